This design comes from an exercise in tuning for small area on the open sky130 flow, not from production work. In this exercise RTL edits were held to simulation tests only and were not proved equivalent to the original. The runs stand in the order in which they began. Some may have run side by side, so a run need not build on the results above it, and the first need not be the original design. The series may have gaps, and a smaller design here may also do less where the tests do not look. No activity file was given, so power comes from the tool's default toggle rates.

<file path="flow/design.v">
`timescale 1ns / 1ps
module decryption_regfile #(
			parameter addr_witdth = 8,
			parameter reg_width 	 = 16
		)(
			input clk, 
			input rst_n,
			input[addr_witdth - 1:0] addr,
			input read,
			input write,
			input [reg_width -1 : 0] wdata,
			output reg [reg_width -1 : 0] rdata,
			output reg done,
			output reg error,
			output reg[reg_width - 1 : 0] select,
			output reg[reg_width - 1 : 0] caesar_key,
			output reg[reg_width - 1 : 0] scytale_key,
			output reg[reg_width - 1 : 0] zigzag_key
    );
		reg [reg_width - 1: 0] select_register;
		reg [reg_width - 1: 0] caesar_key_register;
		reg [reg_width - 1: 0] scytale_key_register;
		reg [reg_width - 1: 0] zigzag_key_register;
		reg wtb;
		reg rdb;
		reg err;
		always @(posedge clk, negedge rst_n) begin
			if(!rst_n) begin
				select_register <= 16'h0;
				caesar_key_register <= 16'h0;
				scytale_key_register <= 16'hFFFF;
				zigzag_key_register <= 16'h02;
				rdata <= 16'h0;
				done <= 1'b0;
				error <= 1'b0;
				wtb <= 1'b0;
				rdb <= 1'b0;
				err <= 1'b0;
			end 
			else begin
				if(wtb || rdb) begin
					done <= 1;
					wtb <= 0;
					rdb <= 0;
				end
				else if(err) begin
					done <= 1;
					error <= 1;
					err <= 0;
				end
				else begin 
					error <= 0;
					done <= 0;
				end
				case(addr)
					8'h0: begin
						if(write) begin
							select_register[0] <= wdata[0];
							select_register[1] <= wdata[1];
							wtb <= 1;
						end
						else if(read) begin
							rdata <= select_register;
							rdb <= 1;
						end
					end
					8'h10: begin
						if(write) begin	
							caesar_key_register <= wdata;
							wtb <= 1;
						end
						else if (read) begin
							rdata <= caesar_key_register;
							rdb <= 1;
						end
					end
					8'h12: begin
						if(write) begin
							scytale_key_register <= wdata;
							wtb <= 1;
						end
						else if (read) begin
							rdata <= scytale_key_register;
							rdb <= 1;
						end
					end
					8'h14: begin
						if(write) begin
							zigzag_key_register <= wdata;
							wtb <= 1;
						end
						else if(read) begin
							rdata <= zigzag_key_register;
							rdb <= 1;
						end
					end
					default: err <= 1;
				endcase
			end
		end
		always @(*) begin
			select = select_register;
			caesar_key = caesar_key_register;
			scytale_key = scytale_key_register;
			zigzag_key = zigzag_key_register;
		end
endmodule
`timescale 1ns / 1ps
module demux #(
		parameter MST_DWIDTH = 32,
		parameter SYS_DWIDTH = 8
	)(
		input clk_sys,
		input clk_mst,
		input rst_n,
		input[15:0] select,
		input [MST_DWIDTH -1  : 0]	 data_i,
		input 						 	 valid_i,
		output reg [SYS_DWIDTH - 1 : 0] 	data0_o,
		output reg     						valid0_o,
		output reg [SYS_DWIDTH - 1 : 0] 	data1_o,
		output reg     						valid1_o,
		output reg [SYS_DWIDTH - 1 : 0] 	data2_o,
		output reg     						valid2_o
    );
		reg [SYS_DWIDTH+1:0] i,j;
		reg [0:(MST_DWIDTH*SYS_DWIDTH*2)-1] data;
	always @( negedge rst_n, posedge clk_sys) begin
		if(!rst_n) begin
			data0_o <= 0;
			valid0_o <= 0;
			data1_o <= 0;
			valid1_o <= 0;
			data2_o <= 0;
			valid2_o <= 0;
			data <= 0;
			i <= 0;
			j <= 0;
		end
		else if(clk_sys) begin
			if(valid_i) begin
				if(i-(4*(i>>2)) == 0)
					data[(i>>2)*MST_DWIDTH +: MST_DWIDTH] <= data_i;
				i <= i+1;
			end
			if( i>2 ) begin
					case(select)
						'h00:begin			
							valid0_o <= 1;
							data0_o <= data[j*SYS_DWIDTH +: SYS_DWIDTH];
							j <= j+1;
							if(j == i && i != 0) begin
								valid0_o <= 0;
								data0_o <=0;
								i <= 0;
								j <= 0;
								data <= 0;
							end
						end
						'h01:begin
							valid1_o <= 1;
							data1_o <= data[j*SYS_DWIDTH +: SYS_DWIDTH];
							j <= j+1;
							if(j == i && i != 0) begin
								valid1_o <= 0;
								i <= 0;
								j <= 0;
								data1_o <=0;
								data <= 0;
							end
						end
						'h02:begin
							valid2_o <= 1;
							data2_o <= data[j*SYS_DWIDTH +: SYS_DWIDTH];
							j <= j+1;
							if(j == i && i != 0) begin
								valid2_o <= 0;
								i <= 0;
								j <= 0;
								data2_o <=0;
								data<= 0;
							end
						end
					endcase
			end
		end
	end
endmodule
`timescale 1ns / 1ps
module caesar_decryption #(
				parameter D_WIDTH = 8,
				parameter KEY_WIDTH = 16
			)(
			input clk,
			input rst_n,
			input[D_WIDTH - 1:0] data_i,
			input valid_i,
			input[KEY_WIDTH - 1 : 0] key,
			output reg[D_WIDTH - 1:0] data_o,
			output reg valid_o,
			output reg busy
    );
		always @(posedge clk, negedge rst_n) begin
			if(!rst_n) begin
				valid_o <= 0;
				data_o <= 0;
				busy <= 0;
				data_o <= 0;
			end
			else begin
				if(valid_i) begin
					data_o <= data_i-key;
					valid_o <= 1;
				end
				else begin
					valid_o <= 0;
					data_o <= 0;
				end
			end
		end
endmodule
`timescale 1ns / 1ps
module scytale_decryption #(
			parameter D_WIDTH = 8, 
			parameter KEY_WIDTH = 8, 
			parameter MAX_NOF_CHARS = 50,
			parameter START_DECRYPTION_TOKEN = 8'hFA
		)(
			input clk,
			input rst_n,
			input[D_WIDTH - 1:0] data_i,
			input valid_i,
			input[KEY_WIDTH - 1 : 0] key_N,
			input[KEY_WIDTH - 1 : 0] key_M,
			output reg[D_WIDTH - 1:0] data_o,
			output reg valid_o,
			output reg busy
    );
			reg [D_WIDTH-1:0] string_mem [0:MAX_NOF_CHARS-1];  
			reg [5:0] i,j;  
			reg flag;  
			always @(posedge clk, negedge rst_n) begin
				if(!rst_n) begin
					busy <= 0;
					valid_o <= 0;
					data_o <= 0;	
					i <= 0;
					j <= 0;
					flag <= 0;
				end
				else begin
					if(valid_i && !busy) begin
						string_mem[i] <= data_i;
						i <= i+1;
					end
					if(data_i == START_DECRYPTION_TOKEN) begin
						busy <= 1;
					end
					if(busy) begin
							valid_o <= 1;
							data_o <= string_mem[j];
							if(j+key_N > i-2)
									j <= j+key_N+2-i;
							else 
									j <= j+key_N;
							if(j == i-2) begin
								flag <= 1;
								i <= 0;
							end
							if(flag) begin
								data_o <= 'h00;
								j <= 0;
								valid_o <= 0;
								busy <= 0;
								flag <= 0;
							end
					end
				end
			end
endmodule
`timescale 1ns / 1ps
module zigzag_decryption #(
				parameter D_WIDTH = 8,
				parameter KEY_WIDTH = 8,
				parameter MAX_NOF_CHARS = 50,
				parameter START_DECRYPTION_TOKEN = 8'hFA
			)(
			input clk,
			input rst_n,
			input[D_WIDTH - 1:0] data_i,
			input valid_i,
			input[KEY_WIDTH - 1 : 0] key,
			output reg[D_WIDTH - 1:0] data_o,
			output reg valid_o,
			output reg busy
    );
			reg [D_WIDTH-1:0] string_mem [0:MAX_NOF_CHARS-1];  
			reg [5:0] i,j;  
			reg flag, is_special;  
			reg [4:0] div, div3;  
			always @(posedge clk, negedge rst_n) begin
				if(!rst_n) begin
					busy <= 0;
					valid_o <= 0;
					data_o <= 0;	
					i <= 0;
					j <= 0;
					flag <= 0;
					div <= 0;
					div3 <= 0;
					is_special <= 0;
				end
				else begin
					if(valid_i && !busy) begin
						string_mem[i] <= data_i;
						i <= i+1;
						div <= i>>1;
						div3 <= (i-div)>>1;
						if(key == 2 && i[0] == 1)begin
							div <= div + 1;
						end	
					end
						if(data_i == START_DECRYPTION_TOKEN) begin
							busy <= 1;
							if(i-div-1-2*div3 == 1 && key == 3) begin
										is_special <= 1;
							end
							if(i-div-1-2*div3 == 0 && key == 3 && i[0] == 1) begin
								is_special <= 1;
								div3 <= div3 + 1;
							end
						end
						if(busy) begin
							valid_o <= 1;
							case(key)
									'h02: begin
											data_o <= string_mem[j];
											if(j < div) 
												j <= j+div; 
											else
												j <= j+1-div; 
											if((j == i-2 && i[0] == 1) || (j+div == i-1 && i[0] == 0)) begin
												flag <= 1;
												i <= 0;
											end
									end
									'h03: begin
												data_o <= string_mem[j];
												if(j < div3)
													j <= 2*j+div3;
												else if(j > div+div3-1 && j < i-1) begin
													if(!is_special) begin
															if(div[0] == 0)
																j <= j-(i-j+div3-2);
															else 
																j <= j-(i-j+div3-2)+1;
													end
													else begin
															if(div[0] == 1)
																j <= j-(i-j+div3-2);
															else 
																j <= j-(i-j+div3-2)+1;
													end
												end
												else begin
													if(div3[0] == 0) begin
														if(j[0] == 0)
															j <= j+div-((j-div3)>>1);
														else j <= ((j-div3)>>1)+1;
													end
													else begin
														if(j[0] == 1)
															j <= j+div-((j-div3)>>1);
														else j <= ((j-div3)>>1)+1;
													end
												end
												if(!is_special && ((j == i-2 && i[0] == 0) || (j+div3+1 == i-1 && i[0] == 1))) begin
													flag <= 1;
													i <= 0;
												end
												else if(is_special && ((j == div3+div-1 && i[0] == 1) || (j == div3-1 && i[0] == 0)))begin
													flag <= 1;
													i <= 0;
												end
									end
							endcase
											if(flag) begin
												data_o <= 'h00;
												j <= 0;
												valid_o <= 0;
												busy <= 0;
												flag <= 0;
												div <= 0;
												div3 <= 0;
												is_special<=0;
											end		
						end		
				end
			end
endmodule
`timescale 1ns / 1ps
module mux #(
		parameter D_WIDTH = 8
	)(
		input clk,
		input rst_n,
		input[15:0] select,
		output reg[D_WIDTH - 1 : 0] data_o,
		output reg						 valid_o,
		input [D_WIDTH - 1 : 0] 	data0_i,
		input   							valid0_i,
		input [D_WIDTH - 1 : 0] 	data1_i,
		input   							valid1_i,
		input [D_WIDTH - 1 : 0] 	data2_i,
		input     						valid2_i
    );
	always @(posedge clk, negedge rst_n) begin
		if(!rst_n) begin
			data_o <= 0;
			valid_o <= 0;
		end
		else begin
			case(select)
				'h00:begin
					data_o <= data0_i;
					if(data0_i != 'h00)
						valid_o <= 1;
					if(data0_i == 'h00 && valid_o) begin 
						valid_o <= 0;
						data_o <= 0;
					end
				end
				'h01:begin
					data_o <= data1_i;
					if(data1_i != 'h00)
						valid_o <= 1;
					if(data1_i == 'h00 && valid_o) begin
						valid_o <= 0;
						data_o <= 0;
					end
				end
				'h02:begin
					data_o <= data2_i;
					if(data2_i != 'h00)
						valid_o <= 1;
					if(data2_i == 'h00 && valid_o) begin
						valid_o <= 0;
						data_o <= 0;
					end
				end
			endcase
		end
	end
endmodule
`timescale 1ns / 1ps
module decryption_top #(
			parameter addr_witdth = 8,
			parameter reg_width 	 = 16,
			parameter MST_DWIDTH = 32,
			parameter SYS_DWIDTH = 8
		)(
		input clk_sys,
		input rst_n,
		input [MST_DWIDTH -1 : 0] data_i,
		input 						  valid_i,
		output busy,
		output [SYS_DWIDTH - 1 : 0] data_o,
		output      					 valid_o,
		input[addr_witdth - 1:0] addr,
		input read,
		input write,
		input [reg_width - 1 : 0] wdata,
		output[reg_width - 1 : 0] rdata,
		output done,
		output error
    );
		wire [reg_width-1 :0] select;
		wire [reg_width-1 :0] caesar_key;
		wire [reg_width-1 :0] scytale_key;
		wire [SYS_DWIDTH-1 :0] zigzag_key;
		wire [SYS_DWIDTH - 1 : 0] 	data0_o;
		wire     						valid0_o;
		wire [SYS_DWIDTH - 1 : 0] 	data0_o1;
		wire     						valid0_o1;
		wire [SYS_DWIDTH - 1 : 0] 	data1_o;
		wire     						valid1_o;
		wire [SYS_DWIDTH - 1 : 0] 	data1_o1;
		wire     						valid1_o1;
		wire [SYS_DWIDTH - 1 : 0] 	data2_o;
		wire     						valid2_o;
		wire [SYS_DWIDTH - 1 : 0] 	data2_o1;
		wire     						valid2_o1;
		wire busy0, busy1, busy2;
		decryption_regfile #(addr_witdth,reg_width) r(clk_sys,rst_n,addr,read,write,wdata,rdata,done,error,select,caesar_key,scytale_key,zigzag_key);
		demux #(MST_DWIDTH,SYS_DWIDTH) dm(clk_sys,1'b0,rst_n,select,data_i,valid_i,data0_o,valid0_o,data1_o,valid1_o,data2_o,valid2_o);
		caesar_decryption #(SYS_DWIDTH,reg_width) cd(clk_sys,rst_n,data0_o,valid0_o,caesar_key,data0_o1,valid0_o1, busy0);
		scytale_decryption #(SYS_DWIDTH,SYS_DWIDTH,50,8'hFA) sd(clk_sys,rst_n,data1_o,valid1_o,scytale_key[15:8],scytale_key[7:0],data1_o1,valid1_o1,busy1);
		zigzag_decryption #(SYS_DWIDTH,SYS_DWIDTH,50,8'hFA) zd(clk_sys,rst_n,data2_o,valid2_o,zigzag_key,data2_o1,valid2_o1,busy2);
		or or1(busy,busy0,busy1,busy2);
		mux #(SYS_DWIDTH) m(clk_sys,rst_n,select,data_o,valid_o, data0_o1,valid0_o1, data1_o1, valid1_o1, data2_o1, valid2_o1);
endmodule
</file>
<file path="flow/run.sh">
#!/bin/bash
# synth_recipe.tcl (not shown) runs the flow's synth.tcl, then flattens the netlist and writes it again
# the make line also repeats each setting of config.mk as NAME=value (left out here)
make -C /OpenROAD-flow-scripts/flow DESIGN_CONFIG=/design/flow/config.mk WORK_HOME=/design/flow/orfs CLKGATE_MAP_FILE= SYNTH_SCRIPT=/design/flow/synth_recipe.tcl finish
</file>
<file path="flow/config.mk">
export PLATFORM = sky130hd
export DESIGN_NAME = decryption_top
export DESIGN_NICKNAME = decryption_top
export VERILOG_FILES = /design/flow/design.v
export SDC_FILE = /design/flow/constraint.sdc
export NUM_CORES = 4
export LEC_CHECK = 0
export CAP_MARGIN = 20
export CORE_MARGIN = 2
export CORE_UTILIZATION = 40
export SLEW_MARGIN = 20
</file>
<file path="flow/constraint.sdc">
create_clock -name core_clock -period 10.0 [get_ports {clk_sys}]
set_input_delay 2.0000 -clock core_clock [delete_from_list [all_inputs] [get_ports {clk_sys}]]
set_output_delay 2.0000 -clock core_clock [all_outputs]
set_load 0.01 [all_outputs]
</file>
==> flow_metrics.env, run 1 <==
export IMPL_crit_slowest_cell="dfrtp_1"
export IMPL_cp_start_kind="flop"
export IMPL_slew_violations=0
export IMPL_core_area_sq_um=169000
export IMPL_synth_adder_area_share_pct=3.23
export IMPL_fin_worst_skew_ps=54.4
export IMPL_start_util_pct=40.2
export IMPL_async_reset_ff_share_pct=46.7
export IMPL_min_period_ps=6140
export IMPL_crit_top_cell="ha_1"
export IMPL_synthesis_nets=5877
export IMPL_synth_compound_area_share_pct=11.1
export IMPL_grt_max_degree=230
export IMPL_syn_to_final_growth_pct=13.0
export IMPL_synth_edff_count=800
export IMPL_fillers=15300
export IMPL_globalplace_congestion=0.964
export IMPL_netlist_top_cells_area="edfxtp_1, dfrtp_1, nand2_1"
export IMPL_worstSetupPathType="reg -> reg"
export IMPL_die_w_microns=417
export IMPL_cts_root_buf="clkbuf_16"
export IMPL_worst_pin_slew_ps=1210
export IMPL_dp_hpwl_mm=137
export IMPL_finalSetupTns_ps=0
export IMPL_grt_pass1_vias=46200
export IMPL_synth_top_area_cell="edfxtp_1"
export IMPL_grt_ovfl_total=0
export IMPL_io_pins=89
export IMPL_postRouteAntennaNets=0
export IMPL_dpl_cell_area_sq_um=71600
export IMPL_hold_viol_final=0
export IMPL_synth_area_sq_um=68100
export IMPL_syn_inst=5651
export IMPL_path_depth=21
export IMPL_ir_worst_vdd_mv=0.186
export IMPL_critPathCaptureType="flop"
export IMPL_core_rowCount=151
export IMPL_met1_usage_pct=33.7
export IMPL_crit_buf_inv=1
export IMPL_critPathMaxStageDelay_ps=690
export IMPL_grt_first_pass_wirelength_mm=313
export IMPL_cp_arrival_ps=6870
export IMPL_synthMuxAreaShare_pct=7.51
export IMPL_clk_pin_slew_ps=60
export IMPL_cap_violations=0
export IMPL_grt_util_all_layers_pct=24.2
export IMPL_drive_above_1_share_pct=13.2
export IMPL_p_per_area_nw_per_um2=229
export IMPL_cts_resized=0
export IMPL_busiest_layer="met2"
export IMPL_drcViolationCount=0
export IMPL_synth_common_cells="nand2_1, edfxtp_1, dfrtp_1"
export IMPL_synth_xor_area_share_pct=1.75
export IMPL_rr_worst_depth=21
export IMPL_cp_cell_sequence="inv_1, ha_1, nor2b_1, o21a_1, o21ai_0, nor4b_1, a2111oi_0, ha_1, nand2_1, a21oi_1, a211oi_2, nand2_1, ha_1, nor4_1, nand3b_1, nor3_1, and3_1, o2111ai_1, or3_1, mux2_1, a21oi_1"
export IMPL_die_area_sq_um=174000
export IMPL_static_leakage_power_nw=30.1
export IMPL_clock_latency_ps=830
export IMPL_ys_warnings_count=9
export IMPL_dr_first_iter_drc_count=6463
export IMPL_io_buffers=88
export IMPL_synth_seq_cells=1502
export IMPL_finalPower_mw=17.6
export IMPL_ys_types=92
export IMPL_wl_per_cell_microns=26.4
export IMPL_r2r_setup_slack_ps=3860
export IMPL_synth_flop_cell="edfxtp_1"
export IMPL_slew_headroom_pct=19.3
export IMPL_synth_top_area_share_pct=35.3
export IMPL_timing_final_crit_share_pct=61.4
export IMPL_num_vias=47800
export IMPL_hold_class="reg -> reg"
export IMPL_postCtsSetupRepairBufs=0
export IMPL_postLayoutCellArea_sq_um=76900
export IMPL_cts_tree="yes"
export IMPL_avgSynthCellArea_sq_um=12.0
export IMPL_synth_simple_area_share_pct=12.4
export IMPL_antenna_found_initial=4
export IMPL_firstDrtPassIters=8
export IMPL_die_h_microns=417
export IMPL_hold_depth=1
export IMPL_numClockSinks=1502
export IMPL_grt_setup_unrepaired="false"
export IMPL_grtUsageMet2_pct=37.4
export IMPL_viasPerCell=5.93
export IMPL_fmax_ghz=0.163
export IMPL_use_met3_pct=4.78
export IMPL_yosysSeqAreaShare_pct=61.1
export IMPL_synth_top_family_by_area="simple AND/OR/NAND/NOR gates"
export IMPL_htreeDepth=4
export IMPL_cp_max_fo=13
export IMPL_cp_required_ps=10740
export IMPL_drt_total_wl_mm=213
export IMPL_cpLargestDelayFamily="simple AND/OR/NAND/NOR gates"
export IMPL_holdBufCountCts=0
export IMPL_synth_most_common_cell="nand2_1"
export IMPL_setup_viol=0
export IMPL_outcome="no timing/DRC/antenna violations"
export IMPL_fin_nets=5929
export IMPL_numCtsBuffers=161
export IMPL_clock_path_buffers=3
cells by family after synthesis:
group,count (synthesis)
fa+ha+maj,166
compound gates,1192
simple gates,1903
xor+xnor,135
flops,1502
mux,294
buf+inv,459
where the power goes:
part	switching [mW]	total, mW	leakage [nW]	internal [mW]
clock	2.61	5.97	2.57	3.37
sequential	0.661	7.74	18.3	7.08
combinational	2.29	3.93	9.28	1.64
total	5.56	17.6	30.1	12.1
per-stage QoR:
| stage | cells | hold WS, ps | worst slack [ps] | utilization, % |
|---|---|---|---|---|
| 2_1_floorplan | 5651 | 442 | 4860 | - |
| 3_3_place_gp | 7756 | 463 | 3750 | 42.3 |
| 3_5_place_dp | 7757 | 472 | 3600 | 42.3 |
| 4_1_cts | 8051 | 486 | 3590 | 45.4 |
| 5_1_grt | 8052 | 498 | 3170 | 45.4 |
| 6_report | 8053 | 479 | 3860 | 45.4 |
worst register-to-register path, stage by stage, from the launching register on:
cell,delay [ps]
dfrtp_1,690
inv_1,310
ha_1,280
nor2b_1,120
o21a_1,150
o21ai_0,100
nor4b_1,160
a2111oi_0,650
ha_1,410
nand2_1,90
a21oi_1,50
a211oi_2,570
nand2_1,130
ha_1,330
nor4_1,280
nand3b_1,110
nor3_1,230
and3_1,180
o2111ai_1,190
or3_1,560
mux2_1,360
a21oi_1,140
cell usage in the layout, fill, tap and decap left out, types with 19 or more instances in the layout:
cell / synthesis / routed
nor2_2: 30 / 44
nand3_1: 86 / 86
buf_4: 5 / 171
clkdlybuf4s50_1: 0 / 85
mux2_2: 55 / 55
xnor2_1: 88 / 88
o21ai_0: 72 / 72
nor4_1: 34 / 31
ha_1: 148 / 148
inv_1: 83 / 83
a221oi_1: 59 / 59
dfrtp_1: 685 / 666
nor3_1: 39 / 37
nor2_1: 319 / 305
clkbuf_1: 225 / 45
mux2i_1: 70 / 70
nand2_1: 1127 / 1127
a21oi_1: 578 / 576
edfxtp_1: 800 / 800
nor2b_1: 23 / 22
clkinv_2: 0 / 27
mux4_2: 168 / 168
a22o_1: 79 / 79
nand4_1: 90 / 90
clkbuf_8: 0 / 19
clkbuf_16: 0 / 161
xor2_1: 46 / 46
a22oi_1: 276 / 276
state kept, by name (all words and copies together) (netlist names), 16 cells and up:
name	cells
dm.data	512
zd.string_mem	400
r.zigzag_key_register	16
r.rdata	16
r.caesar_key_register	16
r.scytale_key_register	16
sd.string_mem	400
final timing paths:
check / startpoint / endpoint
min: r.err / r.done
min in group asynchronous: rst_n / dm.data[422]
max reg2reg: zd.i[0] / zd.div3[0]
max in group asynchronous: rst_n / dm.data[83]
min reg2reg: r.err / r.done
max: zd.i[0] / zd.div3[0]
metal layers:
metal | up-vias | routed length, microns
met2 | 2374 | 97100
met1 | 24200 | 87300
met5 | - | 25
met3 | 463 | 19900
li1 | 20800 | -
met4 | 4 | 8550
cell type report:
class / instances / area [sq um] / area share [%]
clock buffers: 225 / 4460 / 5.80
well taps: 2218 / 2780 / 3.61
clock inverters: 69 / 828 / 1.08
repair buffers: 262 / 2210 / 2.87
multi-input cells: 3690 / 24700 / 32.1
flip-flops and latches: 1502 / 41700 / 54.2
diodes: 1 / 2.50 / 0.00325
inverters: 86 / 323 / 0.420
==> inputs of run 2 (changes only) <==
==> flow/design.v (replaced) <==
module decryption_regfile (
    input             clk,
    input             rst_n,
    input      [7:0]  addr,
    input             read,
    input             write,
    input      [15:0] wdata,
    output reg [15:0] rdata,
    output reg        done,
    output reg        error,
    output reg [1:0]  select,
    output reg [15:0] caesar_key,
    output reg [15:0] scytale_key,
    output reg [15:0] zigzag_key
);
    wire a_sel = (addr == 8'h00);
    wire a_cae = (addr == 8'h10);
    wire a_scy = (addr == 8'h12);
    wire a_zig = (addr == 8'h14);
    wire a_ok  = a_sel | a_cae | a_scy | a_zig;
    reg acc;    
    reg err;    
    always @(posedge clk or negedge rst_n) begin
        if (!rst_n) begin
            select      <= 2'b00;
            caesar_key  <= 16'h0000;
            scytale_key <= 16'hFFFF;
            zigzag_key  <= 16'h0002;
            rdata       <= 16'h0000;
            done        <= 1'b0;
            error       <= 1'b0;
            acc         <= 1'b0;
            err         <= 1'b0;
        end else begin
            done  <= acc | err;
            if (!acc) error <= err;
            acc <= a_ok & (read | write);
            err <= ~a_ok;
            if (write) begin
                if (a_sel) select      <= wdata[1:0];
                if (a_cae) caesar_key  <= wdata;
                if (a_scy) scytale_key <= wdata;
                if (a_zig) zigzag_key  <= wdata;
            end else if (read & a_ok) begin
                rdata <= ({16{a_sel}} & {14'b0, select})
                       | ({16{a_cae}} & caesar_key)
                       | ({16{a_scy}} & scytale_key)
                       | ({16{a_zig}} & zigzag_key);
            end
        end
    end
endmodule
module decryption_top #(
    parameter addr_witdth = 8,
    parameter reg_width   = 16,
    parameter MST_DWIDTH  = 32,
    parameter SYS_DWIDTH  = 8
)(
    input                       clk_sys,
    input                       rst_n,
    input  [MST_DWIDTH-1:0]     data_i,
    input                       valid_i,
    output reg                  busy,
    output reg [SYS_DWIDTH-1:0] data_o,
    output                      valid_o,
    input  [addr_witdth-1:0]    addr,
    input                       read,
    input                       write,
    input  [reg_width-1:0]      wdata,
    output [reg_width-1:0]      rdata,
    output                      done,
    output                      error
);
    wire [1:0]  select;
    wire [15:0] caesar_key, scytale_key, zigzag_key;
    decryption_regfile r (
        .clk(clk_sys), .rst_n(rst_n), .addr(addr), .read(read), .write(write),
        .wdata(wdata), .rdata(rdata), .done(done), .error(error), .select(select),
        .caesar_key(caesar_key), .scytale_key(scytale_key), .zigzag_key(zigzag_key));
    assign valid_o = |data_o;
    wire sel_c = (select == 2'd0);
    wire sel_s = (select == 2'd1);
    wire sel_z = (select == 2'd2);
    reg [31:0] mem [0:11];
    reg [7:0]  mem48;
    reg        act;         
    reg        rx;          
    reg [6:0]  n;           
    reg [6:0]  k;           
    reg [5:0]  ra;          
    wire       k_neg = k[6] & k[5];
    wire [5:0] t     = k[5:0];
    wire [6:0] nw   = act ? n : 7'd0;
    wire       wr   = valid_i & (nw[1:0] == 2'b00);
    wire [3:0] q    = nw[5:2];
    wire [3:0] slot = (q[3] & q[2]) ? {2'b00, q[1:0]} : q;
    wire       wr_w = wr & (~(q[3] & q[2]) | sel_c);
    always @(posedge clk_sys) begin
        if (wr_w) mem[slot] <= data_i;
        if (wr & (q == 4'd12)) mem48 <= data_i[31:24];
    end
    wire       z3   = zigzag_key[0];
    wire [5:0] L1   = n[5:0] - 6'd1;                  
    wire [5:0] h2   = n[6:1];                         
    wire [5:0] a3   = {2'b00, n[5:2]} + {5'b0, n[1]};  
    wire [5:0] ab3  = L1 - {2'b00, n[5:2]};           
    wire [5:0] zoff = (t[0] | ~z3) ? {1'b0, t[5:1]} : {2'b00, t[5:2]};
    wire [5:0] zbas = t[0] ? (z3 ? a3 : h2) : ((z3 & t[1]) ? ab3 : 6'd0);
    wire [5:0] zidx = zbas + zoff;
    wire [5:0] N    = scytale_key[13:8];
    wire [6:0] s1   = {1'b0, ra} + {1'b0, N};
    wire [6:0] s2   = s1 + 7'd2 - n;                  
    wire       wrap = ~s2[6] & (s2 != 7'd0);
    wire [5:0] cidx = (t[5] & t[4]) ? {2'b00, t[3:0]} : t;
    wire [5:0] ridx = sel_c ? cidx : (sel_s ? ra : zidx);
    reg [7:0] rbyte;
    always @(*) begin
        if (ridx[5:2] < 4'd12) rbyte = mem[ridx[5:2]][31 - 8*ridx[1:0] -: 8];
        else                   rbyte = mem48;
    end
    always @(posedge clk_sys or negedge rst_n) begin
        if (!rst_n) begin
            act    <= 1'b0;
            rx     <= 1'b0;
            busy   <= 1'b0;
            data_o <= 8'h00;
        end else if (!act) begin
            if (valid_i) begin
                act <= 1'b1;
                rx  <= 1'b1;
            end
        end else begin
            if (rx & ~valid_i) rx <= 1'b0;
            if (sel_c) begin
                if (!k_neg) begin
                    if (k == n & ~rx) begin
                        data_o <= 8'h00;
                        act    <= 1'b0;
                    end else begin
                        data_o <= rbyte - caesar_key[7:0];
                    end
                end
            end else if (!rx) begin
                if (k == 7'd126) busy <= 1'b1;
                if (!k_neg) begin
                    if (busy) begin
                        data_o <= rbyte;
                        if (t == n[5:0] - 6'd2) busy <= 1'b0;
                    end else begin
                        data_o <= 8'h00;
                        act    <= 1'b0;
                    end
                end
            end
        end
    end
    always @(posedge clk_sys) begin
        if (!act) begin
            n <= 7'd1;
            k <= 7'd124;
        end else begin
            if (valid_i) n <= n + 7'd1;
            if (rx & ~valid_i & ~sel_c) k <= 7'd124;
            else k <= k + 7'd1;
        end
        if (k_neg) ra <= 6'd0;
        else if (busy) ra <= wrap ? s2[5:0] : s1[5:0];
    end
endmodule
==> run 2 against run 1 <==
Synthesized cell count shrank 74%. Non-clock buffer count down 148. Sequential power down 68%. Critical path depth grew 6. Highest routed layer unchanged. Still clean on timing, DRC and antenna. Register-to-register slack got worse by 1400 ps.
==> flow_metrics.env, run 2 <==
export IMPL_grt_pass1_vias=12900
export IMPL_synth_seq_cells=493
export IMPL_numCtsBuffers=51
export IMPL_clock_path_buffers=3
export IMPL_setup_viol=0
export IMPL_slew_headroom_pct=35.3
export IMPL_ys_types=74
export IMPL_min_period_ps=7580
export IMPL_cts_tree="yes"
export IMPL_synth_most_common_cell="edfxtp_1"
export IMPL_final_cell_mix="edfxtp_1, nand2_1, clkdlybuf4s50_1, a21oi_1"
export IMPL_synth_top_area_cell="edfxtp_1"
export IMPL_intPower_mw=4.62
export IMPL_outcome="no timing/DRC/antenna violations"
export IMPL_r2r_setup_slack_ps=2420
export IMPL_htreeDepth=2
export IMPL_holdBufCountCts=0
export IMPL_dr_first_iter_drc_count=1095
export IMPL_crit_slowest_cell="buf_4"
export IMPL_viasPerCell=5.51
export IMPL_core_rowCount=85
export IMPL_cp_start_kind="flop"
export IMPL_finalSetupTns_ps=0
export IMPL_p_per_area_nw_per_um2=284
export IMPL_top_register="mem"
export IMPL_diodes=0
export IMPL_yosysSeqAreaShare_pct=65.5
export IMPL_grt_util_all_layers_pct=18.6
export IMPL_clockPowerShare_pct=27.2
export IMPL_seqPwrFrac_pct=35.2
export IMPL_slew_violations=0
export IMPL_syn_inst=1470
export IMPL_critPathMaxStageDelay_ps=670
export IMPL_drt_total_wl_mm=51.6
export IMPL_r2r_end="data_o[7]"
export IMPL_ys_warnings_count=2
export IMPL_die_h_microns=237
export IMPL_p_sw_mw=2.49
export IMPL_hold_class="reg -> reg"
export IMPL_io_pins=89
export IMPL_clock_latency_ps=600
export IMPL_drive_above_1_share_pct=17.6
export IMPL_wl_per_cell_microns=22.5
export IMPL_numClockSinks=493
export IMPL_die_w_microns=237
export IMPL_cap_violations=0
export IMPL_synthesis_nets=1580
export IMPL_synth_top_area_share_pct=54.3
export IMPL_antenna_found_initial=2
export IMPL_critPathCaptureType="flop"
export IMPL_grt_ovfl_total=0
export IMPL_crit_start="n[3]"
export IMPL_avgSynthCellArea_sq_um=14.8
export IMPL_ir_worst_vdd_mv=0.155
export IMPL_static_leakage_power_nw=8.82
export IMPL_globalplace_congestion=0.812
export IMPL_final_common_cell="edfxtp_1"
export IMPL_worst_pin_slew_ps=969
export IMPL_netlist_top_cells_area="edfxtp_1, dfrtp_1, mux4_2"
export IMPL_fin_worst_skew_ps=16.0
export IMPL_hold_viol_final=0
export IMPL_postCtsSetupRepairBufs=0
export IMPL_syn_to_final_growth_pct=15.3
export IMPL_worstSetupPathType="reg -> reg"
export IMPL_dp_hpwl_mm=30.1
export IMPL_rr_startpoint="n[3]"
export IMPL_num_vias=12600
export IMPL_postRouteAntennaNets=0
export IMPL_synth_flop_cell="edfxtp_1"
export IMPL_p_comb_share_pct=37.6
export IMPL_dp_slack_ps=2450
export IMPL_setup_ws_ps=2420
export IMPL_io_buffers=88
export IMPL_timing_final_crit_share_pct=75.8
export IMPL_synth_edff_count=392
export IMPL_start_util_pct=40.4
export IMPL_clk_pin_slew_ps=60
export IMPL_die_area_sq_um=56100
export IMPL_grt_setup_unrepaired="false"
export IMPL_async_reset_ff_share_pct=16.4
export IMPL_core_area_sq_um=53700
export IMPL_switching_share_pct=35.0
export IMPL_cp_arrival_ps=8100
export IMPL_synth_area_sq_um=21700
export IMPL_grt_first_pass_wirelength_mm=79.4
export IMPL_rr_worst_depth=27
export IMPL_worstSetupEndpoint="data_o[7]"
export IMPL_cp_required_ps=10520
export IMPL_cts_resized=0
export IMPL_fin_nets=1666
export IMPL_cts_root_buf="clkbuf_16"
export IMPL_firstDrtPassIters=5
export IMPL_synth_common_cells="edfxtp_1, nand2_1, a21oi_1"
export IMPL_largest_reg_flops=384
export IMPL_cp_max_fo=50
export IMPL_grt_max_degree=82
export IMPL_drcViolationCount=0
export IMPL_fmax_ghz=0.132
-- run 2: cell types whose count changed after synthesis, sizes merged, moves of 104 or more --
cell / previous run / this run
a21oi: 578 / 74
a22oi: 276 / 4
buf: 147 / 42
clkbuf: 226 / 39
dfrtp: 685 / 64
edfxtp: 800 / 392
ha: 148 / 44
nand2: 1127 / 178
nor2: 349 / 72
-- run 2: routing by layer --
layer  vias up  track usage (%)  share of wire (%)
met5         -                0              0.043
met4         4             6.16                2.9
met3        99             3.19                5.5
met2       373             30.6                 48
met1      6408             25.2                 44
li1       5746                -                  -
-- run 2: cells by family after synthesis --
kind of cell               share of synthesized area, %
muxes                                              12.9
and+or+nand+nor                                    7.69
DFF                                                65.5
AOI/OAI and AO/OA                                  6.42
xor gates and xnor gates                           1.65
buffers and inverters                              2.71
adders and majority gates                          3.05
-- run 2: power by group through the flow --
stage | registers (mW) | logic (mW) | clock network (mW)
floorplan | 2.48 | 2.00 | 0
global placement | 2.54 | 2.65 | 0
detailed placement | 2.55 | 2.68 | 0
CTS | 2.51 | 2.69 | 1.98
global route | 2.53 | 2.92 | 2.05
finish | 2.51 | 2.67 | 1.94
-- run 2: cell type report --
class | count | area (sq um)
clock buffer | 68 | 1400
clock inverter | 26 | 313
fill | 4665 | 28700
inverter | 35 | 131
multi-input combinational | 861 | 6980
sequential | 493 | 14200
tap | 696 | 871
timing repair buffer | 114 | 1090
-- run 2: metrics by stage --
| step | hold WS (ps) | instance area, sq um | std cells | total power, mW | utilization (%) |
|---|---|---|---|---|---|
| floorplan | 435 | 21700 | 1470 | 4.48 | - |
| global placement | 443 | 23300 | 2199 | 5.19 | 43.4 |
| detailed placement | 446 | 23300 | 2199 | 5.23 | 43.4 |
| CTS | 460 | 25000 | 2293 | 7.18 | 46.6 |
| global route | 481 | 25000 | 2293 | 7.50 | 46.6 |
| finish | 458 | 25000 | 2293 | 7.11 | 46.6 |
-- run 2: worst min path at each step --
stage	end	slack, ps	from	cells after the start
floorplan	r.done	440	r.err	1
CTS	r.done	460	r.err	1
global route	r.done	480	r.err	1
finish	r.done	460	r.err	1
detailed placement	r.done	450	r.err	1
global placement	r.done	440	r.err	1
-- run 2: critical path: cells and delay by family, from the launching register on --
family	cells	cell delay [ps]
compound gates	13	2900
xor+xnor	1	110
fa+ha+maj	3	1010
buf+inv	2	910
flops	1	650
mux	2	610
simple gates	6	1270
==> inputs of run 3 (changes only) <==
--- a/flow/design.v
+++ b/flow/design.v
@@ -82,25 +82,26 @@
     wire sel_s = (select == 2'd1);
     wire sel_z = (select == 2'd2);
-    reg [31:0] mem [0:11];
-    reg [7:0]  mem48;
+    reg [7:0]  st [0:48];
     reg        act;         
     reg        rx;          
-    reg [6:0]  n;           
-    reg [6:0]  k;           
+    reg [5:0]  n;           
+    reg [5:0]  k;           
     reg [5:0]  ra;          
-    wire       k_neg = k[6] & k[5];
-    wire [5:0] t     = k[5:0];
-    wire [6:0] nw   = act ? n : 7'd0;
-    wire       wr   = valid_i & (nw[1:0] == 2'b00);
-    wire [3:0] q    = nw[5:2];
-    wire [3:0] slot = (q[3] & q[2]) ? {2'b00, q[1:0]} : q;
-    wire       wr_w = wr & (~(q[3] & q[2]) | sel_c);
+    reg [5:0]  z;           
+    wire       k_neg = k[5] & k[4] & k[3] & k[2];
+    wire [5:0] t     = k;
+    wire       wr   = valid_i & (~act | (n[1:0] == 2'b00));
+    wire       wr_l = wr & (~act | ~(n[5] & n[4]) | sel_c);
+    integer s;
     always @(posedge clk_sys) begin
-        if (wr_w) mem[slot] <= data_i;
-        if (wr & (q == 4'd12)) mem48 <= data_i[31:24];
+        for (s = 4; s < 49; s = s + 1) st[s] <= st[s-1];
+        st[3] <= wr   ? data_i[31:24] : st[2];
+        st[2] <= wr_l ? data_i[23:16] : st[1];
+        st[1] <= wr_l ? data_i[15:8]  : st[0];
+        st[0] <= wr_l ? data_i[7:0]   : st[48];
     end
     wire       z3   = zigzag_key[0];
-    wire [5:0] L1   = n[5:0] - 6'd1;                  
-    wire [5:0] h2   = n[6:1];                         
+    wire [5:0] L1   = n - 6'd1;                       
+    wire [5:0] h2   = {1'b0, n[5:1]};                 
     wire [5:0] a3   = {2'b00, n[5:2]} + {5'b0, n[1]};  
     wire [5:0] ab3  = L1 - {2'b00, n[5:2]};           
@@ -110,13 +111,11 @@
     wire [5:0] N    = scytale_key[13:8];
     wire [6:0] s1   = {1'b0, ra} + {1'b0, N};
-    wire [6:0] s2   = s1 + 7'd2 - n;                  
+    wire [6:0] s2   = s1 + 7'd2 - {1'b0, n};          
     wire       wrap = ~s2[6] & (s2 != 7'd0);
-    wire [5:0] cidx = (t[5] & t[4]) ? {2'b00, t[3:0]} : t;
-    wire [5:0] ridx = sel_c ? cidx : (sel_s ? ra : zidx);
-    reg [7:0] rbyte;
-    always @(*) begin
-        if (ridx[5:2] < 4'd12) rbyte = mem[ridx[5:2]][31 - 8*ridx[1:0] -: 8];
-        else                   rbyte = mem48;
-    end
+    wire [5:0] ridx = sel_s ? ra : zidx;
+    wire [6:0] sd   = {1'b0, z} - {1'b0, ridx};
+    wire [5:0] sdm  = sd[6] ? sd[5:0] + 6'd49 : sd[5:0];
+    wire [5:0] stg  = sel_c ? 6'd7 : sdm;
+    wire [7:0] rbyte = st[stg];
     always @(posedge clk_sys or negedge rst_n) begin
         if (!rst_n) begin
@@ -133,18 +132,16 @@
             if (rx & ~valid_i) rx <= 1'b0;
             if (sel_c) begin
-                if (!k_neg) begin
-                    if (k == n & ~rx) begin
-                        data_o <= 8'h00;
-                        act    <= 1'b0;
-                    end else begin
-                        data_o <= rbyte - caesar_key[7:0];
-                    end
+                if (~rx & ~k_neg) begin
+                    data_o <= 8'h00;
+                    act    <= 1'b0;
+                end else if (rx ^ k_neg) begin
+                    data_o <= rbyte - caesar_key[7:0];
                 end
             end else if (!rx) begin
-                if (k == 7'd126) busy <= 1'b1;
+                if (k == 6'd62) busy <= 1'b1;
                 if (!k_neg) begin
                     if (busy) begin
                         data_o <= rbyte;
-                        if (t == n[5:0] - 6'd2) busy <= 1'b0;
+                        if (t == n - 6'd2) busy <= 1'b0;
                     end else begin
                         data_o <= 8'h00;
@@ -157,10 +154,12 @@
     always @(posedge clk_sys) begin
         if (!act) begin
-            n <= 7'd1;
-            k <= 7'd124;
+            n <= 6'd1;
+            k <= 6'd60;
+            z <= 6'd3;
         end else begin
-            if (valid_i) n <= n + 7'd1;
-            if (rx & ~valid_i & ~sel_c) k <= 7'd124;
-            else k <= k + 7'd1;
+            if (valid_i) n <= n + 6'd1;
+            if (rx & ~valid_i) k <= 6'd60;
+            else k <= k + 6'd1;
+            z <= (z == 6'd48) ? 6'd0 : z + 6'd1;
         end
         if (k_neg) ra <= 6'd0;
==> run 3 against run 2 <==
Still clean on timing, DRC and antenna. Utilization rose by 1.3 points. Critical path depth rose by 11. Area after synthesis fell by 16%. Register-to-register slack got worse by 1600 ps. Clock-buffer cell count rose by 2. Via count rose by 6.3%. Flip-flop and latch count rose by 4. Global-route usage rose by 4.4 points.
==> flow_metrics.env, run 3 <==
export IMPL_grt_pass1_vias=13500
export IMPL_critPathCaptureType="flop"
export IMPL_holdBufCountCts=0
export IMPL_synthesis_nets=1722
export IMPL_seq_area_sq_um=10400
export IMPL_final_common_cell="dfxtp_1"
export IMPL_cp_required_ps=10450
export IMPL_start_util_pct=40.4
export IMPL_grt_setup_unrepaired="false"
export IMPL_finalSetupTns_ps=0
export IMPL_cp_arrival_ps=9640
export IMPL_die_w_microns=218
export IMPL_clock_path_buffers=3
export IMPL_diodes=0
export IMPL_die_h_microns=218
export IMPL_numCtsBuffers=48
export IMPL_fin_worst_skew_ps=22.3
export IMPL_cpLargestDelayFamily="compound AO/OA/AOI/OAI gates"
export IMPL_cp_max_fo=12
export IMPL_core_rowCount=78
export IMPL_synth_top_area_cell="dfxtp_1"
export IMPL_cts_tree="yes"
export IMPL_die_area_sq_um=47400
export IMPL_cap_violations=0
export IMPL_clk_pin_slew_ps=60
export IMPL_largest_reg_flops=392
export IMPL_globalplace_congestion=0.919
export IMPL_timing_final_crit_share_pct=91.9
export IMPL_synth_edff_count=0
export IMPL_synth_area_sq_um=18300
export IMPL_synth_seq_cells=497
export IMPL_grt_first_pass_wirelength_mm=83.2
export IMPL_numClockSinks=497
export IMPL_top_layer="met4"
export IMPL_netlist_top_cells_area="dfxtp_1, dfrtp_1, mux2_2"
export IMPL_antenna_found_initial=1
export IMPL_slew_violations=0
export IMPL_final_cell_mix="dfxtp_1, mux2_2, nand2_1, clkdlybuf4s50_1, a22oi_1"
export IMPL_synth_top_area_share_pct=45.6
export IMPL_drt_met1_wl_mm=23.8
export IMPL_ys_types=97
export IMPL_fin_nets=1829
export IMPL_drt_total_wl_mm=55.0
export IMPL_worstSetupPathType="reg -> reg"
export IMPL_num_vias=13400
export IMPL_ys_warnings_count=3
export IMPL_synth_most_common_cell="dfxtp_1"
export IMPL_cts_resized=0
export IMPL_dr_first_iter_drc_count=1232
export IMPL_io_buffers=88
export IMPL_io_pins=89
export IMPL_grt_util_all_layers_pct=23.1
export IMPL_grt_ovfl_total=0
export IMPL_grt_max_degree=82
export IMPL_crit_buf_inv=4
export IMPL_firstDrtPassIters=7
export IMPL_synth_flop_cell="dfxtp_1"
export IMPL_met3WireLength_mm=3.92
export IMPL_postCtsSetupRepairBufs=0
export IMPL_htreeDepth=2
export IMPL_fillers=4153
export IMPL_drive_above_1_share_pct=16.8
export IMPL_crit_slowest_cell="nand4b_1"
export IMPL_worst_pin_slew_ps=976
export IMPL_cp_start_kind="flop"
export IMPL_fmax_ghz=0.109
export IMPL_synth_common_cells="dfxtp_1, mux2_2, nand2_1"
export IMPL_slew_headroom_pct=34.6
export IMPL_yosysSeqAreaShare_pct=56.8
export IMPL_multi_input_area_sq_um=7500
export IMPL_syn_inst=1604
export IMPL_top_register="st"
export IMPL_outcome="no timing/DRC/antenna violations"
export IMPL_hold_viol_final=0
export IMPL_critPathMaxStageDelay_ps=700
export IMPL_setup_viol=0
export IMPL_avgSynthCellArea_sq_um=11.4
export IMPL_drcViolationCount=0
export IMPL_hold_class="reg -> reg"
export IMPL_core_area_sq_um=45300
export IMPL_cts_root_buf="clkbuf_16"
export IMPL_async_reset_ff_share_pct=16.3
export IMPL_wl_per_cell_microns=23.4
export IMPL_postRouteAntennaNets=0
export IMPL_viasPerCell=5.72
export IMPL_clock_latency_ps=590
export IMPL_met2_length_mm=25.3
export IMPL_min_period_ps=9190
export IMPL_syn_to_final_growth_pct=18.7
export IMPL_dp_hpwl_mm=37.6
run 3: cell types whose count changed after synthesis, sizes merged, moves of 45 or more:
cell    delta
dfxtp    +396
edfxtp   -392
nand2     -85
nor3      +45
a22oi     +69
mux4      -67
run 3: cells by family (layout without fill, tap and decap cells):
family                   Yosys count  in the layout  share of synthesized area, %
XOR/XNOR                          50             50                          2.87
buffers and inverters            127            270                          2.77
AO/OA/AOI/OAI                    400            400                          16.3
AND/OR/NAND/NOR                  347            347                          9.54
adder cells (fa/ha/maj)           57             57                          4.15
flip-flops                       497            497                          56.8
multiplexers                     126            126                          7.61
run 3: worst paths after layout:
kind | startpoint | to | slack (ps) | depth (start not counted)
min in group asynchronous | rst_n | r.caesar_key[12] | 1460 | 1
max | n[2] | data_o[7] | 810 | 38
min | st[29][7] | st[30][7] | 340 | 0
max reg2reg | n[2] | data_o[7] | 810 | 38
min reg2reg | st[29][7] | st[30][7] | 340 | 0
max in group asynchronous | rst_n | r.zigzag_key[2] | 8030 | 1
run 3: metrics by stage:
stage	utilization (%)	instance area [sq um]	cells	worst slack (ps)	hold slack, ps
4_1_cts	47.9	21700	2347	1060	342
3_3_place_gp	44.2	20000	2261	1350	328
5_1_grt	47.9	21700	2347	270	345
6_report	47.9	21700	2347	809	337
2_1_floorplan	-	18300	1604	2600	323
3_5_place_dp	44.2	20000	2261	1110	330
run 3: area by class of cell:
class                      count  area share (%)
clock inverter                16            1.19
sequential                   497            47.8
tap                          600            3.46
inverter                      50           0.865
clock buffer                  70            6.43
timing repair buffer         134            5.66
multi-input combinational    980            34.6
run 3: layer usage:
layer,vias up,global-route usage [%]
li1,6134,-
met5,-,0
met3,121,3.84
met1,6619,30.7
met2,552,37.6
met4,0,8.75
Power of run 3 is not shown: the default activity estimate is doubtful for this run.
==> inputs of run 4 (changes only) <==
--- a/flow/config.mk
+++ b/flow/config.mk
@@ -6,6 +6,7 @@
 export NUM_CORES = 4
 export LEC_CHECK = 0
-export CAP_MARGIN = 20
+export CAP_MARGIN = 0
 export CORE_MARGIN = 2
-export CORE_UTILIZATION = 40
-export SLEW_MARGIN = 20
+export CORE_UTILIZATION = 70
+export PLACE_DENSITY = 0.8
+export SLEW_MARGIN = 0
==> run 4 against run 3 <==
Area after synthesis unchanged. Worst setup slack got worse by 120 ps. Fmax decreased by 1.3%. Clock-buffer cell count shrank 3. Design area shrank 2.0%. Via count rose by 4.6%. Highest routed layer is now met5.
==> flow_metrics.env, run 4 <==
export IMPL_fin_nets=1819
export IMPL_grt_first_pass_wirelength_mm=83.4
export IMPL_cp_start_kind="flop"
export IMPL_io_pins=89
export IMPL_avgSynthCellArea_sq_um=11.4
export IMPL_cts_resized=0
export IMPL_num_vias=14000
export IMPL_synth_most_common_cell="dfxtp_1"
export IMPL_cts_tree="yes"
export IMPL_critPathCaptureType="flop"
export IMPL_htreeDepth=2
export IMPL_synth_seq_cells=497
export IMPL_synth_top_area_share_pct=45.6
export IMPL_wl_per_cell_microns=26.1
export IMPL_hold_viol_final=0
export IMPL_top_register="st"
export IMPL_antenna_found_initial=4
export IMPL_setup_viol=0
export IMPL_drcViolationCount=0
export IMPL_synthesis_nets=1722
export IMPL_cap_violations=0
export IMPL_final_common_cell="dfxtp_1"
export IMPL_fmax_ghz=0.107
export IMPL_numCtsBuffers=47
export IMPL_critPathMaxStageDelay_ps=820
export IMPL_clock_latency_ps=560
export IMPL_globalplace_congestion=0.963
export IMPL_postRouteAntennaNets=0
export IMPL_finalSetupTns_ps=0
export IMPL_synth_flop_cell="dfxtp_1"
export IMPL_ys_types=97
export IMPL_grt_util_all_layers_pct=38.9
export IMPL_synth_edff_count=0
export IMPL_grt_max_degree=82
export IMPL_cp_max_fo=14
export IMPL_syn_to_final_growth_pct=16.3
export IMPL_placed_cells=1987
export IMPL_yosysSeqAreaShare_pct=56.8
export IMPL_viasPerCell=6.79
export IMPL_async_reset_ff_share_pct=16.3
export IMPL_cp_required_ps=10430
export IMPL_firstDrtPassIters=8
export IMPL_fin_worst_skew_ps=15.8
export IMPL_crit_slowest_cell="nor4_1"
export IMPL_slew_headroom_pct=22.6
export IMPL_synth_common_cells="dfxtp_1, mux2_2, nand2_1"
export IMPL_fillers=1503
export IMPL_outcome="no timing/DRC/antenna violations"
export IMPL_core_area_sq_um=25800
export IMPL_synth_area_sq_um=18300
export IMPL_crit_top_cell="ha_1"
export IMPL_synth_top_area_cell="dfxtp_1"
export IMPL_worst_pin_slew_ps=1150
export IMPL_drive_above_1_share_pct=16.1
export IMPL_dr_first_iter_drc_count=1827
export IMPL_drt_total_wl_mm=54.0
export IMPL_grt_ovfl_total=0
export IMPL_cts_root_buf="clkbuf_16"
export IMPL_ys_warnings_count=3
export IMPL_die_h_microns=166
export IMPL_postCtsSetupRepairBufs=0
export IMPL_die_area_sq_um=27400
export IMPL_core_rowCount=59
export IMPL_clk_pin_slew_ps=60
export IMPL_die_w_microns=166
export IMPL_holdBufCountCts=0
export IMPL_start_util_pct=70.8
export IMPL_netlist_top_cells_area="dfxtp_1, dfrtp_1, mux2_2"
export IMPL_numClockSinks=497
export IMPL_cp_arrival_ps=9740
export IMPL_layout_cells_non_filler=2068
export IMPL_worstSetupPathType="reg -> reg"
export IMPL_syn_inst=1604
export IMPL_largest_reg_flops=392
export IMPL_dp_hpwl_mm=35.1
export IMPL_grt_setup_unrepaired="false"
export IMPL_timing_final_crit_share_pct=93.1
export IMPL_hold_class="reg -> reg"
export IMPL_clock_path_buffers=3
export IMPL_min_period_ps=9310
export IMPL_slew_violations=0
export IMPL_final_cell_mix="dfxtp_1, mux2_2, nand2_1, clkdlybuf4s50_1, a22oi_1"
export IMPL_grt_pass1_vias=14500
export IMPL_io_buffers=88
run 4: cell counts after synthesis:
No cell type changed its count.
run 4: final cells by class:
class / count / area (sq um) / share of cell area [%]
Antenna cell: 1 / 2.50 / 0.0118
Clock buffer: 67 / 1400 / 6.57
Clock inverter: 13 / 230 / 1.08
Inverter: 50 / 188 / 0.883
Multi-Input combinational cell: 980 / 7500 / 35.3
Sequential cell: 497 / 10400 / 48.8
Tap cell: 335 / 419 / 1.97
Timing Repair Buffer: 125 / 1160 / 5.44
run 4: worst paths after layout:
check,from,endpoint,slack [ps],cells after the start
min,st[44][7],st[45][7],340,0
min reg2reg,st[44][7],st[45][7],340,0
min in group asynchronous,rst_n,busy,1610,1
max,n[1],data_o[7],690,30
max reg2reg,n[1],data_o[7],690,30
max in group asynchronous,rst_n,r.done,7690,1
run 4: cell families after synthesis:
group / Yosys count / synth area share [%]
AND/OR/NAND/NOR: 347 / 9.54
multiplexers: 126 / 7.61
buffers and inverters: 127 / 2.77
AO/OA/AOI/OAI: 400 / 16.3
XOR/XNOR: 50 / 2.87
flip-flops: 497 / 56.8
adder cells (fa/ha/maj): 57 / 4.15
run 4: stage by stage:
step	hold WS, ps	cell area, sq um	worst slack, ps	util [%]
detailed placement	330	19600	939	76.0
global route	350	21300	310	82.3
global placement	326	19600	1180	76.0
floorplan	323	18300	2600	-
finish	343	21300	689	82.3
CTS	343	21300	962	82.3
run 4: critical path, delay by kind of cell (launching register included):
kind | cells | cell delay, ps
buffers and inverters | 3 | 700
AO/OA/AOI/OAI | 12 | 2490
AND/OR/NAND/NOR | 6 | 2330
XOR/XNOR | 1 | 140
multiplexers | 2 | 670
flip-flops | 1 | 520
adder cells (fa/ha/maj) | 6 | 2320
run 4: routing by layer:
metal / wire, microns / global-route usage [%] / share of wire, % / vias up
met5: 35 / 0 / 0.065 / -
li1: - / - / - / 6106
met3: 5710 / 10.3 / 11 / 247
met1: 20300 / 48.0 / 38 / 6806
met4: 3050 / 19.8 / 5.6 / 6
met2: 24900 / 63.3 / 46 / 878
Power of run 4 is not shown: the default activity estimate is doubtful for this run.
==> inputs of run 5 (changes only) <==
==> flow/flow/run.sh (new file) <==
#!/bin/bash
# Layout flow: the standard ORFS flow, with two changes.
#  - Synthesis is the standard synthesis (same script, same registers), but the
#    combinational logic is mapped by ABC with an area-oriented script
#    (flow/area.abc) instead of ORFS's speed script.
#  - Port buffers use buf_1 and CTS uses small clock buffers without dummy loads.
# Each tool's output goes to the ORFS logs under orfs/logs; make's own output
# goes to flow_make.log here.
set -euo pipefail
W=$(pwd)

# synthesis core: ORFS synth.tcl with the ABC script swapped
sed -e "s#^\(\s*\)log_cmd abc {\*}\$abc_args#\1set abc_args [lreplace \$abc_args 1 1 $W/flow/area.abc]\n\1log_cmd abc {*}\$abc_args#" \
    "$FLOW_HOME/scripts/synth.tcl" > "$W/flow_synth_core.tcl"
grep -q "flow/area.abc" "$W/flow_synth_core.tcl"
sed -e "s#^source \$::env(SCRIPTS_DIR)/synth.tcl#source $W/flow_synth_core.tcl#" \
    "$W/synth_recipe.tcl" > "$W/flow_synth.tcl"
grep -q "flow_synth_core.tcl" "$W/flow_synth.tcl"

# standard.sh with the synthesis script replaced
sed -e "s#SYNTH_SCRIPT=[^ ]*#SYNTH_SCRIPT=$W/flow_synth.tcl#" "$W/standard.sh" > "$W/flow_standard.sh"
grep -q "flow_synth.tcl" "$W/flow_standard.sh"

export BUFFER_PORTS_ARGS="-buffer_cell sky130_fd_sc_hd__buf_1"
export SYNTH_OPERATIONS_ARGS="-nofsm"
export ADDER_MAP_FILE=""
export CTS_ARGS="-sink_clustering_enable -repair_clock_nets -dont_use_dummy_load -buf_list {sky130_fd_sc_hd__clkbuf_4 sky130_fd_sc_hd__clkbuf_8}"

bash "$W/flow_standard.sh" "${@:-finish}" > "$W/flow_make.log" 2>&1
==> flow/flow/area.abc (new file) <==
strash
&get -n
&st
&dch -f
&nf -R 1000
&put
==> flow/standard.sh (new file) <==
#!/bin/bash
# synth_recipe.tcl (not shown) runs the flow's synth.tcl, then flattens the netlist and writes it again
# the make line also repeats each setting of config.mk as NAME=value (left out here)
make -C /OpenROAD-flow-scripts/flow DESIGN_CONFIG=/design/flow/config.mk WORK_HOME=/design/flow/orfs CLKGATE_MAP_FILE= SYNTH_SCRIPT=/design/flow/synth_recipe.tcl "${@:-finish}"
--- a/flow/config.mk
+++ b/flow/config.mk
@@ -6,7 +6,6 @@
 export NUM_CORES = 4
 export LEC_CHECK = 0
-export CAP_MARGIN = 0
+export CAP_MARGIN = 20
 export CORE_MARGIN = 2
-export CORE_UTILIZATION = 70
-export PLACE_DENSITY = 0.8
-export SLEW_MARGIN = 0
+export CORE_UTILIZATION = 40
+export SLEW_MARGIN = 20
removed: flow/run.sh
==> run 5 against run 4 <==
Synthesized cell count fell by 17%. Routed wire length shrank 26%. Global-route usage down 19 points. Design area fell by 14%. Register-to-register slack gained 480 ps. Still clean on timing, DRC and antenna. Utilization shrank 36 points. Clock-buffer cell count increased by 13. Final cell count down 1.4%. Largest cell class unchanged. Worst setup slack improved by 480 ps. Worst hold slack lost 47 ps.
==> flow_metrics.env, run 5 <==
export IMPL_outcome="no timing/DRC/antenna violations"
export IMPL_grt_max_degree=82
export IMPL_grt_setup_unrepaired="false"
export IMPL_grt_util_all_layers_pct=19.5
export IMPL_antenna_found_initial=6
export IMPL_hold_depth=0
export IMPL_slew_headroom_pct=29.3
export IMPL_cp_start_kind="flop"
export IMPL_critPathCaptureType="flop"
export IMPL_crit_start="n[1]"
export IMPL_postCtsSetupRepairBufs=0
export IMPL_synth_most_common_cell="dfxtp_1"
export IMPL_io_buffers=88
export IMPL_fin_nets=1573
export IMPL_setup_ws_ps=1170
export IMPL_synth_seq_cells=497
export IMPL_die_area_sq_um=41900
export IMPL_synthesis_nets=1393
export IMPL_grt_ovfl_total=0
export IMPL_worstSetupPathType="reg -> reg"
export IMPL_start_util_pct=40.6
export IMPL_final_common_cell="dfxtp_1"
export IMPL_slew_violations=0
export IMPL_io_pins=89
export IMPL_yosysSeqAreaShare_pct=64.3
export IMPL_clock_latency_ps=620
export IMPL_avgSynthCellArea_sq_um=12.1
export IMPL_timing_final_crit_share_pct=88.3
export IMPL_dp_slack_ps=1270
export IMPL_critPathMaxStageDelay_ps=710
export IMPL_largest_reg_flops=392
export IMPL_core_area_sq_um=39700
export IMPL_hold_class="reg -> reg"
export IMPL_worstSetupEndpoint="data_o[7]"
export IMPL_fillers=3759
export IMPL_synth_area_sq_um=16100
export IMPL_ys_types=44
export IMPL_synth_common_cells="dfxtp_1, nor2_1, nand2_1"
export IMPL_cts_tree="yes"
export IMPL_globalplace_congestion=0.888
export IMPL_drive_above_1_share_pct=7.48
export IMPL_cp_max_fo=16
export IMPL_holdBufCountCts=0
export IMPL_num_vias=11200
export IMPL_crit_top_cell="xnor2_1"
export IMPL_die_h_microns=205
export IMPL_synth_flop_cell="dfxtp_1"
export IMPL_synth_edff_count=0
export IMPL_numCtsBuffers=80
export IMPL_rr_startpoint="n[1]"
export IMPL_hold_path_startpoint="st[26][7]"
export IMPL_viasPerCell=5.49
export IMPL_final_cell_mix="dfxtp_1, nor2_1, nand2_1, buf_1, mux2_1"
export IMPL_postLayoutCellArea_sq_um=18300
export IMPL_syn_inst=1332
export IMPL_wl_per_cell_microns=19.7
export IMPL_synth_top_area_share_pct=51.6
export IMPL_r2r_setup_slack_ps=1170
export IMPL_top_register="st"
export IMPL_drcViolationCount=0
export IMPL_hold_viol_final=0
export IMPL_syn_to_final_growth_pct=13.7
export IMPL_firstDrtPassIters=8
export IMPL_clk_pin_slew_ps=60
export IMPL_clock_path_buffers=3
export IMPL_core_rowCount=73
export IMPL_drt_total_wl_mm=40.1
export IMPL_netlist_top_cells_area="dfxtp_1, dfrtp_1, mux2_1"
export IMPL_postRouteAntennaNets=0
export IMPL_htreeDepth=3
export IMPL_grt_pass1_vias=11300
export IMPL_finalSetupTns_ps=0
export IMPL_ys_warnings_count=3
export IMPL_dp_hpwl_mm=28.3
export IMPL_grt_first_pass_wirelength_mm=63.2
export IMPL_die_w_microns=205
export IMPL_async_reset_ff_share_pct=16.3
export IMPL_cp_arrival_ps=9300
export IMPL_cp_required_ps=10470
export IMPL_fin_worst_skew_ps=65.0
export IMPL_cts_root_buf="clkbuf_8"
export IMPL_crit_slowest_cell="o41ai_1"
export IMPL_cts_resized=0
export IMPL_numClockSinks=497
export IMPL_setup_viol=0
export IMPL_worst_pin_slew_ps=1060
export IMPL_dpl_cell_area_sq_um=17200
export IMPL_min_period_ps=8830
export IMPL_r2r_end="data_o[7]"
export IMPL_rr_worst_depth=34
export IMPL_cap_violations=0
export IMPL_fmax_ghz=0.113
export IMPL_dr_first_iter_drc_count=1023
export IMPL_synth_top_area_cell="dfxtp_1"
[run 5: changes by cell type in the layout (fill, tap and decap cells not counted), sizes merged, moves of 16 or more]
| cell | before | now |
|---|---|---|
| o31ai | 19 | 1 |
| inv | 50 | 0 |
| a21oi | 67 | 41 |
| nand3 | 41 | 25 |
| mux2 | 101 | 83 |
| a222oi | 26 | 80 |
| a22oi | 73 | 52 |
| a31oi | 24 | 8 |
| ha | 51 | 0 |
| buf | 38 | 97 |
| nor3 | 49 | 17 |
| nor2 | 75 | 122 |
| clkdlybuf4s50 | 87 | 0 |
| xnor2 | 35 | 59 |
[run 5: per-stage QoR]
step,std cells,util [%],hold WS (ps)
after global routing,2038,46.1,291
after floorplan,1332,-,330
after global placement,1955,43.3,332
after CTS,2035,46.1,287
after detailed placement,1955,43.3,335
final,2039,46.1,296
[run 5: worst max-delay path, delay by kind of cell (launching register included)]
| kind | cells | cell delay, ps |
|---|---|---|
| AOI/OAI and AO/OA | 11 | 2730 |
| DFF | 1 | 650 |
| and+or+nand+nor | 13 | 2840 |
| xor gates and xnor gates | 7 | 1230 |
| adders and majority gates | 3 | 1290 |
[run 5: how the worst min path moves through the flow]
stage | end | slack [ps]
2_1_floorplan | st[10][0] | 330
3_3_place_gp | st[15][0] | 330
3_5_place_dp | st[4][6] | 340
4_1_cts | st[27][7] | 290
5_1_grt | st[27][7] | 290
6_report | st[27][7] | 300
[run 5: cell type report]
type	count	area, sq um	share of cell area (%)
Tap cell	525	657	3.58
Clock buffer	80	1100	6.01
Antenna cell	4	10.0	0.0546
Timing Repair Buffer	98	413	2.25
Sequential cell	497	10400	56.6
Inverter	10	37.5	0.205
Multi-Input combinational cell	825	5740	31.3
[run 5: per-layer routing]
metal	routed length (microns)	share of wire [%]	vias up	GRT usage [%]
li1	-	-	5329	-
met1	18100	45	5391	26.0
met2	17600	44	366	29.0
met3	2710	6.8	100	5.15
met4	1670	4.2	2	9.91
met5	13	0.032	-	0
[run 5: cell families (layout without fill, tap and decap cells)]
family	Yosys count	in the layout	synth area share [%]
AOI/OAI and AO/OA	276	276	13.1
xor gates and xnor gates	85	85	4.62
buffers and inverters	10	188	0.233
other	0	4	0
adders and majority gates	11	11	0.683
DFF	497	497	64.3
muxes	99	99	6.79
and+or+nand+nor	354	354	10.2
Power of run 5 is not shown: the default activity estimate is doubtful for this run.
==> inputs of run 6 (changes only) <==
--- a/flow/design.v
+++ b/flow/design.v
@@ -90,4 +90,5 @@
     reg [5:0]  z;           
     wire       k_neg = k[5] & k[4] & k[3] & k[2];
+    wire       n_ge5 = ~((n[5:3] == 3'b000) & (n[2:0] != 3'd0) & (n[2:0] <= 3'd4));
     wire [5:0] t     = k;
     wire       wr   = valid_i & (~act | (n[1:0] == 2'b00));
@@ -116,6 +117,6 @@
     wire [6:0] sd   = {1'b0, z} - {1'b0, ridx};
     wire [5:0] sdm  = sd[6] ? sd[5:0] + 6'd49 : sd[5:0];
-    wire [5:0] stg  = sel_c ? 6'd7 : sdm;
-    wire [7:0] rbyte = st[stg];
+    wire [7:0] rbyte = st[sdm];
+    wire [7:0] cbyte = st[7] - caesar_key[7:0];
     always @(posedge clk_sys or negedge rst_n) begin
         if (!rst_n) begin
@@ -135,6 +136,6 @@
                     data_o <= 8'h00;
                     act    <= 1'b0;
-                end else if (rx ^ k_neg) begin
-                    data_o <= rbyte - caesar_key[7:0];
+                end else if (rx ? n_ge5 : 1'b1) begin
+                    data_o <= cbyte;
                 end
             end else if (!rx) begin
@@ -159,5 +160,5 @@
         end else begin
             if (valid_i) n <= n + 6'd1;
-            if (rx & ~valid_i) k <= 6'd60;
+            if (rx) k <= 6'd60;
             else k <= k + 6'd1;
             z <= (z == 6'd48) ? 6'd0 : z + 6'd1;
--- a/flow/flow/run.sh
+++ b/flow/flow/run.sh
@@ -25,5 +25,5 @@
 export SYNTH_OPERATIONS_ARGS="-nofsm"
 export ADDER_MAP_FILE=""
-export CTS_ARGS="-sink_clustering_enable -repair_clock_nets -dont_use_dummy_load -buf_list {sky130_fd_sc_hd__clkbuf_4 sky130_fd_sc_hd__clkbuf_8}"
+export CTS_ARGS="-sink_clustering_enable -repair_clock_nets -dont_use_dummy_load -buf_list {sky130_fd_sc_hd__clkbuf_4} -sink_clustering_size 10 -sink_clustering_max_diameter 40"
 
 bash "$W/flow_standard.sh" "${@:-finish}" > "$W/flow_make.log" 2>&1
--- a/flow/config.mk
+++ b/flow/config.mk
@@ -8,4 +8,4 @@
 export CAP_MARGIN = 20
 export CORE_MARGIN = 2
-export CORE_UTILIZATION = 40
+export CORE_UTILIZATION = 50
 export SLEW_MARGIN = 20
==> run 6 against run 5 <==
Utilization rose by 9.2 points. Critical endpoint is now data_o[2]. Clock-buffer cell count fell by 14. Critical path depth fell by 7. Die area fell by 20%. Register-to-register slack improved by 1400 ps.
==> flow_metrics.env, run 6 <==
export IMPL_outcome="no timing/DRC/antenna violations"
export IMPL_ys_warnings_count=3
export IMPL_dp_slack_ps=2630
export IMPL_placed_cells=1819
export IMPL_firstDrtPassIters=9
export IMPL_fin_nets=1546
export IMPL_worst_pin_slew_ps=1150
export IMPL_cts_resized=0
export IMPL_cts_tree="yes"
export IMPL_hold_viol_final=0
export IMPL_whs_endpoint="st[39][2]"
export IMPL_die_w_microns=183
export IMPL_final_common_cell="dfxtp_1"
export IMPL_antenna_found_initial=2
export IMPL_grt_max_degree=62
export IMPL_async_reset_ff_share_pct=16.3
export IMPL_syn_inst=1319
export IMPL_cts_root_buf="clkbuf_4"
export IMPL_drcViolationCount=0
export IMPL_start_util_pct=50.9
export IMPL_globalplace_congestion=0.921
export IMPL_numCtsBuffers=66
export IMPL_clock_latency_ps=740
export IMPL_seq_area_sq_um=10400
export IMPL_finalSetupTns_ps=0
export IMPL_top_register="st"
export IMPL_holdBufCountCts=0
export IMPL_hold_path_startpoint="st[38][2]"
export IMPL_io_buffers=88
export IMPL_cp_start_kind="flop"
export IMPL_fmax_ghz=0.135
export IMPL_ys_types=42
export IMPL_hold_class="reg -> reg"
export IMPL_synth_flop_cell="dfxtp_1"
export IMPL_synth_most_common_cell="dfxtp_1"
export IMPL_crit_buf_inv=1
export IMPL_grt_first_pass_wirelength_mm=64.7
export IMPL_die_area_sq_um=33600
export IMPL_grt_setup_unrepaired="false"
export IMPL_critPathCaptureType="flop"
export IMPL_critPathMaxStageDelay_ps=920
export IMPL_grt_util_all_layers_pct=25.6
export IMPL_numClockSinks=497
export IMPL_min_period_ps=7400
export IMPL_slew_headroom_pct=22.6
export IMPL_fin_worst_skew_ps=78.6
export IMPL_syn_to_final_growth_pct=8.81
export IMPL_cp_required_ps=10640
export IMPL_synth_edff_count=0
export IMPL_crit_slowest_cell="nor3_1"
export IMPL_fillers=2773
export IMPL_synthesis_nets=1380
export IMPL_final_cell_mix="dfxtp_1, nor2_1, a222oi_1, buf_1, mux2_1"
export IMPL_die_h_microns=183
export IMPL_setup_ws_ps=2600
export IMPL_r2r_end="data_o[2]"
export IMPL_core_area_sq_um=31600
export IMPL_htreeDepth=3
export IMPL_cap_violations=0
export IMPL_cp_max_fo=16
export IMPL_rr_startpoint="n[0]"
export IMPL_yosysSeqAreaShare_pct=64.6
export IMPL_largest_reg_flops=392
export IMPL_synth_area_sq_um=16100
export IMPL_postLayoutCoreUtil_pct=55.4
export IMPL_synth_seq_cells=497
export IMPL_hold_depth=0
export IMPL_grt_pass1_vias=11100
export IMPL_r2r_setup_slack_ps=2600
export IMPL_synth_top_area_share_pct=51.9
export IMPL_cpLargestDelayFamily="simple AND/OR/NAND/NOR gates"
export IMPL_drt_total_wl_mm=42.1
export IMPL_dr_first_iter_drc_count=1209
export IMPL_netlist_top_cells_area="dfxtp_1, dfrtp_1, a222oi_1"
export IMPL_num_vias=11300
export IMPL_cp_arrival_ps=8040
export IMPL_clock_path_buffers=3
export IMPL_core_rowCount=65
export IMPL_layout_cells_non_filler=1886
export IMPL_worstSetupPathType="reg -> reg"
export IMPL_postRouteAntennaNets=0
export IMPL_multi_input_area_sq_um=5620
export IMPL_synth_top_area_cell="dfxtp_1"
export IMPL_io_pins=89
export IMPL_avgSynthCellArea_sq_um=12.2
export IMPL_synth_common_cells="dfxtp_1, nor2_1, a222oi_1"
export IMPL_setup_viol=0
export IMPL_rr_worst_depth=27
export IMPL_timing_final_crit_share_pct=74.0
export IMPL_wl_per_cell_microns=22.3
export IMPL_dp_hpwl_mm=29.1
export IMPL_drive_above_1_share_pct=6.41
export IMPL_clk_pin_slew_ps=110
export IMPL_viasPerCell=5.98
export IMPL_postCtsSetupRepairBufs=0
export IMPL_grt_ovfl_total=0
export IMPL_slew_violations=0
## run 6: changes by cell type after synthesis, moves of 13 or more
cell,delta
nand3_1,+37
a222oi_1,+31
a221oi_1,-16
a22o_1,-15
a22oi_1,-14
nand2_1,-14
nand4_1,-13
## run 6: worst max path at each step
| stage | start | slack, ps | endpoint | depth (start not counted) |
|---|---|---|---|---|
| global route | n[0] | 1960 | data_o[2] | 28 |
| global placement | n[2] | 2870 | data_o[3] | 27 |
| detailed placement | n[0] | 2630 | data_o[2] | 27 |
| floorplan | n[0] | 3290 | data_o[6] | 26 |
| finish | n[0] | 2600 | data_o[2] | 27 |
| CTS | n[0] | 2660 | data_o[2] | 27 |
## run 6: area by class of cell
cell class | instances | share of cell area [%]
timing repair buffer | 98 | 2.34
inverter | 16 | 0.344
tap | 402 | 2.88
clock buffer | 66 | 2.84
multi-input combinational | 806 | 32.2
antenna | 1 | 0.0143
sequential | 497 | 59.4
## run 6: kinds of logic after synthesis
family,count (synthesis),share of synthesized area (%)
compound gates,254,12.5
xor+xnor,87,4.83
fa+ha+maj,12,0.748
buf+inv,16,0.374
flops,497,64.6
mux,94,6.49
simple gates,359,10.5
## run 6: routing by layer
| metal | vias up | routed length (microns) | GRT usage [%] |
|---|---|---|---|
| met4 | 2 | 1590 | 10.9 |
| met3 | 100 | 3250 | 6.79 |
| li1 | 5290 | - | - |
| met5 | - | 13 | 0 |
| met2 | 389 | 19100 | 40.6 |
| met1 | 5488 | 18100 | 33.1 |
## run 6: per-stage QoR
stage / hold slack (ps) / instance area [sq um]
global placement: 331 / 17000
floorplan: 327 / 16100
detailed placement: 336 / 17000
CTS: 315 / 17500
finish: 306 / 17500
global route: 318 / 17500
Power of run 6 is not shown: default switching activity piles up to over one toggle a cycle in this logic, so the estimate is an artifact.
==> inputs of run 7 (changes only) <==
==> flow/flow/area.abc (replaced) <==
strash
ifraig
scorr
dc2
strash
&get -n
&st
&dch -f
&nf -R 1000
&put
==> run 7 against run 6 <==
Worst hold slack worse by 7.9 ps. Largest cell class unchanged. Still clean on timing, DRC and antenna. Synthesized cell count down 2.0%. Design area is 0.53% higher. Highest routed layer is now met4. Via count up 5.2%.
==> flow_metrics.env, run 7 <==
export IMPL_syn_to_final_growth_pct=10.3
export IMPL_htreeDepth=3
export IMPL_numCtsBuffers=68
export IMPL_firstDrtPassIters=9
export IMPL_antenna_found_initial=2
export IMPL_cp_max_fo=15
export IMPL_holdBufCountCts=0
export IMPL_cts_resized=0
export IMPL_ys_types=46
export IMPL_hold_viol_final=0
export IMPL_synth_edff_count=0
export IMPL_grt_max_degree=55
export IMPL_die_w_microns=182
export IMPL_synth_flop_cell="dfxtp_1"
export IMPL_top_register="st"
export IMPL_avgSynthCellArea_sq_um=12.3
export IMPL_ys_warnings_count=3
export IMPL_syn_inst=1293
export IMPL_setup_viol=0
export IMPL_clock_latency_ps=760
export IMPL_hold_class="reg -> reg"
export IMPL_globalplace_congestion=1.02
export IMPL_fin_nets=1549
export IMPL_postCtsSetupRepairBufs=0
export IMPL_synth_seq_cells=497
export IMPL_viasPerCell=6.28
export IMPL_grt_ovfl_total=0
export IMPL_outcome="no timing/DRC/antenna violations"
export IMPL_core_rowCount=65
export IMPL_dr_first_iter_drc_count=1603
export IMPL_cp_start_kind="flop"
export IMPL_seq_area_sq_um=10400
export IMPL_start_util_pct=50.6
export IMPL_synth_most_common_cell="dfxtp_1"
export IMPL_grt_first_pass_wirelength_mm=74.0
export IMPL_synthesis_nets=1354
export IMPL_async_reset_ff_share_pct=16.3
export IMPL_worst_pin_slew_ps=1080
export IMPL_die_h_microns=182
export IMPL_wl_per_cell_microns=26.4
export IMPL_timing_final_crit_share_pct=78.1
export IMPL_crit_slowest_cell="nor3_2"
export IMPL_synth_top_area_cell="dfxtp_1"
export IMPL_final_cell_mix="dfxtp_1, a222oi_1, nand2_1, nor2_1, buf_1"
export IMPL_postRouteAntennaNets=0
export IMPL_netlist_top_cells_area="dfxtp_1, dfrtp_1, a222oi_1"
export IMPL_synth_area_sq_um=15900
export IMPL_cts_tree="yes"
export IMPL_crit_buf_inv=2
export IMPL_postLayoutCoreUtil_pct=55.8
export IMPL_grt_util_all_layers_pct=30.1
export IMPL_io_buffers=88
export IMPL_grt_pass1_vias=11800
export IMPL_slew_violations=0
export IMPL_cpLargestDelayFamily="simple AND/OR/NAND/NOR gates"
export IMPL_cp_required_ps=10670
export IMPL_finalSetupTns_ps=0
export IMPL_multi_input_area_sq_um=5510
export IMPL_grt_setup_unrepaired="false"
export IMPL_critPathCaptureType="flop"
export IMPL_fmax_ghz=0.128
export IMPL_io_pins=89
export IMPL_die_area_sq_um=33300
export IMPL_drt_total_wl_mm=49.8
export IMPL_fin_worst_skew_ps=94.1
export IMPL_synth_common_cells="dfxtp_1, a222oi_1, nand2_1"
export IMPL_largest_reg_flops=392
export IMPL_slew_headroom_pct=27.4
export IMPL_yosysSeqAreaShare_pct=65.2
export IMPL_core_area_sq_um=31500
export IMPL_drcViolationCount=0
export IMPL_num_vias=11900
export IMPL_cap_violations=0
export IMPL_synth_top_area_share_pct=52.3
export IMPL_dp_hpwl_mm=34.7
export IMPL_cp_arrival_ps=8480
export IMPL_critPathMaxStageDelay_ps=840
export IMPL_fillers=2692
export IMPL_cts_root_buf="clkbuf_4"
export IMPL_clock_path_buffers=3
export IMPL_final_common_cell="dfxtp_1"
export IMPL_numClockSinks=497
export IMPL_drive_above_1_share_pct=8.48
export IMPL_min_period_ps=7810
export IMPL_worstSetupPathType="reg -> reg"
export IMPL_clk_pin_slew_ps=110
run 7: changes by cell type after synthesis, moves of 8 or more:
| cell | previous run | this run |
|---|---|---|
| nand2_1 | 79 | 97 |
| nand3_1 | 62 | 24 |
| nand4_1 | 10 | 23 |
| a2111oi_0 | 2 | 11 |
| o21ai_0 | 31 | 56 |
| xnor2_1 | 59 | 47 |
| nor2_1 | 119 | 92 |
| o22a_1 | 0 | 8 |
run 7: final timing paths:
check,start,end,slack (ps),cells past startpoint
worst max-delay path,n[3],data_o[2],2190,27
worst max register to register,n[3],data_o[2],2190,27
worst min register to register,st[16][6],st[17][6],300,0
worst min-delay path,st[16][6],st[17][6],300,0
min in group asynchronous,rst_n,data_o[4],1180,1
max in group asynchronous,rst_n,busy,7650,2
run 7: logic make-up (layout without fill, tap and decap cells):
kind of cell,count (synthesis),in the layout,share of synthesized area (%)
other cells,0,1,0
flops,497,497,65.2
buf+inv,13,206,0.306
compound gates,289,289,14.1
fa+ha+maj,13,13,0.817
xor+xnor,79,79,4.34
simple gates,314,314,9.16
mux,88,88,6.15
run 7: final cells by class:
cell class,instances,area share [%]
Multi-Input combinational cell,783,31.4
Antenna cell,1,0.0142
Tap cell,402,2.86
Inverter,13,0.278
Clock buffer,68,2.91
Sequential cell,497,59.1
Timing Repair Buffer,125,3.48
run 7: worst register-to-register path, stage by stage (launching register included):
cell and delay, ps:
dfxtp_1 620, clkinv_1 250, nand2_1 150, nand2_1 70
a32o_1 220, a32oi_1 300, xnor2_1 180, xnor2_1 140
nand2_1 60, o21ai_0 140, xor2_1 150, nor2b_1 160
a21o_1 180, maj3_1 390, maj3_1 400, maj3_1 400
maj3_1 440, nor2_1 200, xor2_1 130, nand2_1 440
nor2_1 340, buf_4 270, nor4_1 390, nand4_1 160
nor3_2 840, a21oi_1 170, a21oi_1 390, o22a_1 200
run 7: through the flow:
step	cell area, sq um	setup slack [ps]	cells	hold WS (ps)
after CTS	17600	2450	1888	303
after global routing	17600	1780	1889	304
final	17600	2190	1889	298
after global placement	17100	2590	1820	333
after floorplan	15900	3790	1293	327
after detailed placement	17100	2440	1820	335
run 7: layer usage:
| layer | up-vias | part of all wire [%] | wire [microns] | global-route usage [%] |
|---|---|---|---|---|
| met5 | - | 0 | 0 | 0 |
| met4 | 0 | 4.4 | 2200 | 13.1 |
| met3 | 157 | 10 | 4970 | 8.32 |
| met2 | 626 | 44 | 22100 | 46.6 |
| met1 | 5788 | 41 | 20500 | 39.7 |
| li1 | 5286 | - | - | - |
Power of run 7 is left out for the same reason.
==> inputs of run 8 (changes only) <==
--- a/flow/design.v
+++ b/flow/design.v
@@ -87,5 +87,4 @@
     reg [5:0]  n;           
     reg [5:0]  k;           
-    reg [5:0]  ra;          
     reg [5:0]  z;           
     wire       k_neg = k[5] & k[4] & k[3] & k[2];
@@ -111,8 +110,8 @@
     wire [5:0] zidx = zbas + zoff;
     wire [5:0] N    = scytale_key[13:8];
-    wire [6:0] s1   = {1'b0, ra} + {1'b0, N};
+    wire [6:0] s1   = {1'b0, k} + {1'b0, N};
     wire [6:0] s2   = s1 + 7'd2 - {1'b0, n};          
     wire       wrap = ~s2[6] & (s2 != 7'd0);
-    wire [5:0] ridx = sel_s ? ra : zidx;
+    wire [5:0] ridx = sel_s ? k : zidx;
     wire [6:0] sd   = {1'b0, z} - {1'b0, ridx};
     wire [5:0] sdm  = sd[6] ? sd[5:0] + 6'd49 : sd[5:0];
@@ -161,9 +160,8 @@
             if (valid_i) n <= n + 6'd1;
             if (rx) k <= 6'd60;
+            else if (sel_s & ~k_neg) k <= wrap ? s2[5:0] : s1[5:0];
             else k <= k + 6'd1;
             z <= (z == 6'd48) ? 6'd0 : z + 6'd1;
         end
-        if (k_neg) ra <= 6'd0;
-        else if (busy) ra <= wrap ? s2[5:0] : s1[5:0];
     end
 endmodule
==> run 8 against run 7 <==
Still clean on timing, DRC and antenna. Flip-flop and latch count shrank 6. Routed wire length grew 1.6%. Area after synthesis shrank 0.20%. Critical path type unchanged. Critical endpoint is now data_o[6].
==> flow_metrics.env, run 8 <==
export IMPL_crit_top_cell="maj3_1"
export IMPL_worst_pin_slew_ps=1200
export IMPL_finalSetupTns_ps=0
export IMPL_cap_violations=0
export IMPL_cp_arrival_ps=8240
export IMPL_grt_setup_unrepaired="false"
export IMPL_grt_ovfl_total=0
export IMPL_io_pins=89
export IMPL_synthesis_nets=1385
export IMPL_antenna_found_initial=4
export IMPL_critPathMaxStageDelay_ps=970
export IMPL_syn_inst=1324
export IMPL_drive_above_1_share_pct=7.89
export IMPL_top_register="st"
export IMPL_fin_nets=1572
export IMPL_final_common_cell="dfxtp_1"
export IMPL_drt_total_wl_mm=50.6
export IMPL_die_w_microns=182
export IMPL_cts_tree="yes"
export IMPL_fmax_ghz=0.130
export IMPL_yosysSeqAreaShare_pct=64.5
export IMPL_cp_cell_sequence="clkinv_1, nand2_1, mux2i_1, or2_0, nand2_1, a21oi_1, nor2b_1, clkinv_1, maj3_1, maj3_1, maj3_1, maj3_1, maj3_1, nor2_1, xor2_1, or3_1, nor2_1, nor4_1, nand4_1, or3_1, nor2_1, o41ai_1, a31oi_1"
export IMPL_met3WireLength_mm=4.06
export IMPL_async_reset_ff_share_pct=16.5
export IMPL_hold_class="reg -> reg"
export IMPL_top_layer="met4"
export IMPL_fin_worst_skew_ps=74.2
export IMPL_drcViolationCount=0
export IMPL_firstDrtPassIters=8
export IMPL_grt_max_degree=82
export IMPL_holdBufCountCts=0
export IMPL_ys_types=50
export IMPL_slew_headroom_pct=19.7
export IMPL_wl_per_cell_microns=26.4
export IMPL_setup_ws_ps=2290
export IMPL_syn_to_final_growth_pct=9.96
export IMPL_core_rowCount=65
export IMPL_synth_area_sq_um=15900
export IMPL_grt_util_all_layers_pct=30.6
export IMPL_postRouteAntennaNets=0
export IMPL_cp_start_kind="flop"
export IMPL_outcome="no timing/DRC/antenna violations"
export IMPL_htreeDepth=3
export IMPL_netlist_top_cells_area="dfxtp_1, dfrtp_1, a222oi_1"
export IMPL_cts_resized=0
export IMPL_setup_viol=0
export IMPL_worstSetupPathType="reg -> reg"
export IMPL_start_util_pct=50.6
export IMPL_synth_most_common_cell="dfxtp_1"
export IMPL_numCtsBuffers=66
export IMPL_viasPerCell=6.17
export IMPL_dp_slack_ps=2290
export IMPL_clock_latency_ps=720
export IMPL_met2_length_mm=23.1
export IMPL_synth_top_area_cell="dfxtp_1"
export IMPL_ys_warnings_count=3
export IMPL_dp_hpwl_mm=35.6
export IMPL_critPathCaptureType="flop"
export IMPL_synth_seq_cells=491
export IMPL_synth_flop_cell="dfxtp_1"
export IMPL_avgSynthCellArea_sq_um=12.0
export IMPL_dr_first_iter_drc_count=1499
export IMPL_cts_root_buf="clkbuf_4"
export IMPL_postCtsSetupRepairBufs=0
export IMPL_placed_cells=1845
export IMPL_synth_top_area_share_pct=51.6
export IMPL_die_h_microns=182
export IMPL_crit_slowest_cell="nor2_1"
export IMPL_final_cell_mix="dfxtp_1, nor2_1, nand2_1, a222oi_1, buf_1"
export IMPL_clk_pin_slew_ps=100
export IMPL_fillers=2794
export IMPL_synth_edff_count=0
export IMPL_num_vias=11800
export IMPL_cp_max_fo=16
export IMPL_grt_first_pass_wirelength_mm=75.2
export IMPL_hold_viol_final=0
export IMPL_slew_violations=0
export IMPL_globalplace_congestion=0.958
export IMPL_synth_common_cells="dfxtp_1, nor2_1, nand2_1"
export IMPL_drt_met1_wl_mm=21.5
export IMPL_io_buffers=88
export IMPL_postLayoutCellArea_sq_um=17500
export IMPL_numClockSinks=491
export IMPL_layout_cells_non_filler=1913
export IMPL_min_period_ps=7710
export IMPL_core_area_sq_um=31400
export IMPL_clock_path_buffers=3
export IMPL_cp_required_ps=10530
export IMPL_largest_reg_flops=392
export IMPL_dpl_cell_area_sq_um=17000
export IMPL_die_area_sq_um=33200
export IMPL_timing_final_crit_share_pct=77.1
export IMPL_grt_pass1_vias=11900
-- run 8: changes by cell type after synthesis, sizes merged, moves of 5 or more --
cell / before / now
a2111oi: 11 / 2
o22a: 8 / 1
a22oi: 40 / 34
a31oi: 6 / 12
clkinv: 13 / 26
a21oi: 37 / 44
nor2: 92 / 118
a222oi: 104 / 99
o21ai: 56 / 46
mux2i: 9 / 3
dfxtp: 416 / 410
mux2: 79 / 73
-- run 8: per-layer routing --
layer | vias to the layer above | GRT usage [%]
met1 | 5748 | 40.6
li1 | 5349 | -
met4 | 0 | 13.6
met5 | - | 0
met2 | 578 | 48.3
met3 | 134 | 6.69
-- run 8: through the flow --
step	utilization, %	hold WS, ps
global placement	54.0	332
CTS	55.6	313
global route	55.7	317
floorplan	-	327
detailed placement	54.1	336
finish	55.7	314
-- run 8: kinds of logic (layout without fill, tap and decap cells) --
group | Yosys count | after routing | synth area share (%)
compound gates | 285 | 285 | 13.8
xor+xnor | 76 | 76 | 4.36
fa+ha+maj | 17 | 17 | 1.07
buf+inv | 26 | 211 | 0.614
flops | 491 | 491 | 64.5
mux | 76 | 76 | 5.36
other cells | 0 | 2 | 0
simple gates | 353 | 353 | 10.3
-- run 8: area by class of cell --
class | count | area (sq um) | area share [%]
repair buffers | 119 | 571 | 3.26
inverters | 26 | 97.6 | 0.558
flip-flops and latches | 491 | 10300 | 58.7
diodes | 2 | 5.00 | 0.0286
well taps | 402 | 503 | 2.88
multi-input cells | 807 | 5550 | 31.8
clock buffers | 66 | 495 | 2.84
-- run 8: worst max-delay path, delay by kind of cell (launching register included) --
family,cells,cell delay (ps)
AND/OR/NAND/NOR,11,3370
adder cells (fa/ha/maj),5,2070
AO/OA/AOI/OAI,3,810
flip-flops,1,680
buffers and inverters,2,270
multiplexers,1,240
XOR/XNOR,1,140
-- run 8: path summary, 6_finish.rpt --
kind	slack, ps	start	depth (start not counted)	end
max in group asynchronous	8000	rst_n	2	r.zigzag_key[13]
worst min register to register	310	st[46][4]	0	st[47][4]
worst max-delay path	2290	k[0]	23	data_o[6]
worst max register to register	2290	k[0]	23	data_o[6]
worst min-delay path	310	st[46][4]	0	st[47][4]
min in group asynchronous	1440	rst_n	2	r.caesar_key[7]
Power of run 8 is left out for the same reason.
==> inputs of run 9 (changes only) <==
--- a/flow/design.v
+++ b/flow/design.v
@@ -118,4 +118,6 @@
     wire [7:0] rbyte = st[sdm];
     wire [7:0] cbyte = st[7] - caesar_key[7:0];
+    wire cae_out = act & sel_c & (rx ? n_ge5 : k_neg);
+    wire sz_out  = act & ~sel_c & ~rx & ~k_neg & busy;
     always @(posedge clk_sys or negedge rst_n) begin
         if (!rst_n) begin
@@ -124,27 +126,23 @@
             busy   <= 1'b0;
             data_o <= 8'h00;
-        end else if (!act) begin
-            if (valid_i) begin
-                act <= 1'b1;
-                rx  <= 1'b1;
-            end
         end else begin
-            if (rx & ~valid_i) rx <= 1'b0;
-            if (sel_c) begin
-                if (~rx & ~k_neg) begin
-                    data_o <= 8'h00;
-                    act    <= 1'b0;
-                end else if (rx ? n_ge5 : 1'b1) begin
-                    data_o <= cbyte;
+            data_o <= cae_out ? cbyte : (sz_out ? rbyte : 8'h00);
+            if (!act) begin
+                if (valid_i) begin
+                    act <= 1'b1;
+                    rx  <= 1'b1;
                 end
-            end else if (!rx) begin
-                if (k == 6'd62) busy <= 1'b1;
-                if (!k_neg) begin
-                    if (busy) begin
-                        data_o <= rbyte;
-                        if (t == n - 6'd2) busy <= 1'b0;
-                    end else begin
-                        data_o <= 8'h00;
-                        act    <= 1'b0;
+            end else begin
+                if (rx & ~valid_i) rx <= 1'b0;
+                if (sel_c) begin
+                    if (~rx & ~k_neg) act <= 1'b0;
+                end else if (!rx) begin
+                    if (k == 6'd62) busy <= 1'b1;
+                    if (!k_neg) begin
+                        if (busy) begin
+                            if (t == n - 6'd2) busy <= 1'b0;
+                        end else begin
+                            act <= 1'b0;
+                        end
                     end
                 end
--- a/flow/flow/run.sh
+++ b/flow/flow/run.sh
@@ -25,5 +25,5 @@
 export SYNTH_OPERATIONS_ARGS="-nofsm"
 export ADDER_MAP_FILE=""
-export CTS_ARGS="-sink_clustering_enable -repair_clock_nets -dont_use_dummy_load -buf_list {sky130_fd_sc_hd__clkbuf_4} -sink_clustering_size 10 -sink_clustering_max_diameter 40"
+export CTS_ARGS="-sink_clustering_enable -repair_clock_nets -dont_use_dummy_load -buf_list {sky130_fd_sc_hd__clkbuf_4} -sink_clustering_size 8 -sink_clustering_max_diameter 40"
 
 bash "$W/flow_standard.sh" "${@:-finish}" > "$W/flow_make.log" 2>&1
--- a/flow/config.mk
+++ b/flow/config.mk
@@ -9,3 +9,4 @@
 export CORE_MARGIN = 2
 export CORE_UTILIZATION = 50
+export GPL_TIMING_DRIVEN = 0
 export SLEW_MARGIN = 20
==> run 9 against run 8 <==
Design area decreased by 0.50%. Clock-buffer cell count up 8. Non-clock buffer count fell by 19. Sequential share of layout area is 0.30 points higher. Fmax down 1.8%. Flip-flop and latch count unchanged. Final cell count fell by 2.1%. First-iteration DRC count down 5.5%. Synthesized cell count shrank 2.1%.
==> flow_metrics.env, run 9 <==
export IMPL_synth_top_area_share_pct=52.0
export IMPL_cp_arrival_ps=8390
export IMPL_wl_per_cell_microns=24.5
export IMPL_layout_cells_non_filler=1873
export IMPL_slew_headroom_pct=13.2
export IMPL_timing_final_crit_share_pct=78.5
export IMPL_rr_startpoint="r.zigzag_key[0]"
export IMPL_async_reset_ff_share_pct=16.5
export IMPL_slew_violations=0
export IMPL_clock_path_buffers=3
export IMPL_synth_common_cells="dfxtp_1, nor2_1, nand2_1"
export IMPL_largest_reg_flops=392
export IMPL_syn_to_final_growth_pct=10.1
export IMPL_r2r_end="data_o[5]"
export IMPL_synth_area_sq_um=15800
export IMPL_drt_total_wl_mm=45.9
export IMPL_cts_root_buf="clkbuf_4"
export IMPL_hold_path_startpoint="st[36][2]"
export IMPL_num_vias=11500
export IMPL_hold_viol_final=0
export IMPL_globalplace_congestion=0.890
export IMPL_dp_hpwl_mm=30.2
export IMPL_final_common_cell="dfxtp_1"
export IMPL_rr_worst_depth=23
export IMPL_cap_violations=0
export IMPL_htreeDepth=3
export IMPL_grt_ovfl_total=0
export IMPL_drive_above_1_share_pct=9.25
export IMPL_critPathMaxStageDelay_ps=710
export IMPL_holdBufCountCts=0
export IMPL_cp_cell_sequence="nor2b_1, mux2i_1, or2_0, maj3_1, maj3_1, maj3_1, xnor2_1, nand2_1, o21ai_0, xnor2_1, o21ai_0, maj3_1, a21oi_1, xor2_1, or2_0, nor2_1, a22o_1, a221oi_1, nand3_1, a221oi_1, nand4_1, a21oi_1, o32ai_1"
export IMPL_numClockSinks=491
export IMPL_grt_max_degree=33
export IMPL_grt_util_all_layers_pct=28.2
export IMPL_setup_viol=0
export IMPL_outcome="no timing/DRC/antenna violations"
export IMPL_fin_nets=1533
export IMPL_cp_start_kind="flop"
export IMPL_drcViolationCount=0
export IMPL_fmax_ghz=0.127
export IMPL_worst_pin_slew_ps=1300
export IMPL_yosysSeqAreaShare_pct=65.0
export IMPL_r2r_setup_slack_ps=2150
export IMPL_dr_first_iter_drc_count=1416
export IMPL_crit_top_cell="maj3_1"
export IMPL_min_period_ps=7850
export IMPL_synth_edff_count=0
export IMPL_postLayoutCoreUtil_pct=55.5
export IMPL_core_area_sq_um=31300
export IMPL_fin_worst_skew_ps=94.6
export IMPL_critPathCaptureType="flop"
export IMPL_grt_setup_unrepaired="false"
export IMPL_hold_depth=0
export IMPL_synth_most_common_cell="dfxtp_1"
export IMPL_io_pins=89
export IMPL_grt_first_pass_wirelength_mm=69.8
export IMPL_die_w_microns=182
export IMPL_viasPerCell=6.16
export IMPL_clock_latency_ps=710
export IMPL_core_rowCount=65
export IMPL_start_util_pct=50.4
export IMPL_cp_required_ps=10540
export IMPL_avgSynthCellArea_sq_um=12.2
export IMPL_crit_slowest_cell="or2_0"
export IMPL_io_buffers=88
export IMPL_worstSetupPathType="reg -> reg"
export IMPL_numCtsBuffers=74
export IMPL_netlist_top_cells_area="dfxtp_1, dfrtp_1, a222oi_1"
export IMPL_syn_inst=1296
export IMPL_whs_endpoint="st[37][2]"
export IMPL_die_h_microns=182
export IMPL_cp_max_fo=16
export IMPL_cts_resized=0
export IMPL_placed_cells=1795
export IMPL_postCtsSetupRepairBufs=0
export IMPL_grt_pass1_vias=11500
export IMPL_cts_tree="yes"
export IMPL_antenna_found_initial=3
export IMPL_die_area_sq_um=33000
export IMPL_postLayoutCellArea_sq_um=17400
export IMPL_final_cell_mix="dfxtp_1, nand2_1, a222oi_1, buf_1, mux2_1"
export IMPL_synth_flop_cell="dfxtp_1"
export IMPL_synth_seq_cells=491
export IMPL_postRouteAntennaNets=0
export IMPL_top_register="st"
export IMPL_finalSetupTns_ps=0
export IMPL_ys_types=51
export IMPL_synthesis_nets=1357
export IMPL_dpl_cell_area_sq_um=16800
export IMPL_synth_top_area_cell="dfxtp_1"
export IMPL_ys_warnings_count=3
export IMPL_hold_class="reg -> reg"
export IMPL_clk_pin_slew_ps=90
export IMPL_firstDrtPassIters=10
-- run 9: stage by stage --
step | setup WS (ps) | hold WS (ps)
final | 2150 | 308
after global routing | 1750 | 297
after CTS | 2310 | 280
after detailed placement | 2290 | 335
after global placement | 1190 | 333
after floorplan | 3850 | 326
-- run 9: layer usage --
metal	global-route usage (%)	wire (microns)
met1	36.8	19200
met2	45.1	21000
met3	7.16	4150
met4	11.1	1530
met5	0	24
-- run 9: logic make-up (layout without fill, tap and decap cells) --
kind of cell / after synthesis / count (layout) / share of synthesized area (%)
adder cells (fa/ha/maj): 12 / 12 / 0.761
XOR/XNOR: 75 / 75 / 4.16
other: 0 / 1 / 0
AND/OR/NAND/NOR: 333 / 333 / 9.85
buffers and inverters: 13 / 187 / 0.309
AO/OA/AOI/OAI: 287 / 287 / 13.9
multiplexers: 85 / 85 / 6.03
flip-flops: 491 / 491 / 65.0
-- run 9: worst max path at each step --
stage / end / startpoint / depth (start not counted) / slack (ps)
floorplan: data_o[7] / r.zigzag_key[0] / 22 / 3850
global placement: data_o[5] / n[1] / 23 / 1190
detailed placement: data_o[5] / n[1] / 24 / 2290
CTS: data_o[5] / r.zigzag_key[0] / 23 / 2310
global route: data_o[5] / r.zigzag_key[0] / 23 / 1750
finish: data_o[5] / r.zigzag_key[0] / 23 / 2150
-- run 9: layout make-up --
class | count | area, sq um
Fill cell | 2720 | 13900
Sequential cell | 491 | 10300
Multi-Input combinational cell | 792 | 5570
Clock buffer | 74 | 556
Tap cell | 402 | 503
Timing Repair Buffer | 100 | 454
Inverter | 13 | 48.8
Antenna cell | 1 | 2.50
-- run 9: worst max-delay path: cells and delay by family (launching register included) --
| family | cells | cell delay, ps |
|---|---|---|
| compound gates | 8 | 2210 |
| mux | 1 | 190 |
| xor+xnor | 3 | 720 |
| fa+ha+maj | 4 | 1690 |
| simple gates | 7 | 2320 |
| flops | 1 | 580 |
Power of run 9 is not shown: the default activity estimate is doubtful for this run.
==> inputs of run 10 (changes only) <==
--- a/flow/config.mk
+++ b/flow/config.mk
@@ -8,5 +8,5 @@
 export CAP_MARGIN = 20
 export CORE_MARGIN = 2
-export CORE_UTILIZATION = 50
+export CORE_UTILIZATION = 70
 export GPL_TIMING_DRIVEN = 0
 export SLEW_MARGIN = 20
==> run 10 against run 9 <==
Register-to-register slack got worse by 180 ps. Final cell count decreased by 6.6%. Critical endpoint unchanged. Utilization increased by 23 points. Critical path type unchanged. Fmax decreased by 2.2%. Routed wire length decreased by 2.3%. Die area decreased by 28%. Still clean on timing, DRC and antenna. Clock skew decreased by 15 ps. Synthesized cell count unchanged.
==> flow_metrics.env, run 10 <==
export IMPL_outcome="no timing/DRC/antenna violations"
export IMPL_cts_resized=0
export IMPL_min_period_ps=8020
export IMPL_cp_cell_sequence="nor2b_1, mux2i_1, or2_0, maj3_1, maj3_1, maj3_1, xnor2_1, nand2_1, o21ai_0, xnor2_1, o21ai_0, maj3_1, a21oi_1, xor2_1, or2_0, nor2_1, a22o_1, a221oi_1, nand3_1, a221oi_1, nand4_1, a21oi_1, o32ai_1"
export IMPL_r2r_setup_slack_ps=1980
export IMPL_fin_nets=1532
export IMPL_crit_top_cell="maj3_1"
export IMPL_fillers=1500
export IMPL_final_common_cell="dfxtp_1"
export IMPL_finalSetupTns_ps=0
export IMPL_slew_headroom_pct=11.0
export IMPL_dp_hpwl_mm=29.4
export IMPL_whs_ps=291
export IMPL_die_h_microns=154
export IMPL_wl_per_cell_microns=25.6
export IMPL_synth_common_cells="dfxtp_1, nor2_1, nand2_1"
export IMPL_setup_viol=0
export IMPL_postRouteAntennaNets=0
export IMPL_grt_max_degree=30
export IMPL_synth_flop_cell="dfxtp_1"
export IMPL_cp_start_kind="flop"
export IMPL_postLayoutCellArea_sq_um=17200
export IMPL_postCtsSetupRepairBufs=0
export IMPL_cpLargestDelayFamily="simple AND/OR/NAND/NOR gates"
export IMPL_synth_seq_cells=491
export IMPL_async_reset_ff_share_pct=16.5
export IMPL_multi_input_area_sq_um=5570
export IMPL_grt_setup_unrepaired="false"
export IMPL_worst_pin_slew_ps=1330
export IMPL_ys_warnings_count=3
export IMPL_start_util_pct=71.9
export IMPL_syn_inst=1296
export IMPL_top_register="st"
export IMPL_hold_class="reg -> reg"
export IMPL_whs_endpoint="st[4][3]"
export IMPL_synthesis_nets=1357
export IMPL_io_pins=89
export IMPL_fin_worst_skew_ps=79.4
export IMPL_yosysSeqAreaShare_pct=65.0
export IMPL_clock_path_buffers=3
export IMPL_critPathCaptureType="flop"
export IMPL_hold_viol_final=0
export IMPL_crit_slowest_cell="or2_0"
export IMPL_grt_util_all_layers_pct=37.9
export IMPL_drive_above_1_share_pct=9.12
export IMPL_final_cell_mix="dfxtp_1, nand2_1, a222oi_1, buf_1, mux2_1"
export IMPL_r2r_end="data_o[5]"
export IMPL_num_vias=11800
export IMPL_numClockSinks=491
export IMPL_core_rowCount=54
export IMPL_cp_required_ps=10520
export IMPL_grt_pass1_vias=12000
export IMPL_seq_area_sq_um=10300
export IMPL_fmax_ghz=0.125
export IMPL_cp_max_fo=16
export IMPL_avgSynthCellArea_sq_um=12.2
export IMPL_setup_ws_ps=1980
export IMPL_hold_path_startpoint="st[3][3]"
export IMPL_drt_total_wl_mm=44.8
export IMPL_netlist_top_cells_area="dfxtp_1, dfrtp_1, a222oi_1"
export IMPL_htreeDepth=3
export IMPL_dr_first_iter_drc_count=1622
export IMPL_synth_top_area_cell="dfxtp_1"
export IMPL_globalplace_congestion=0.914
export IMPL_io_buffers=88
export IMPL_core_area_sq_um=22000
export IMPL_cts_root_buf="clkbuf_4"
export IMPL_rr_startpoint="r.zigzag_key[0]"
export IMPL_critPathMaxStageDelay_ps=890
export IMPL_clk_pin_slew_ps=90
export IMPL_crit_buf_inv=0
export IMPL_die_w_microns=154
export IMPL_hold_depth=0
export IMPL_die_area_sq_um=23800
export IMPL_synth_most_common_cell="dfxtp_1"
export IMPL_synth_top_area_share_pct=52.0
export IMPL_largest_reg_flops=392
export IMPL_dp_slack_ps=2210
export IMPL_rr_worst_depth=23
export IMPL_synth_area_sq_um=15800
export IMPL_firstDrtPassIters=26
export IMPL_viasPerCell=6.74
export IMPL_numCtsBuffers=72
export IMPL_drcViolationCount=0
export IMPL_cp_arrival_ps=8550
export IMPL_slew_violations=0
export IMPL_cts_tree="yes"
export IMPL_timing_final_crit_share_pct=80.2
export IMPL_clock_latency_ps=720
export IMPL_holdBufCountCts=0
export IMPL_grt_ovfl_total=0
export IMPL_antenna_found_initial=1
export IMPL_worstSetupPathType="reg -> reg"
export IMPL_dpl_cell_area_sq_um=16600
export IMPL_synth_edff_count=0
export IMPL_ys_types=51
export IMPL_syn_to_final_growth_pct=9.13
export IMPL_cap_violations=0
export IMPL_grt_first_pass_wirelength_mm=67.7
## run 10: cell type report
type	instances	area share [%]
multi-input combinational	792	32.3
antenna	1	0.0145
clock buffer	72	3.14
timing repair buffer	101	2.70
tap	280	2.03
inverter	13	0.283
sequential	491	59.5
## run 10: logic make-up after synthesis
kind of cell    share of synthesized area, %
flops                                   65.0
simple gates                            9.85
compound gates                          13.9
mux                                     6.03
xor+xnor                                4.16
buf+inv                                0.309
fa+ha+maj                              0.761
## run 10: routing by layer
layer / GRT usage [%] / share of wire, % / vias to the layer above
li1: - / - / 5246
met1: 46.8 / 37 / 5539
met2: 60.1 / 45 / 781
met3: 11.4 / 12 / 224
met4: 20.6 / 5.6 / 0
met5: 0 / 0 / -
## run 10: how the worst max path moves through the flow
stage / startpoint / to / cells past startpoint
floorplan: r.zigzag_key[0] / data_o[7] / 22
global placement: r.zigzag_key[0] / data_o[5] / 21
detailed placement: r.zigzag_key[0] / data_o[2] / 23
CTS: r.zigzag_key[0] / data_o[2] / 23
global route: r.zigzag_key[0] / data_o[5] / 23
finish: r.zigzag_key[0] / data_o[5] / 23
## run 10: through the flow
stage | utilization (%) | instances
floorplan | - | 1296
global placement | 75.0 | 1664
detailed placement | 75.8 | 1674
CTS | 78.2 | 1746
global route | 78.5 | 1750
finish | 78.5 | 1750
Power of run 10 is not shown: default switching activity piles up to over one toggle a cycle in this logic, so the estimate is an artifact.
==> inputs of run 11 (changes only) <==
--- a/flow/config.mk
+++ b/flow/config.mk
@@ -8,5 +8,5 @@
 export CAP_MARGIN = 20
 export CORE_MARGIN = 2
-export CORE_UTILIZATION = 70
+export CORE_UTILIZATION = 60
 export GPL_TIMING_DRIVEN = 0
 export SLEW_MARGIN = 20
==> run 11 against run 10 <==
Via count fell by 1.8%. Final cell count rose by 3.3%. Still clean. Non-clock buffer count rose by 1. Clock skew rose by 63 ps. Area after synthesis did not move. Critical endpoint is now data_o[7]. Design area rose by 0.70%.
==> flow_metrics.env, run 11 <==
export IMPL_fin_nets=1534
export IMPL_finalSetupTns_ps=0
export IMPL_synth_most_common_cell="dfxtp_1"
export IMPL_slew_violations=0
export IMPL_htreeDepth=3
export IMPL_drt_total_wl_mm=44.5
export IMPL_die_h_microns=166
export IMPL_clock_path_buffers=3
export IMPL_grt_first_pass_wirelength_mm=67.8
export IMPL_grt_setup_unrepaired="false"
export IMPL_slew_headroom_pct=17.1
export IMPL_num_vias=11600
export IMPL_grt_max_degree=24
export IMPL_holdBufCountCts=0
export IMPL_io_buffers=88
export IMPL_syn_to_final_growth_pct=9.90
export IMPL_dp_hpwl_mm=29.7
export IMPL_grt_util_all_layers_pct=32.2
export IMPL_die_area_sq_um=27600
export IMPL_crit_start="k[1]"
export IMPL_ys_warnings_count=3
export IMPL_postCtsSetupRepairBufs=0
export IMPL_rr_worst_depth=23
export IMPL_cp_arrival_ps=8240
export IMPL_core_area_sq_um=26000
export IMPL_yosysSeqAreaShare_pct=65.0
export IMPL_clock_latency_ps=750
export IMPL_grt_pass1_vias=11500
export IMPL_cp_required_ps=10540
export IMPL_r2r_setup_slack_ps=2300
export IMPL_dr_first_iter_drc_count=1479
export IMPL_postLayoutCoreUtil_pct=66.8
export IMPL_synth_edff_count=0
export IMPL_core_rowCount=59
export IMPL_synthesis_nets=1357
export IMPL_fillers=2069
export IMPL_ys_types=51
export IMPL_cp_max_fo=15
export IMPL_io_pins=89
export IMPL_worst_pin_slew_ps=1240
export IMPL_firstDrtPassIters=6
export IMPL_largest_reg_flops=392
export IMPL_synth_flop_cell="dfxtp_1"
export IMPL_hold_viol_final=0
export IMPL_cts_root_buf="clkbuf_4"
export IMPL_final_cell_mix="dfxtp_1, nand2_1, a222oi_1, buf_1, mux2_1"
export IMPL_final_common_cell="dfxtp_1"
export IMPL_netlist_top_cells_area="dfxtp_1, dfrtp_1, a222oi_1"
export IMPL_hold_depth=0
export IMPL_antenna_found_initial=3
export IMPL_globalplace_congestion=0.913
export IMPL_hold_class="reg -> reg"
export IMPL_synth_top_area_share_pct=52.0
export IMPL_fin_worst_skew_ps=142
export IMPL_grt_ovfl_total=0
export IMPL_synth_seq_cells=491
export IMPL_async_reset_ff_share_pct=16.5
export IMPL_syn_inst=1296
export IMPL_drcViolationCount=0
export IMPL_avgSynthCellArea_sq_um=12.2
export IMPL_cts_resized=0
export IMPL_fmax_ghz=0.130
export IMPL_critPathCaptureType="flop"
export IMPL_numClockSinks=491
export IMPL_numCtsBuffers=73
export IMPL_cap_violations=0
export IMPL_viasPerCell=6.40
export IMPL_rr_startpoint="k[1]"
export IMPL_setup_viol=0
export IMPL_drive_above_1_share_pct=9.04
export IMPL_clk_pin_slew_ps=90
export IMPL_worstSetupEndpoint="data_o[7]"
export IMPL_outcome="no timing/DRC/antenna violations"
export IMPL_start_util_pct=60.8
export IMPL_synth_area_sq_um=15800
export IMPL_wl_per_cell_microns=24.6
export IMPL_timing_final_crit_share_pct=77.0
export IMPL_cts_tree="yes"
export IMPL_die_w_microns=166
export IMPL_min_period_ps=7700
export IMPL_synth_common_cells="dfxtp_1, nor2_1, nand2_1"
export IMPL_cp_start_kind="flop"
export IMPL_postRouteAntennaNets=0
export IMPL_top_register="st"
export IMPL_r2r_end="data_o[7]"
export IMPL_synth_top_area_cell="dfxtp_1"
export IMPL_worstSetupPathType="reg -> reg"
-- run 11: cell count changes in the layout (fill, tap and decap cells not counted), sizes merged --
cell and delta:
buf +1, diode +1, clkbuf +1
-- run 11: critical path: stages (launching register included) --
cell and delay, ps:
dfxtp_1 610, nand2_1 140, nor2_1 280, a31oi_1 170, or2_0 310, maj3_1 420
maj3_1 400, maj3_1 400, xnor2_1 140, nand2_1 60, o21ai_0 170, xnor2_1 270
o21ai_0 180, maj3_1 460, a21oi_1 240, xor2_1 340, nand2_1 530, nor2_1 1120
nor4_1 120, nand3_1 160, nor3_2 100, buf_6 170, a2111oi_0 610, o21ai_0 160
-- run 11: routing by layer --
| metal | vias to the layer above | track usage (%) | wire length (microns) |
|---|---|---|---|
| li1 | 5263 | - | - |
| met1 | 5562 | 41.4 | 17600 |
| met2 | 606 | 51.9 | 20400 |
| met3 | 144 | 8.84 | 4660 |
| met4 | 2 | 12.8 | 1820 |
| met5 | - | 0 | 12 |
-- run 11: layout make-up --
| type | instances | area [sq um] | share of cell area, % |
|---|---|---|---|
| Antenna cell | 2 | 5.00 | 0.0288 |
| Inverter | 13 | 48.8 | 0.281 |
| Clock buffer | 73 | 548 | 3.16 |
| Tap cell | 335 | 419 | 2.42 |
| Timing Repair Buffer | 102 | 515 | 2.97 |
| Multi-Input combinational cell | 792 | 5560 | 32.0 |
| Sequential cell | 491 | 10300 | 59.1 |
-- run 11: kinds of logic (layout without fill, tap and decap cells) --
group                      after synthesis  in the layout  synth area share [%]
DFF                                    491            491                  65.0
other                                    0              2                     0
adders and majority gates               12             12                 0.761
muxes                                   85             85                  6.03
xor gates and xnor gates                75             75                  4.16
AOI/OAI and AO/OA                      287            287                  13.9
buffers and inverters                   13            188                 0.309
and+or+nand+nor                        333            333                  9.85
-- run 11: how the worst min path moves through the flow --
stage | start | endpoint | slack [ps]
after floorplan | st[8][0] | st[9][0] | 330
after global placement | st[11][5] | st[12][5] | 330
after detailed placement | st[26][5] | st[27][5] | 330
after CTS | st[21][0] | st[22][0] | 270
after global routing | st[21][0] | st[22][0] | 260
final | st[9][5] | st[10][5] | 280
-- run 11: metrics by stage --
stage | cell area [sq um] | setup WS (ps) | hold WS (ps) | std cells
after floorplan | 15800 | 3850 | 326 | 1296
after global placement | 16500 | 1270 | 331 | 1719
after detailed placement | 16800 | 2190 | 335 | 1732
after CTS | 17300 | 2210 | 270 | 1805
after global routing | 17300 | 1780 | 262 | 1807
final | 17400 | 2300 | 281 | 1808
Power of run 11 is not shown: the default activity estimate is doubtful for this run.
==> inputs of run 12 (changes only) <==
==> flow/flow/area.abc (replaced) <==
strash
ifraig
scorr
dc2
strash
dc2
strash
&get -n
&st
&dch -f
&nf -R 1000
&put
--- a/flow/config.mk
+++ b/flow/config.mk
@@ -8,5 +8,5 @@
 export CAP_MARGIN = 20
 export CORE_MARGIN = 2
-export CORE_UTILIZATION = 60
+export CORE_UTILIZATION = 50
 export GPL_TIMING_DRIVEN = 0
 export SLEW_MARGIN = 20
==> run 12 against run 11 <==
Via count grew 1.5%. Critical endpoint is now data_o[4]. Critical path depth shrank 1. Area after synthesis shrank 0.34%. Worst setup slack lost 200 ps. Utilization shrank 10 points. Non-clock buffer count grew 3.
==> flow_metrics.env, run 12 <==
export IMPL_min_period_ps=7900
export IMPL_dpl_cell_area_sq_um=16900
export IMPL_io_buffers=88
export IMPL_drive_above_1_share_pct=10.9
export IMPL_htreeDepth=3
export IMPL_grt_setup_unrepaired="false"
export IMPL_die_h_microns=181
export IMPL_grt_first_pass_wirelength_mm=71.9
export IMPL_syn_inst=1280
export IMPL_antenna_found_initial=1
export IMPL_grt_max_degree=33
export IMPL_clock_latency_ps=770
export IMPL_fin_nets=1525
export IMPL_whs_ps=290
export IMPL_ys_warnings_count=3
export IMPL_synth_top_area_cell="dfxtp_1"
export IMPL_drcViolationCount=0
export IMPL_yosysSeqAreaShare_pct=65.2
export IMPL_clk_pin_slew_ps=90
export IMPL_cp_max_fo=18
export IMPL_synth_common_cells="dfxtp_1, nor2_1, a222oi_1"
export IMPL_fin_worst_skew_ps=117
export IMPL_cp_start_kind="flop"
export IMPL_dp_hpwl_mm=31.7
export IMPL_avgSynthCellArea_sq_um=12.3
export IMPL_hold_class="reg -> reg"
export IMPL_outcome="no timing/DRC/antenna violations"
export IMPL_largest_reg_flops=392
export IMPL_slew_headroom_pct=16.0
export IMPL_netlist_top_cells_area="dfxtp_1, dfrtp_1, a222oi_1"
export IMPL_syn_to_final_growth_pct=11.1
export IMPL_globalplace_congestion=0.877
export IMPL_viasPerCell=6.32
export IMPL_synth_top_area_share_pct=52.2
export IMPL_grt_util_all_layers_pct=29.4
export IMPL_finalSetupTns_ps=0
export IMPL_holdBufCountCts=0
export IMPL_die_area_sq_um=32900
export IMPL_worstSetupPathType="reg -> reg"
export IMPL_cts_tree="yes"
export IMPL_core_rowCount=64
export IMPL_cp_arrival_ps=8510
export IMPL_timing_final_crit_share_pct=79.0
export IMPL_synth_area_sq_um=15700
export IMPL_cp_required_ps=10600
export IMPL_fillers=2665
export IMPL_numClockSinks=491
export IMPL_cts_root_buf="clkbuf_4"
export IMPL_cts_resized=0
export IMPL_wl_per_cell_microns=25.9
export IMPL_final_cell_mix="dfxtp_1, a222oi_1, buf_1, mux2_1, nor2_1"
export IMPL_slew_violations=0
export IMPL_io_pins=89
export IMPL_clock_path_buffers=3
export IMPL_worst_pin_slew_ps=1250
export IMPL_synthesis_nets=1341
export IMPL_multi_input_area_sq_um=5560
export IMPL_drt_total_wl_mm=48.1
export IMPL_numCtsBuffers=77
export IMPL_cap_violations=0
export IMPL_synth_edff_count=0
export IMPL_postLayoutCellArea_sq_um=17500
export IMPL_hold_viol_final=0
export IMPL_dr_first_iter_drc_count=1626
export IMPL_die_w_microns=181
export IMPL_fmax_ghz=0.127
export IMPL_core_area_sq_um=30800
export IMPL_postCtsSetupRepairBufs=0
export IMPL_top_register="st"
export IMPL_firstDrtPassIters=9
export IMPL_grt_ovfl_total=0
export IMPL_setup_viol=0
export IMPL_seq_area_sq_um=10300
export IMPL_synth_most_common_cell="dfxtp_1"
export IMPL_synth_flop_cell="dfxtp_1"
export IMPL_synth_seq_cells=491
export IMPL_num_vias=11800
export IMPL_critPathCaptureType="flop"
export IMPL_postRouteAntennaNets=0
export IMPL_async_reset_ff_share_pct=16.5
export IMPL_grt_pass1_vias=11600
export IMPL_final_common_cell="dfxtp_1"
export IMPL_start_util_pct=51.0
export IMPL_ys_types=47
-- run 12: cell types whose count changed in the layout (fill, tap and decap cells not counted), moves of 4 or more --
| cell | previous run | this run |
|---|---|---|
| xor2_1 | 26 | 30 |
| nand2_1 | 97 | 76 |
| o211ai_1 | 2 | 8 |
| nor2_2 | 25 | 42 |
| a221oi_1 | 8 | 13 |
| nand2b_1 | 10 | 5 |
| or2_0 | 7 | 2 |
| nand3_1 | 14 | 23 |
| clkbuf_4 | 73 | 77 |
| o21ai_0 | 48 | 31 |
-- run 12: layer usage --
layer,routed length (microns),GRT usage (%)
met1,20400,40.9
met2,20900,43.9
met3,5170,7.64
met4,1650,11.7
met5,0,0
-- run 12: final timing paths --
| kind | slack, ps | depth (start not counted) | startpoint | endpoint |
|---|---|---|---|---|
| max in group asynchronous | 8070 | 3 | rst_n | r.scytale_key[4] |
| max reg2reg | 2100 | 22 | n[1] | data_o[4] |
| max | 2100 | 22 | n[1] | data_o[4] |
| min reg2reg | 290 | 0 | st[46][4] | st[47][4] |
| min | 290 | 0 | st[46][4] | st[47][4] |
| min in group asynchronous | 1200 | 1 | rst_n | busy |
-- run 12: metrics by stage --
stage | util (%) | setup WS (ps) | cells
floorplan | - | 3170 | 1280
detailed placement | 54.8 | 2090 | 1781
finish | 56.7 | 2100 | 1859
CTS | 56.7 | 2110 | 1858
global placement | 53.7 | 448 | 1764
global route | 56.7 | 1620 | 1859
-- run 12: layout make-up --
class / count / share of cell area, %
diodes: 1 / 0.0143
clock buffers: 77 / 3.31
inverters: 13 / 0.279
multi-input cells: 776 / 31.8
flip-flops and latches: 491 / 58.7
well taps: 396 / 2.84
repair buffers: 105 / 3.08
-- run 12: cells by family after synthesis --
logic type | count (synthesis) | synth area share (%)
flops | 491 | 65.2
simple gates | 325 | 9.61
compound gates | 278 | 13.9
mux | 84 | 5.98
xor+xnor | 76 | 4.23
buf+inv | 13 | 0.310
fa+ha+maj | 13 | 0.827
-- run 12: critical path: stages, from the launching register on --
cell and delay, ps:
dfxtp_1 750, xor2_1 150, or3_1 380, a32oi_1 370, xnor2_1 140, xnor2_1 130, nand2_1 60, o21ai_0 150
maj3_1 420, maj3_1 400, maj3_1 410, maj3_1 410, maj3_1 450, nor2_1 160, nor2_1 90, or3_1 720
nor2_1 1090, nor4_1 150, nand4_1 170, nor3_2 120, buf_6 170, a2111oi_0 730, o32ai_1 190
Power of run 12 is not shown: the default activity estimate is doubtful for this run.
==> inputs of run 13 (changes only) <==
--- a/flow/config.mk
+++ b/flow/config.mk
@@ -6,7 +6,7 @@
 export NUM_CORES = 4
 export LEC_CHECK = 0
-export CAP_MARGIN = 20
+export CAP_MARGIN = 5
 export CORE_MARGIN = 2
 export CORE_UTILIZATION = 50
 export GPL_TIMING_DRIVEN = 0
-export SLEW_MARGIN = 20
+export SLEW_MARGIN = 5
==> run 13 against run 12 <==
Now fails the layout checks on capacitance limit, slew limit. Worst hold slack got worse by 1.8 ps. Non-clock buffer count decreased by 4. First-iteration DRC count decreased by 3.5%. Flip-flop and latch count unchanged. Final cell count decreased by 0.32%. Fmax decreased by 7.9%. Register-to-register slack got worse by 680 ps. Design area decreased by 0.86%. Critical path type unchanged.
==> flow_metrics.env, run 13 <==
export IMPL_numClockSinks=491
export IMPL_postCtsSetupRepairBufs=0
export IMPL_grt_setup_unrepaired="false"
export IMPL_cts_tree="yes"
export IMPL_start_util_pct=51.0
export IMPL_fmax_ghz=0.116
export IMPL_cts_resized=0
export IMPL_numCtsBuffers=75
export IMPL_dp_slack_ps=1630
export IMPL_grt_pass1_vias=11600
export IMPL_num_vias=11800
export IMPL_io_pins=89
export IMPL_setup_viol=0
export IMPL_htreeDepth=3
export IMPL_rr_worst_depth=25
export IMPL_viasPerCell=6.38
export IMPL_critPathCaptureType="flop"
export IMPL_wl_per_cell_microns=26.0
export IMPL_synth_edff_count=0
export IMPL_hold_class="reg -> reg"
export IMPL_synth_most_common_cell="dfxtp_1"
export IMPL_cap_violations=10
export IMPL_min_period_ps=8590
export IMPL_clock_latency_ps=740
export IMPL_violations="capacitance limit, slew limit"
export IMPL_cts_root_buf="clkbuf_4"
export IMPL_cp_required_ps=10560
export IMPL_top_register="st"
export IMPL_hold_depth=0
export IMPL_ys_types=47
export IMPL_hold_viol_final=0
export IMPL_largest_reg_flops=392
export IMPL_fin_nets=1519
export IMPL_core_rowCount=64
export IMPL_yosysSeqAreaShare_pct=65.2
export IMPL_outcome="finished with violations"
export IMPL_grt_max_degree=38
export IMPL_final_cell_mix="dfxtp_1, nor2_1, a222oi_1, buf_1, mux2_1"
export IMPL_grt_util_all_layers_pct=29.2
export IMPL_netlist_top_cells_area="dfxtp_1, dfrtp_1, a222oi_1"
export IMPL_ys_warnings_count=3
export IMPL_cp_arrival_ps=9150
export IMPL_dr_first_iter_drc_count=1569
export IMPL_slew_violations=30
export IMPL_slew_headroom_pct=-6.63
export IMPL_synthesis_nets=1341
export IMPL_avgSynthCellArea_sq_um=12.3
export IMPL_antenna_found_initial=1
export IMPL_io_buffers=88
export IMPL_core_area_sq_um=30800
export IMPL_async_reset_ff_share_pct=16.5
export IMPL_synth_top_area_cell="dfxtp_1"
export IMPL_synth_area_sq_um=15700
export IMPL_drt_total_wl_mm=48.1
export IMPL_dp_hpwl_mm=31.4
export IMPL_synth_flop_cell="dfxtp_1"
export IMPL_die_w_microns=181
export IMPL_postRouteAntennaNets=0
export IMPL_fin_worst_skew_ps=104
export IMPL_drcViolationCount=0
export IMPL_die_h_microns=181
export IMPL_synth_top_area_share_pct=52.2
export IMPL_final_common_cell="dfxtp_1"
export IMPL_cp_start_kind="flop"
export IMPL_drive_above_1_share_pct=8.45
export IMPL_syn_to_final_growth_pct=10.1
export IMPL_die_area_sq_um=32900
export IMPL_firstDrtPassIters=9
export IMPL_syn_inst=1280
export IMPL_synth_seq_cells=491
export IMPL_clock_path_buffers=3
export IMPL_holdBufCountCts=0
export IMPL_postLayoutCellArea_sq_um=17300
export IMPL_finalSetupTns_ps=0
export IMPL_globalplace_congestion=0.877
export IMPL_setup_ws_ps=1410
export IMPL_worstSetupPathType="reg -> reg"
export IMPL_grt_first_pass_wirelength_mm=71.5
export IMPL_worst_pin_slew_ps=1590
export IMPL_cp_max_fo=18
export IMPL_dpl_cell_area_sq_um=16700
export IMPL_clk_pin_slew_ps=90
export IMPL_grt_ovfl_total=0
export IMPL_timing_final_crit_share_pct=85.9
export IMPL_whs_ps=289
export IMPL_synth_common_cells="dfxtp_1, nor2_1, a222oi_1"
[run 13: cell count changes in the layout (fill, tap and decap cells not counted), sizes merged]
cell | before | now
buf | 105 | 101
clkbuf | 77 | 75
[run 13: layout make-up]
type | instances | area (sq um)
repair buffers | 101 | 480
multi-input cells | 776 | 5480
diodes | 1 | 2.50
flip-flops and latches | 491 | 10300
well taps | 396 | 495
fillers | 2683 | 13500
clock buffers | 75 | 563
inverters | 13 | 48.8
[run 13: logic make-up after synthesis]
logic type      share of synthesized area, %
fa+ha+maj                              0.827
mux                                     5.98
xor+xnor                                4.23
simple gates                            9.61
buf+inv                                0.310
flops                                   65.2
compound gates                          13.9
[run 13: worst paths after layout]
path                                     to     start  slack (ps)
hold reg to reg                    st[5][3]  st[4][3]         290
min in group asynchronous   r.zigzag_key[8]     rst_n        1180
max in group asynchronous  r.scytale_key[4]     rst_n        7940
hold / removal                     st[5][3]  st[4][3]         290
setup reg to reg                  data_o[2]      n[1]        1410
setup / recovery                  data_o[2]      n[1]        1410
[run 13: per-layer routing]
metal  global-route usage [%]  part of all wire, %
met5                        0                    0
met2                     43.6                   43
met1                     41.0                   43
met3                     7.30                   10
met4                     11.2                  3.4
[run 13: through the flow]
step,std cells,utilization [%]
after global placement,1764,53.7
final,1853,56.2
after floorplan,1280,-
after detailed placement,1776,54.3
after global routing,1853,56.2
after CTS,1851,56.1
[run 13: worst max-delay path: stages, from the launching register on]
cell       delay [ps]
dfxtp_1           750
xor2_1            150
or3_1             380
a32oi_1           360
xnor2_1           140
xnor2_1           130
nand2_1            60
o21ai_0           150
maj3_1            420
maj3_1            400
maj3_1            400
maj3_1            400
maj3_1            450
nor2_1            160
and2_0            250
xor2_1            380
o21ai_1           180
buf_4             240
nor2_1           1210
nor4_1            140
nand2_1           130
nor3_1             50
nand4_1           170
nor3_2            120
a2111oi_0         970
o32ai_1           260
Power of run 13 is not shown: the default activity estimate is doubtful for this run.

-- afterwards: timing with drivers on the ports --
The results above use ideal ports. As a check the final layouts listed here were re-extracted and re-timed, cells and wires unchanged. Step 1: set_driving_cell puts a clkbuf_16 on clk_sys and a buf_2 on each other input, an assumption about the parent block. Step 2 also shifts input and output timing later by t, the mid clock arrival at the registers, as if the neighbouring blocks saw the same clock. a / b / c = ideal ports / drivers / drivers and shift; a / b = the first two.
run	shift t [ns]	setup WS [ns]	slew at the worst register clock pin (ns)	pins driven straight from the clock port
run 1	0.886	3.865 / 3.865 / 3.865	0.07 / 0.07	1
run 2	0.650	2.425 / 2.425 / 2.425	0.06 / 0.06	1
run 3	0.637	0.809 / 0.809 / 0.809	0.07 / 0.07	1
run 4	0.605	0.689 / 0.689 / 0.689	0.07 / 0.07	1
run 5	0.643	1.172 / 1.172 / 1.172	0.06 / 0.06	1
run 6	0.755	2.599 / 2.599 / 2.599	0.11 / 0.11	1
run 7	0.768	2.194 / 2.194 / 2.194	0.12 / 0.12	1
run 8	0.731	2.289 / 2.289 / 2.289	0.11 / 0.11	1
run 9	0.725	2.151 / 2.151 / 2.151	0.10 / 0.10	1
run 10	0.730	1.975 / 1.975 / 1.975	0.10 / 0.10	1
run 11	0.729	2.300 / 2.300 / 2.300	0.09 / 0.09	1
run 12	0.756	2.096 / 2.096 / 2.096	0.10 / 0.10	1
run 13	0.743	1.414 / 1.414 / 1.414	0.10 / 0.10	1
